This is an optimization exercise on Yosys and OpenROAD, whose aim is small area and a short achievable clock period, not a production implementation.
Only simulation tests tie the RTL to the original design; equivalence was not proved.
The runs stand in the order in which they began. Some may have run side by side, so a run need not build on the results above it, and the first need not be the original design.
Not every run is shown, and edits may drop behaviour that the tests do not exercise.
Power figures rest on the tool's default switching activity, not on a simulated workload.

===== design/flow/run.sh =====
#!/bin/bash
# synth_recipe.tcl (not shown) runs the flow's synth.tcl, then flattens the netlist and writes it again
# the make line also repeats each setting of config.mk as NAME=value (left out here)
make -C /OpenROAD-flow-scripts/flow DESIGN_CONFIG=/design/flow/config.mk WORK_HOME=/design/flow/orfs CLKGATE_MAP_FILE= SYNTH_SCRIPT=/design/flow/synth_recipe.tcl finish

===== design/flow/constraint.sdc =====
create_clock -name core_clock -period 11.0 [get_ports {clk_div}]
set_input_delay 2.2000 -clock core_clock [delete_from_list [all_inputs] [get_ports {clk_div}]]
set_output_delay 2.2000 -clock core_clock [all_outputs]
set_load 0.01 [all_outputs]

===== design/flow/design.v =====
module CPU(
    input clk_div, rst_n,
    input ext_irq,
    output [31:0] imem_addr,
    input  [31:0] imem_data,
    output [31:0] dmem_addr,
    output [31:0] dmem_wdata,
    output dmem_we,
    output dmem_re,
    input  [31:0] dmem_rdata
);
    wire clk;
    assign clk = clk_div;
    wire rst;
    assign rst = ~rst_n;
    wire IF_flush,
        IF2ID_flush, 
        IF2ID_EN, 
        ID2EX_flush, 
        PCWrite;
    wire [31:0] IFPC_In;
    wire [31:0] IFPC_Out,  
        IF2ID_PCIn,
        IF2ID_PCOut,
        ID2EX_PC_In,
        ID2EX_PC_Out,
        EX2MEM_PC_In,
        EX2MEM_PC_Out,
        MEM2WB_PC_In,
        MEM2WB_PC_Out;
    wire [31:0] IF2ID_InstructionIn,
        IF2ID_InstructionOut;
    wire ID2EX_AluSrc1_In, 
        ID2EX_AluSrc2_In, 
        ID2EX_RegWrite_In, 
        ID2EX_Branch_In, 
        ID2EX_Jump_In, 
        ID2EX_MemWrite_In, 
        ID2EX_MemRead_In, 
        ID2EX_Sign_In;
    wire [31:0] rdata1, 
        rdata2, 
        ID2EX_DataBusA_In, 
        ID2EX_DataBusB_In, 
        ID2EX_Imm_In;
    wire [4:0] ID2EX_Rd_In, 
        ID2EX_Rt_In, 
        ID2EX_Rs_In, 
        ID2EX_Shamt_In; 
    wire [5:0] ID2EX_ALUFun_In; 
    wire [2:0] ID2EX_PCSrc_In;
    wire [1:0] ID2EX_RegDst_In, 
        ID2EX_MemtoReg_In;
    wire ID2EX_AluSrc1_Out, 
        ID2EX_AluSrc2_Out, 
        ID2EX_RegWrite_Out, 
        ID2EX_Branch_Out, 
        ID2EX_Jump_Out, 
        ID2EX_MemWrite_Out, 
        ID2EX_MemRead_Out, 
        ID2EX_Sign_Out;
    wire [31:0] ID2EX_DataBusA_Out, 
        ID2EX_DataBusB_Out, 
        ID2EX_Imm_Out,
        DataBusC;
    wire [4:0] ID2EX_Rd_Out, 
        ID2EX_Rt_Out, 
        ID2EX_Rs_Out,
        ID2EX_Shamt_Out;
    wire [5:0] ID2EX_ALUFun_Out; 
    wire [2:0] ID2EX_PCSrc_Out;  
    wire [1:0] ID2EX_RegDst_Out, 
        ID2EX_MemtoReg_Out;
    wire IRQ,                
        IRQ_;
    reg IRQ__;
    wire ExtOp,LuOp,Sign;    
    wire [4:0] Rs;
    wire [4:0] Rd;
    wire [4:0] Rt;
    wire [15:0] Imm16;
    wire [31:0] ConBA;
    reg [31:0] wdata;
    wire Branch;
    wire EX2MEM_RegWrite_In, 
        EX2MEM_MemWrite_In, 
        EX2MEM_MemRead_In;
    wire [31:0] EX2MEM_ALUOut_In, 
        EX2MEM_DataBusB_In;
    wire [4:0] EX2MEM_AddrC_In;
    wire [1:0] EX2MEM_MemtoReg_In;
    wire EX2MEM_RegWrite_Out, 
        EX2MEM_MemWrite_Out, 
        EX2MEM_MemRead_Out;
    wire [31:0] EX2MEM_ALUOut_Out,
        EX2MEM_DataBusB_Out;
    wire [4:0] EX2MEM_AddrC_Out;
    wire [1:0] EX2MEM_MemtoReg_Out; 
    wire ForwardC, 
        ForwardD;
    wire [1:0] ForwardA, 
        ForwardB;
    reg [31:0] ALU1, 
        ForwardB_Out;
    wire [31:0] ALU2;
    wire MEM2WB_RegWrite_Out; 
    wire [4:0] MEM2WB_AddrC_Out; 
    wire MEM2WB_RegWrite_In; 
    wire [31:0] MEM2WB_ALUOut_In, 
        MEM2WB_rdata_In;
    wire [4:0] MEM2WB_AddrC_In; 
    wire [1:0] MEM2WB_MemtoReg_In;
    wire [31:0] MEM2WB_ALUOut_Out, 
        MEM2WB_rdata_Out; 
    wire [1:0] MEM2WB_MemtoReg_Out; 
    wire Branch_;
    assign Branch_ = ~IRQ_ & Branch;
    IF RegIF(
        .clk(clk), 
        .rst(rst), 
        .flush(IF_flush), 
        .PCSrc(ID2EX_PCSrc_In), 
        .PCWrite(PCWrite), 
        .Branch(Branch_), 
        .ConBA(ConBA), 
        .JT(IF2ID_InstructionOut[25:0]), 
        .DataBusA(ID2EX_DataBusA_In), 
        .PC_In(IF2ID_PCIn), 
        .PC_Out(IFPC_Out)
    );
    assign imem_addr = IFPC_Out;
    assign IF2ID_InstructionIn = imem_data;
    assign IF2ID_PCIn = IFPC_Out; 
    wire irq_IF2ID_flush;
    wire irq_ID2EX_flush;
    assign irq_ID2EX_flush = ~IRQ_ & ID2EX_flush;
    assign irq_IF2ID_flush = ~IRQ_ & IF2ID_flush;
    IF2ID RegIF2ID(
        .clk(clk), 
        .rst(rst), 
        .flush(irq_IF2ID_flush), 
        .EN(IF2ID_EN), 
        .PCIn(IF2ID_PCIn), 
        .InstructionIn(IF2ID_InstructionIn), 
        .PCOut(IF2ID_PCOut), 
        .InstructionOut(IF2ID_InstructionOut)
    );
    assign ID2EX_PC_In = IF2ID_PCOut;
    assign ID2EX_Shamt_In = IF2ID_InstructionOut[10:6];
    assign Rd = IF2ID_InstructionOut[15:11];
    assign Rt = IF2ID_InstructionOut[20:16];
    assign Rs = IF2ID_InstructionOut[25:21];
    assign Imm16 = IF2ID_InstructionOut[15:0];
    assign ID2EX_Sign_In = Sign;
    assign DataBusC = ExtOp ? {{16{Imm16[15]}}, Imm16} : {16'b0, Imm16};
    assign ID2EX_Imm_In = LuOp ? {Imm16, 16'b0} : DataBusC;
    assign ConBA = {ID2EX_Imm_Out[29:0],2'b0} + ID2EX_PC_In;  
    assign ID2EX_Rd_In = IRQ_ ? 5'h0 : IF2ID_InstructionOut[15:11];
    assign ID2EX_Rt_In = IRQ_ ? 5'h0 : IF2ID_InstructionOut[20:16];
    assign ID2EX_Rs_In = IRQ_ ? 5'h0 : IF2ID_InstructionOut[25:21];
    always @ (posedge clk)
            IRQ__ <= IRQ;  
    assign IRQ_ = ~IRQ__ & IRQ;
    Control control(
        .irq(IRQ_), .PC31(IF2ID_PCOut[31]), 
        .OpCode(IF2ID_InstructionOut[31:26]), 
        .Funct(IF2ID_InstructionOut[5:0]), 
        .PCSrc(ID2EX_PCSrc_In), 
        .RegDst(ID2EX_RegDst_In), .MemtoReg(ID2EX_MemtoReg_In), 
        .ALUFun(ID2EX_ALUFun_In), 
        .RegWrite(ID2EX_RegWrite_In), .ALUSrc1(ID2EX_AluSrc1_In), .ALUSrc2(ID2EX_AluSrc2_In), .Branch(ID2EX_Branch_In),
        .Jump(ID2EX_Jump_In), .MemWrite(ID2EX_MemWrite_In), .MemRead(ID2EX_MemRead_In), .ExtOp(ExtOp), .LuOp(LuOp), .Sign(Sign)
    );
    assign Branch = ID2EX_Branch_Out & EX2MEM_ALUOut_In[0];  
    Hazard hzd(
        .ID2EX_MemRead(ID2EX_MemRead_Out), 
        .Branch(Branch), 
        .Jump(ID2EX_Jump_In),  
        .ID2EX_Rt(ID2EX_Rt_Out), 
        .IF2ID_Rs(ID2EX_Rs_In), 
        .IF2ID_Rt(ID2EX_Rt_In), 
        .PCWrite(PCWrite), 
        .IF2ID_flush(IF2ID_flush), 
        .IF2ID_write(IF2ID_EN), 
        .ID2EX_flush(ID2EX_flush)
    );
    Register register(
        .clk(clk), .rst(rst),
        .RegWrite(MEM2WB_RegWrite_Out), 
        .PC(IFPC_Out), 
        .r1(Rs), .r2(Rt), .w(MEM2WB_AddrC_Out), 
        .wdata(wdata), 
        .rdata1(rdata1), .rdata2(rdata2)
    );
    assign ID2EX_DataBusA_In = (IRQ_ & ~IF2ID_PCOut[31]) ? 32'b0 : 
        ForwardC ? wdata : 
        rdata1;
    assign ID2EX_DataBusB_In = (IRQ_ & ~IF2ID_PCOut[31]) ? (Branch ? ConBA : ID2EX_PC_In) : 
        ForwardD ? wdata : 
        rdata2;
    ID2EX RegID2EX(
        .clk(clk), 
        .rst(rst), 
        .flush(irq_ID2EX_flush), 
        .PC_In(ID2EX_PC_In), 
        .DataBusA_In(ID2EX_DataBusA_In), 
        .DataBusB_In(ID2EX_DataBusB_In), 
        .Imm_In(ID2EX_Imm_In), 
        .Rd_In(ID2EX_Rd_In), 
        .Rt_In(ID2EX_Rt_In), 
        .Rs_In(ID2EX_Rs_In), 
        .Shamt_In(ID2EX_Shamt_In),
        .Sign_In(ID2EX_Sign_In), 
        .AluSrc1_In(ID2EX_AluSrc1_In), 
        .AluSrc2_In(ID2EX_AluSrc2_In), 
        .RegWrite_In(ID2EX_RegWrite_In), 
        .Branch_In(ID2EX_Branch_In), 
        .Jump_In(ID2EX_Jump_In), 
        .MemWrite_In(ID2EX_MemWrite_In), 
        .MemRead_In(ID2EX_MemRead_In), 
        .ALUFun_In(ID2EX_ALUFun_In), 
        .PCSrc_In(ID2EX_PCSrc_In), 
        .RegDst_In(ID2EX_RegDst_In), 
        .MemtoReg_In(ID2EX_MemtoReg_In), 
        .Shamt_Out(ID2EX_Shamt_Out),
        .AluSrc1_Out(ID2EX_AluSrc1_Out), 
        .AluSrc2_Out(ID2EX_AluSrc2_Out), 
        .RegWrite_Out(ID2EX_RegWrite_Out), 
        .Branch_Out(ID2EX_Branch_Out), 
        .Jump_Out(ID2EX_Jump_Out), 
        .MemWrite_Out(ID2EX_MemWrite_Out), 
        .MemRead_Out(ID2EX_MemRead_Out), 
        .Sign_Out(ID2EX_Sign_Out), 
        .PC_Out(ID2EX_PC_Out), 
        .DataBusA_Out(ID2EX_DataBusA_Out), 
        .DataBusB_Out(ID2EX_DataBusB_Out), 
        .Imm_Out(ID2EX_Imm_Out), 
        .Rd_Out(ID2EX_Rd_Out), 
        .Rt_Out(ID2EX_Rt_Out), 
        .Rs_Out(ID2EX_Rs_Out), 
        .ALUFun_Out(ID2EX_ALUFun_Out), 
        .PCSrc_Out(ID2EX_PCSrc_Out),  
        .RegDst_Out(ID2EX_RegDst_Out), 
        .MemtoReg_Out(ID2EX_MemtoReg_Out) 
    );
    assign EX2MEM_RegWrite_In = ID2EX_RegWrite_Out;
    assign EX2MEM_MemWrite_In = ID2EX_MemWrite_Out;
    assign EX2MEM_MemRead_In = ID2EX_MemRead_Out;
    assign EX2MEM_PC_In = ID2EX_PC_Out;
    assign EX2MEM_MemtoReg_In = ID2EX_MemtoReg_Out;
    assign EX2MEM_DataBusB_In = ForwardB_Out;
    always @ (*)
        case (ForwardA)
            2'h0: ALU1 = ID2EX_AluSrc1_Out ? {27'b0,ID2EX_Shamt_Out[4:0]} : ID2EX_DataBusA_Out;
            2'h1: ALU1 = wdata;
            2'h2: ALU1 = EX2MEM_ALUOut_Out;
            default: ALU1 = 32'h0;
        endcase
    always @ (*)
        case (ForwardB)
            2'h0: ForwardB_Out = ID2EX_DataBusB_Out;
            2'h1: ForwardB_Out = wdata;
            2'h2: ForwardB_Out = EX2MEM_ALUOut_Out;
            default: ForwardB_Out = 32'h0;
        endcase
    assign ALU2 = ID2EX_AluSrc2_Out ? ID2EX_Imm_Out : ForwardB_Out;
    ALU alu(
        .in1(ALU1), .in2(ALU2), 
        .ALUFun(ID2EX_ALUFun_Out), .sign(ID2EX_Sign_Out), 
        .out(EX2MEM_ALUOut_In)
    );
    Forward fwd(
        .EX2MEM_RegWrite(EX2MEM_RegWrite_Out), 
        .MEM2WB_RegWrite(MEM2WB_RegWrite_Out), 
        .EX2MEM_Rd(EX2MEM_AddrC_Out), 
        .MEM2WB_Rd(MEM2WB_AddrC_Out), 
        .ID2EX_Rs(ID2EX_Rs_Out), 
        .IF2ID_Rs(ID2EX_Rs_In), 
        .ID2EX_Rt(ID2EX_Rt_Out), 
        .IF2ID_Rt(ID2EX_Rt_In), 
        .ID2EX_Rd(ID2EX_Rd_Out), 
        .ForwardA(ForwardA), 
        .ForwardB(ForwardB), 
        .ForwardC(ForwardC), 
        .ForwardD(ForwardD)
    );
    assign EX2MEM_AddrC_In = (ID2EX_RegDst_Out==2'h0) ? ID2EX_Rd_Out : 
        (ID2EX_RegDst_Out==2'h1) ? ID2EX_Rt_Out : 
        (ID2EX_RegDst_Out==2'h2) ? 5'd31 :  
        (ID2EX_RegDst_Out==2'h3) ? 5'd26 :  
        5'b0;  
    EX2MEM RegEX2MEM(
        .clk(clk), 
        .rst(rst), 
        .RegWrite_In(EX2MEM_RegWrite_In), 
        .MemWrite_In(EX2MEM_MemWrite_In), 
        .MemRead_In(EX2MEM_MemRead_In), 
        .PC_In(EX2MEM_PC_In),  
        .DataBusB_In(EX2MEM_DataBusB_In), 
        .MemtoReg_In(EX2MEM_MemtoReg_In), 
        .ALUOut_In(EX2MEM_ALUOut_In), 
        .AddrC_In(EX2MEM_AddrC_In), 
        .RegWrite_Out(EX2MEM_RegWrite_Out), 
        .MemWrite_Out(EX2MEM_MemWrite_Out), 
        .MemRead_Out(EX2MEM_MemRead_Out), 
        .PC_Out(EX2MEM_PC_Out),  
        .DataBusB_Out(EX2MEM_DataBusB_Out), 
        .ALUOut_Out(EX2MEM_ALUOut_Out), 
        .AddrC_Out(EX2MEM_AddrC_Out), 
        .MemtoReg_Out(EX2MEM_MemtoReg_Out)
    );
    always @ (*) begin
        case (MEM2WB_MemtoReg_Out)
            2'h0: wdata = MEM2WB_ALUOut_Out;
            2'h1: wdata = MEM2WB_rdata_Out;  
            default : wdata = 32'b0;
        endcase
    end
    assign dmem_addr = EX2MEM_ALUOut_Out;
    assign dmem_wdata = EX2MEM_DataBusB_Out;
    assign dmem_we = EX2MEM_MemWrite_Out;
    assign dmem_re = EX2MEM_MemRead_Out;
    assign MEM2WB_rdata_In = EX2MEM_MemRead_Out ? dmem_rdata : 32'b0;
    assign IRQ = ext_irq;
    assign IF_flush = 1'b0;
    assign MEM2WB_RegWrite_In = EX2MEM_RegWrite_Out;
    assign MEM2WB_PC_In = EX2MEM_PC_Out;
    assign MEM2WB_ALUOut_In = EX2MEM_ALUOut_Out;
    assign MEM2WB_AddrC_In = EX2MEM_AddrC_Out;
    assign MEM2WB_MemtoReg_In = EX2MEM_MemtoReg_Out;
    MEM2WB RegMEM2WB(
        .clk(clk), 
        .rst(rst), 
        .RegWrite_In(MEM2WB_RegWrite_In), 
        .PC_In(MEM2WB_PC_In),  
        .ALUOut_In(MEM2WB_ALUOut_In), 
        .rdata_In(MEM2WB_rdata_In), 
        .AddrC_In(MEM2WB_AddrC_In), 
        .MemtoReg_In(MEM2WB_MemtoReg_In), 
        .RegWrite_Out(MEM2WB_RegWrite_Out), 
        .PC_Out(MEM2WB_PC_Out),  
        .ALUOut_Out(MEM2WB_ALUOut_Out), 
        .rdata_Out(MEM2WB_rdata_Out), 
        .AddrC_Out(MEM2WB_AddrC_Out), 
        .MemtoReg_Out(MEM2WB_MemtoReg_Out)
    );
endmodule
module IF(
    input clk, rst, flush,
    input [31:0] PC_In,
    input [2:0] PCSrc, 
    input PCWrite, 
        Branch, 
    input [31:0] ConBA, 
        DataBusA, 
    input [25:0] JT, 
    output reg [31:0] PC_Out
);
    always @(posedge clk or posedge rst) begin
        if (rst) begin
            PC_Out <= 0;
        end else if(flush)
            PC_Out <= {PC_Out[31], {31{1'b0}}};
        else if (PCWrite) begin
            if(Branch) begin
                PC_Out <= ConBA;
            end else case (PCSrc)                 
                3'h0: PC_Out <= PC_In+32'h4;  
                3'h1: PC_Out <= PC_In+32'h4;
                3'h2: PC_Out <= {PC_In[31:28], JT, 2'b0};
                3'h3: PC_Out <= DataBusA;  
                3'h4: PC_Out <= 32'h8000_0004;  
                3'h5: PC_Out <= 32'h8000_0008;  
                default: PC_Out <= 32'h8000_0008;
            endcase
        end else
            PC_Out <= PC_Out; 
        end
endmodule
module IF2ID(
    input clk, rst, flush, EN, 
    input [31:0]PCIn, InstructionIn, 
    output reg [31:0] PCOut, InstructionOut
);
    always @(posedge clk or posedge rst) begin
        if (rst) begin
            PCOut<=32'h8000_0000;
            InstructionOut<=0;
        end else if(flush) begin
            PCOut <= {PCOut[31], {31{1'b0}}};
            InstructionOut<=32'h0;
        end else if(EN) begin
            PCOut<=PCIn;
            InstructionOut<=InstructionIn;
        end else begin
            PCOut<=PCOut;
            InstructionOut<=InstructionOut;
        end
    end
endmodule
module ID2EX(
    input clk, rst, flush, 
    input AluSrc1_In, AluSrc2_In, RegWrite_In, Branch_In, Jump_In, MemWrite_In, MemRead_In, Sign_In,
    input [31:0] PC_In, DataBusA_In, DataBusB_In, Imm_In,
    input [4:0] Rd_In, Rt_In, Rs_In, Shamt_In, 
    input [5:0] ALUFun_In, 
    input [2:0] PCSrc_In, 
    input [1:0] RegDst_In, MemtoReg_In, 
    output reg AluSrc1_Out, AluSrc2_Out, RegWrite_Out, Branch_Out, Jump_Out, MemWrite_Out, MemRead_Out, Sign_Out,
    output reg [31:0] PC_Out, DataBusA_Out, DataBusB_Out, Imm_Out,
    output reg [4:0] Rd_Out, Rt_Out, Rs_Out, Shamt_Out, 
    output reg [5:0] ALUFun_Out, 
    output reg [2:0] PCSrc_Out, 
    output reg [1:0] RegDst_Out, MemtoReg_Out
);
    always @(posedge clk or posedge rst) begin
        if (rst) begin
            AluSrc1_Out <= 0;
            AluSrc2_Out <= 0;
            RegWrite_Out <= 0;
            Branch_Out <= 0;
            Jump_Out <= 0;
            MemWrite_Out <= 0;
            MemRead_Out <= 0;
            Sign_Out <= 0;
            PC_Out <= 0;
            DataBusA_Out <= 0;
            DataBusB_Out <= 0;
            Imm_Out <= 0;
            Rd_Out <= 0;
            Rt_Out <= 0;
            Rs_Out <= 0;
            ALUFun_Out <= 0;
            PCSrc_Out <= 0;
            RegDst_Out <= 0;
            MemtoReg_Out <= 0;
            Shamt_Out <= 0;
        end else if (flush) begin
            AluSrc1_Out <= 0;
            AluSrc2_Out <= 0;
            RegWrite_Out <= 0;
            Branch_Out <= 0;
            Jump_Out <= 0;
            MemWrite_Out <= 0;
            MemRead_Out <= 0;
            Sign_Out <= 0;
            PC_Out <= {PC_Out[31], {31{1'b0}}};
            DataBusA_Out <= 0;
            DataBusB_Out <= 0;
            Imm_Out <= 0;
            Rd_Out <= 0;
            Rt_Out <= 0;
            Rs_Out <= 0;
            ALUFun_Out <= 0;
            PCSrc_Out <= 0;
            RegDst_Out <= 0;
            MemtoReg_Out <= 0;
            Shamt_Out <= 0;
        end else begin
            AluSrc1_Out <= AluSrc1_In;
            AluSrc2_Out <= AluSrc2_In;
            RegWrite_Out <= RegWrite_In;
            Branch_Out <= Branch_In;
            Jump_Out <= Jump_In;
            MemWrite_Out <= MemWrite_In;
            MemRead_Out <= MemRead_In;
            Sign_Out <= Sign_In;
            PC_Out <= PC_In;
            DataBusA_Out <= DataBusA_In;
            DataBusB_Out <= DataBusB_In;
            Imm_Out <= Imm_In;
            Rd_Out <= Rd_In;
            Rt_Out <= Rt_In;
            Rs_Out <= Rs_In;
            ALUFun_Out <= ALUFun_In;
            PCSrc_Out <= PCSrc_In;
            RegDst_Out <= RegDst_In;
            MemtoReg_Out <= MemtoReg_In;
            Shamt_Out <= Shamt_In;
        end
    end
endmodule
module EX2MEM(
    input clk, rst, 
    input RegWrite_In, MemWrite_In, MemRead_In, 
    input [31:0] PC_In, ALUOut_In, DataBusB_In, 
    input [4:0] AddrC_In, 
    input [1:0] MemtoReg_In, 
    output reg RegWrite_Out, MemWrite_Out, MemRead_Out, 
    output reg [31:0] PC_Out, ALUOut_Out, DataBusB_Out, 
    output reg [4:0] AddrC_Out, 
    output reg [1:0] MemtoReg_Out
);
    always @(posedge clk or posedge rst) begin
        if (rst) begin
            RegWrite_Out <= 0;
            MemWrite_Out <= 0;
            MemRead_Out <= 0;
            PC_Out <= 0;
            ALUOut_Out <= 0;
            AddrC_Out <= 0;
            MemtoReg_Out <= 0;
            DataBusB_Out <= 0;
        end else begin
            RegWrite_Out <= RegWrite_In;
            MemWrite_Out <= MemWrite_In;
            MemRead_Out <= MemRead_In;
            PC_Out <= PC_In;
            ALUOut_Out <= ALUOut_In;
            AddrC_Out <= AddrC_In;
            MemtoReg_Out <= MemtoReg_In;
            DataBusB_Out <= DataBusB_In;
        end
    end
endmodule
module MEM2WB(
    input clk, rst,
    input RegWrite_In, 
    input [31:0] PC_In, ALUOut_In, rdata_In, 
    input [4:0] AddrC_In, 
    input [1:0] MemtoReg_In, 
    output reg RegWrite_Out, 
    output reg [31:0] PC_Out, ALUOut_Out, rdata_Out, 
    output reg [4:0] AddrC_Out, 
    output reg [1:0] MemtoReg_Out
);
    always @(posedge clk or posedge rst) begin
        if (rst) begin
            RegWrite_Out <= 0;
            PC_Out <= 0;
            ALUOut_Out <= 0;
            AddrC_Out <= 0;
            MemtoReg_Out <= 0;
            rdata_Out <= 0;
        end else begin
            RegWrite_Out <= RegWrite_In;
            PC_Out <= PC_In;
            ALUOut_Out <= ALUOut_In;
            AddrC_Out <= AddrC_In;
            MemtoReg_Out <= MemtoReg_In;
            rdata_Out <= rdata_In;
        end
    end
endmodule
module Control (
    input irq, PC31,
    input [5:0] OpCode, Funct,
    output [2:0] PCSrc,  
    output [1:0] RegDst, MemtoReg,  
    output RegWrite, ALUSrc1, ALUSrc2, Branch,
        MemWrite, MemRead, ExtOp, LuOp, Sign, 
    output reg Jump, 
    output reg [5:0] ALUFun
);
    wire EXC;  
    reg [5:0] f;
    parameter ALUadd = 6'b000_000;
    parameter ALUsub = 6'b000_001;
    parameter ALUand = 6'b011_000;
    parameter ALUor  = 6'b011_110;
    parameter ALUxor = 6'b010_110;
    parameter ALUnor = 6'b010_001;
    parameter ALUnop = 6'b011_010;
    parameter ALUsll = 6'b100_000;
    parameter ALUsrl = 6'b100_001;
    parameter ALUsra = 6'b100_011;
    parameter ALUeq  = 6'b110_011;
    parameter ALUneq = 6'b110_001;
    parameter ALUlt  = 6'b110_101;
    parameter ALUlez = 6'b111_101;
    parameter ALUgez = 6'b111_001;
    parameter ALUgtz = 6'b111_111;
    assign EXC = ~( ( OpCode <= 6'hd && OpCode >= 6'h1 ) || (OpCode == 6'hf || OpCode == 6'h23 || OpCode == 6'h2b) || 
    ( OpCode == 6'h0 && (Funct == 6'h8 || Funct == 6'h9 || Funct == 6'h0 || Funct == 6'h2 || Funct == 6'h3 || (Funct >= 6'h20 && Funct <= 6'h27) || Funct == 6'h2a || Funct == 6'h2b ) ) );
    assign PCSrc = (~PC31&irq) ? 3'h4 :      
        (~PC31&EXC) ? 3'h5 :  
        (OpCode == 6'h00) ? ( (Funct == 6'h08)|(Funct == 6'h09) ? 3'h3 : 3'h0 ) :  
        (OpCode == 6'h02 || OpCode == 6'h03) ? 3'h2 :  
        (OpCode == 6'h01 || (OpCode > 6'h03 && OpCode < 6'h08)) ? 3'h1 :  
        3'h0 ;  
    assign Branch = (OpCode <= 6'h07 && OpCode >= 6'h4)|(OpCode == 6'h1)|(OpCode == 6'h00 && (Funct == 6'h8 || Funct == 6'h9)) ? 1'b1 : 1'b0;
    always @ (*)
        case (OpCode)
            6'h2: Jump = 1'h1;
            6'h3: Jump = 1'h1;
            6'h0: Jump = (Funct == 6'h8 || Funct == 6'h9) ? 1'h1 : 1'h0;
            default: Jump = 1'h0;
        endcase
    assign RegWrite = (~PC31&irq)|(~PC31&EXC) ? 1'b1 : 
        (OpCode == 6'h01 || OpCode == 6'h02 || OpCode == 6'h04 || OpCode == 6'h05 || OpCode == 6'h06 || OpCode == 6'h07 || OpCode == 6'h2b || (OpCode==6'h00 && Funct==6'h08)) ? 1'b0 : 1'b1;
    assign RegDst = (~PC31&irq)|(~PC31&EXC) ? 2'h3 : 
        (OpCode == 6'h23 || OpCode == 6'hf || OpCode == 6'h8 || OpCode == 6'h9 || OpCode == 6'hc || OpCode == 6'hd || OpCode == 6'ha || OpCode == 6'hb) ? 2'h1 : 
        (OpCode == 6'h03 || (OpCode == 6'h0 && Funct == 6'h9) ) ? 2'h2 : 
        2'h0 ;
    assign MemRead = (~PC31&irq) ? 1'b0 : 
        (OpCode == 6'h23) ? 1'b1 : 1'b0;
    assign MemWrite = (OpCode == 6'h2b) ? 1'b1 : 1'b0;
    assign MemtoReg = (~PC31&irq) ? 2'h0 : 
        (~PC31&EXC) ? 2'h2 :
        (OpCode == 6'h23) ? 2'h1 : 
        ( OpCode == 6'h03 || (OpCode==6'h00 && (Funct == 6'h08 || Funct == 6'h09)) ) ? 2'h2 : 
        2'h0 ;
    assign ALUSrc1 = (~PC31&irq) ? 1'b0 : 
        (OpCode == 6'h00) ? ( (Funct == 6'h0 || Funct == 6'h2 || Funct == 6'h3) ? 1'b1 : 1'b0 ) : 1'b0;
    assign ALUSrc2 = (~PC31&irq) ? 1'b0 : 
        (OpCode == 6'h00 || (OpCode >= 6'h1 && OpCode <= 6'h7) ) ? 1'b0 : 1'b1;
    assign ExtOp = (OpCode == 6'h0) ? ( (Funct == 6'h20 || Funct == 6'h22 || Funct == 6'h2a || Funct == 6'h8) ? 1'b1 : 1'b0 ) : 
            ( (OpCode == 6'h23 || OpCode == 6'h2b || OpCode == 6'h8 || OpCode == 6'h1 || OpCode == 6'ha || (OpCode >= 6'h4 && OpCode <= 6'h7) ) ? 1'b1 : 1'b0 );
    assign LuOp = (OpCode == 6'h0f) ? 1'b1 : 1'b0;
    assign Sign = ExtOp;
    always @ (*)
        case (Funct)
            6'd32: f = ALUadd;
            6'd33: f = ALUadd;
            6'd34: f = ALUsub;
            6'd35: f = ALUsub;
            6'd36: f = ALUand;
            6'd37: f = ALUor;
            6'd38: f = ALUxor;
            6'd39: f = ALUnor;
            6'd0 : f = ALUsll;
            6'd2 : f = ALUsrl;
            6'd3 : f = ALUsra;
            6'd42: f = ALUlt;
            6'd43: f = ALUlt;
            6'd8 : f = ALUadd;
            6'd9 : f = ALUadd;
            default : f = ALUnop;
        endcase
    always @ (*)
        if (~PC31&irq)
            ALUFun = ALUadd;
        else 
            case (OpCode)
                6'h00: ALUFun = f;
                6'h23: ALUFun = ALUadd;
                6'h2b: ALUFun = ALUadd;
                6'h0f: ALUFun = ALUadd;
                6'h08: ALUFun = ALUadd;
                6'h09: ALUFun = ALUadd;
                6'h0c: ALUFun = ALUand;
                6'h0d: ALUFun = ALUor;
                6'h0a: ALUFun = ALUlt;
                6'h0b: ALUFun = ALUlt;
                6'h04: ALUFun = ALUeq;
                6'h05: ALUFun = ALUneq;
                6'h06: ALUFun = ALUlez;
                6'h07: ALUFun = ALUgtz;
                6'h01: ALUFun = ALUgez;
                6'h02: ALUFun = ALUadd;
                6'h03: ALUFun = ALUadd;
                default : ALUFun = ALUnop;  
            endcase
endmodule
module ALU (
    input [31:0] in1, in2, 
    input [5:0] ALUFun,
    input sign, 
    output reg [31:0] out
);
    reg zero, overflow; 
    wire negative;
    reg [31:0] out00, out01, out10, out11;
    reg nega;
    assign negative = sign&nega;
    always @ (*) begin
        case (ALUFun[0])
            1'b0: begin
                out00 = in1 + in2;
                zero = (out00 == 1'b0)? 1'b1 : 1'b0;
                overflow = (sign&(in1[31]&in2[31]) ^ (in1[30]&in2[30])) | (~sign&(in1[31]&in2[31]));
                nega = out00[31];
            end
            1'b1: begin
                out00 = in1 + ~in2 + 32'b1;
                zero = (out00 == 1'b0)? 1'b1 : 1'b0;
                overflow = (sign&(in1[31]&in2[31]) ^ (in1[30]&in2[30])) | (~sign&(in1[31]&in2[31]));
                nega = out00[31];
            end
            default : out00 = 32'b0;
        endcase
        case (ALUFun[3:1])
            3'b001: out11 = zero ? 32'b1 : 32'b0;
            3'b000: out11 = zero ? 32'b0 : 32'b1;
            3'b010: out11 = nega ? 32'b1 : 32'b0;
            3'b110: out11 = (nega|zero) ? 32'b1 : 32'b0;  
            3'b100: out11 = (~in1[31]) ? 32'b1 : 32'b0;  
            3'b111: out11 = (~in1[31]&~zero) ? 32'b1 : 32'b0;  
            default : out11 = 32'b0;
        endcase
        case (ALUFun[3:0])
            4'b1000: out01 = in1 & in2;
            4'b1110: out01 = in1 | in2;
            4'b0110: out01 = in1 ^ in2;
            4'b0001: out01 = ~(in1 | in2);
            4'b1010: out01 = in1;
            default : out01 = 32'b0;
        endcase
        case (ALUFun[1:0])
            2'b00: begin                             
                        out10 = in2;
                        if (in1[4]) out10 = out10<<16;
                        if (in1[3]) out10 = out10<<8;
                        if (in1[2]) out10 = out10<<4;
                        if (in1[1]) out10 = out10<<2;
                        if (in1[0]) out10 = out10<<1;
                    end
            2'b01: begin                             
                        out10 = in2;
                        if (in1[4]) out10 = out10>>16;
                        if (in1[3]) out10 = out10>>8;
                        if (in1[2]) out10 = out10>>4;
                        if (in1[1]) out10 = out10>>2;
                        if (in1[0]) out10 = out10>>1;
                    end
            2'b11: begin                             
                        out10 = in2;
                        if (in1[4]) out10 = (out10>>16) | {{16{in2[31]}},{16{1'b0}}};
                        if (in1[3]) out10 = ((out10>>8) | {{8{in2[31]}},{24{1'b0}}});
                        if (in1[2]) out10 = (out10>>4) | {{4{in2[31]}},{28{1'b0}}};
                        if (in1[1]) out10 = (out10>>2) | {{2{in2[31]}},{30{1'b0}}};
                        if (in1[0]) out10 = (out10>>1) | {{1{in2[31]}},{31{1'b0}}};
                    end
            default : out10 = 32'b0;
        endcase
        case(ALUFun[5:4])
            2'b00: out = out00;
            2'b01: out = out01;
            2'b10: out = out10;
            2'b11: out = out11;
            default: out<= 32'b0;
        endcase
    end
endmodule
module Register (
    input clk, rst,
    input RegWrite, 
    input [4:0] r1, r2, w,  
    input [31:0] wdata,  
        PC,              
    output [31:0] rdata1, rdata2
);
    reg [31:0] Reg[31:1];  
    integer i;
    assign rdata1 = (r1==5'b0) ? 32'b0 : Reg[r1];  
    assign rdata2 = (r2==5'b0) ? 32'b0 : Reg[r2];
    always @ (posedge clk or posedge rst) begin  
        if (rst)                                
            for(i=1;i<32;i=i+1) Reg[i]<=32'b0;   
        else begin 
            if ( RegWrite && ~(w==5'b0) )       
                Reg[w] <= wdata;
        end
    end
endmodule
module Forward(
    input EX2MEM_RegWrite, 
    input MEM2WB_RegWrite, 
    input [4:0] EX2MEM_Rd,      
            MEM2WB_Rd,      
            ID2EX_Rs, 
            IF2ID_Rs, 
            ID2EX_Rt, 
            IF2ID_Rt, 
            ID2EX_Rd, 
    output reg[1:0] ForwardA,
        ForwardB, 
    output reg ForwardC, 
        ForwardD
);
    always @(*) begin
        if((EX2MEM_RegWrite)&&(EX2MEM_Rd!=5'h0)&&(EX2MEM_Rd==ID2EX_Rs))
            ForwardA <= 2'h2;
        else if( (MEM2WB_RegWrite) & (|MEM2WB_Rd) & (MEM2WB_Rd==ID2EX_Rs) & ~(EX2MEM_Rd==ID2EX_Rs&&EX2MEM_RegWrite))
            ForwardA <= 2'h1;
        else
            ForwardA <= 2'h0;
    end
    always @(*) begin
        if((EX2MEM_RegWrite)&(|EX2MEM_Rd)&(EX2MEM_Rd==ID2EX_Rt))
            ForwardB <= 2'h2;
        else if((MEM2WB_RegWrite) & (|MEM2WB_Rd) & (MEM2WB_Rd==ID2EX_Rt) & ~(EX2MEM_Rd==ID2EX_Rt&&EX2MEM_RegWrite)  )
            ForwardB <= 2'h1;
        else
            ForwardB <= 2'h0;
    end
    always @ (*)
        if(MEM2WB_RegWrite & (|MEM2WB_Rd) & (MEM2WB_Rd == IF2ID_Rs))  
            ForwardC = 1'b1;
        else
            ForwardC = 1'b0;
    always @ (*)
        if(MEM2WB_RegWrite & (|MEM2WB_Rd) & (MEM2WB_Rd == IF2ID_Rt))  
            ForwardD = 1'b1;
        else
            ForwardD = 1'b0;
endmodule
module Hazard(
    input ID2EX_MemRead, 
        Branch, 
        Jump, 
    input[4:0] ID2EX_Rt, 
        IF2ID_Rs, 
        IF2ID_Rt, 
    output reg PCWrite, 
        IF2ID_flush, 
        IF2ID_write,
        ID2EX_flush
);
    always @(*) begin
        if(ID2EX_MemRead&((ID2EX_Rt==IF2ID_Rs)|(ID2EX_Rt==IF2ID_Rt))) begin
            PCWrite = 1'b0;
            IF2ID_flush = 1'b0;
            IF2ID_write = 1'b0;
            ID2EX_flush = 1'b1;
        end else if(Jump) begin
            PCWrite = 1'b1;
            IF2ID_flush = 1'b1;
            IF2ID_write = 1'b0;
            ID2EX_flush = 1'b0;
        end else if(Branch) begin 
            PCWrite = 1'b1;
            IF2ID_flush = 1'b1;
            IF2ID_write = 1'b0;
            ID2EX_flush = 1'b1;
        end else begin
            PCWrite = 1'b1;
            IF2ID_flush = 1'b0;
            IF2ID_write = 1'b1;
            ID2EX_flush = 1'b0;
        end
    end
 endmodule

===== design/flow/config.mk =====
export PLATFORM = sky130hd
export DESIGN_NAME = CPU
export DESIGN_NICKNAME = CPU
export VERILOG_FILES = /design/flow/design.v
export SDC_FILE = /design/flow/constraint.sdc
export NUM_CORES = 4
export LEC_CHECK = 0
export CAP_MARGIN = 20
export CORE_MARGIN = 2
export CORE_UTILIZATION = 40
export PLACE_DENSITY = 0.6
export SLEW_MARGIN = 20

==> results.tsv, run 1 <==
stage	metric	value	unit
final_layout	Largest Register	register.Reg	
global_routing	initial antenna violation count	36	
cts	Post-CTS Hold Fix Bufs	0	
sta	Final Hold Fails	0	
synthesis	syn_area_per_cell	8.640	sq um
final_layout	max reg flops	992	
worst_setup_path	Worst EP required	11.75	ns
outcome	status	complete, no violations	
worst_setup_path	r2r endpoint	RegID2EX.Imm_Out[18]$_DFF_PN0_	
cts	CTS tree	built	
sta	RSZ-0062 raised after global routing	no	
worst_setup_path	Worst Setup Path Type	reg -> reg	
power_and_ir_drop	maximum vdd ir drop	0.2032	mV
final_layout	Final nets	8734	
worst_setup_path	Worst setup SP type	register	
synthesis	synthesized area	0.07571	sq mm
floorplan	DIE WIDTH	439.0	microns
synthesis	asr flop ratio synth	99.93	%
worst_setup_path	R2R Path Start	RegMEM2WB.AddrC_Out[2]$_DFF_PN0_	
worst_setup_path	Worst Path Max Fanout	62	
final_layout	share of layout cells above drive strength 1	8.305	%
floorplan	# IOs	165	
route	DRT Pass-1 Iters	13	
floorplan	Row Count	159	
synthesis	Post-synth EDFFs	0	
global_routing	first-pass GRT wire length	566200	microns
global_routing	grt ovf	0	
power_and_ir_drop	pwr/cell area	270.2	mW/mm^2
synthesis	sequential share of the synthesized area	45.18	%
cts	root cell of the clock tree	clkbuf_16	
cts	post-CTS sizing	0	
power_and_ir_drop	switch share	46.40	%
floorplan	Initial Utilization	40.27	%
cts	postcts setup bufs	0	
synthesis	area leader, netlist	dfrtp_1	
synthesis	Ys Warns	12	
power_and_ir_drop	Seq pwr share	36.8	%
route	DRC Markers	0	
sta	setup ws final	0.7964	ns
placement	dpl hpwl	256800	microns
sta	fmax	98.00	MHz
cts	Max clock buf depth	3	
worst_setup_path	flop2flop setup slack	0.80	ns
sta	final setup violation count	0	
route	drt wl/cell	36.65	microns
route	Vias/cell	7.015	
worst_setup_path	crit path capture type	register	
cts	clk slew on worst S/H paths	0.06	ns
global_routing	Total Routing Usage GR	41.30	%
synthesis	Primary FF master, synth	dfrtp_1	
worst_setup_path	R2R cell count	26	
route	Detail Route Antenna Nets	0	
placement	Port Buffers	164	
worst_setup_path	CP arrival	10.95	ns
floorplan	Core Region	0.1880	sq mm
worst_hold_path	HP Class	reg -> reg	
power_and_ir_drop	switching power	10.71	mW
synthesis	Gate Count Post-Synth	8762	
final_layout	Synth-to-Final Area Change	12.81	%
synthesis	Yosys top cell area share	45.12	%
sta	Slew Viols, Final	0	
global_routing	pin count of the biggest net entering global routing	163	
route	drt total wl	409900	microns
route	vias after detailed routing	78450	
sta	Worst-Margin Slew	1.392	ns
power_and_ir_drop	Leakage	36.38	nW
synthesis	Area contributors post-synth	dfrtp_1 (45%), o21ai_0 (8.8%), nand2_1 (7.0%)	
power_and_ir_drop	Combinational Power Share	40.7	%
final_layout	number of fillers in the final layout	18240	
sta	TNS Setup	0	ns
floorplan	DIE AREA	0.1928	sq mm
floorplan	die height	439.0	microns
cts	Skew-Pair Late Insertion Delay	0.84	ns
placement	placer congestion estimate	1.029	
worst_setup_path	Crit path largest cell delay	0.86	ns
cts	CTS Buf Count	147	
synthesis	post-synthesis register bit count	1367	
worst_setup_path	Critical path origin	RegMEM2WB.AddrC_Out[2]$_DFF_PN0_	
placement	DP Worst Slack	1.340	ns
worst_setup_path	end of the critical path	RegID2EX.Imm_Out[18]$_DFF_PN0_	
worst_setup_path	cell mode on critical path	buf_4	
power_and_ir_drop	total power draw	23.08	mW
sta	Layout Skew	0.04267	ns
sta	Min Clock Period, post-route	10.20	ns
power_and_ir_drop	Clk pwr share	22.5	%
synthesis	distinct cell type count after synthesis	94	
sta	Slew HR	6.396	%
sta	period utilization	92.76	%
route	First DRT Iteration DRCs	15550	
run	max_cap viols	0	
global_routing	vias in the first global route	72330	
cts	H-tree levels	4	
cts	clock sink count	1367	
worst_setup_path	Critical-path top delay cell	a222oi_1	
synthesis	Post-Syn Nets	8963	
power_and_ir_drop	Power Internal	12.37	mW
-- stage by stage --
stage / instance area [sq um] / util (%) / hold WS [ns] / std cells
after floorplan: 75710 / - / 0.3312 / 8762
after global placement: 80290 / 42.71 / 0.3331 / 10880
after detailed placement: 80290 / 42.71 / 0.3347 / 10880
after CTS: 85210 / 45.33 / 0.3475 / 11140
after global routing: 85320 / 45.39 / 0.3588 / 11150
final: 85400 / 45.43 / 0.3484 / 11180
-- power groups by stage --
| stage | sequential, mW | combinational [mW] | clock, mW |
|---|---|---|---|
| after global routing | 8.59 | 9.91 | 5.39 |
| final | 8.50 | 9.38 | 5.19 |
| after CTS | 8.36 | 8.99 | 5.18 |
| after detailed placement | 8.43 | 8.96 | 0 |
| after floorplan | 7.68 | 5.44 | 0 |
| after global placement | 8.40 | 8.88 | 0 |
-- cell families after synthesis --
| family | count (synthesis) | share of synthesized area (%) |
|---|---|---|
| flip-flops | 1367 | 45.18 |
| multiplexers | 169 | 2.425 |
| adder cells (fa/ha/maj) | 134 | 2.244 |
| AND/OR/NAND/NOR | 2786 | 16.10 |
| XOR/XNOR | 134 | 1.550 |
| AO/OA/AOI/OAI | 3218 | 27.70 |
| buffers and inverters | 954 | 4.808 |
-- cell usage in the layout, fill, tap and decap left out, types with 131 or more instances in the layout --
cell	instances
nand2_1	1395
buf_4	259
a21oi_1	376
nor3_1	131
a22o_1	201
a221oi_1	248
nand4_1	173
clkdlybuf4s50_1	163
o21ai_0	1331
inv_1	136
ha_1	131
clkbuf_16	154
mux2i_1	144
dfrtp_1	1361
nor2_1	516
nand3_1	141
a22oi_1	481
-- layout make-up --
cell class | instances | area, sq um | share of cell area (%)
flip-flops and latches | 1367 | 34210 | 40.06
inverters | 145 | 544.3 | 0.6373
multi-input cells | 6441 | 38740 | 45.36
clock buffers | 208 | 4367 | 5.113
clock inverters | 53 | 550.5 | 0.6446
repair buffers | 431 | 3766 | 4.410
well taps | 2495 | 3122 | 3.655
diodes | 43 | 107.6 | 0.1260
-- layer usage --
layer	vias to the layer above	part of all wire [%]	global-route usage, %
met5	-	0.13	1.390
met4	34	8.6	28.38
met3	2082	14	16.46
met2	6729	40	57.39
met1	37950	37	52.14
li1	31660	-	-
-- cell usage after synthesis (all sizes together), types with 21 or more instances --
cell type / count
a211oi: 42
a21o: 40
a21oi: 377
a221o: 44
a221oi: 248
a222oi: 86
a22o: 201
a22oi: 482
a31oi: 36
and2: 57
and3: 55
buf: 110
clkbuf: 699
dfrtp: 1365
ha: 131
inv: 141
mux2i: 144
nand2: 1421
nand2b: 34
nand3: 151
nand4: 173
nor2: 579
nor2b: 24
nor3: 135
nor4: 42
o2111ai: 23
o211ai: 37
o21ai: 1346
o221ai: 21
o22ai: 33
o311ai: 23
o31ai: 22
or2: 50
xnor2: 107
xor2: 27
-- worst min path at each step --
stage                                            start                                   to  slack [ns]  cells after the start
finish              RegID2EX.MemtoReg_Out[1]$_DFF_PN0_  RegEX2MEM.MemtoReg_Out[1]$_DFF_PN0_        0.35                      0
global route        RegID2EX.MemtoReg_Out[1]$_DFF_PN0_  RegEX2MEM.MemtoReg_Out[1]$_DFF_PN0_        0.36                      0
CTS                 RegID2EX.MemtoReg_Out[1]$_DFF_PN0_  RegEX2MEM.MemtoReg_Out[1]$_DFF_PN0_        0.35                      0
detailed placement  RegID2EX.MemtoReg_Out[1]$_DFF_PN0_  RegEX2MEM.MemtoReg_Out[1]$_DFF_PN0_        0.33                      0
global placement    RegID2EX.MemtoReg_Out[1]$_DFF_PN0_  RegEX2MEM.MemtoReg_Out[1]$_DFF_PN0_        0.33                      0
floorplan              RegID2EX.MemWrite_Out$_DFF_PN0_     RegEX2MEM.MemWrite_Out$_DFF_PN0_        0.33                      0
-- critical path, delay by kind of cell, from the launching register on --
family | cells | cell delay [ns]
AO/OA/AOI/OAI | 8 | 2.84
flip-flops | 1 | 0.32
adder cells (fa/ha/maj) | 1 | 0.66
AND/OR/NAND/NOR | 12 | 4.42
buffers and inverters | 5 | 1.82
==> run 2, diff against run 1 <==
==> design/flow/design.v (replaced) <==
module CPU(
    input clk_div, rst_n,
    input ext_irq,
    output [31:0] imem_addr,
    input  [31:0] imem_data,
    output [31:0] dmem_addr,
    output [31:0] dmem_wdata,
    output dmem_we,
    output dmem_re,
    input  [31:0] dmem_rdata
);
    wire clk = clk_div;
    reg [31:0] pc;                  
    reg [31:0] d_pc, d_ins;         
    reg        irq_q;               
    reg [31:0] e_a, e_b;            
    reg [15:0] e_imm;
    reg        e_lu, e_ext;
    reg        e_rw, e_mw, e_mr, e_zr;
    reg [4:0]  e_ac;                
    reg        e_fa, e_fb;          
    reg        e_src2, e_sub;
    reg        e_rsum, e_rand, e_ror, e_rxor, e_rnor, e_rpass;
    reg        e_rsll, e_rsrl, e_rsra, e_rlt;
    reg        e_beq, e_bne, e_blez, e_bgez, e_bgtz, e_badd;
    reg        m_rw, m_mw, m_mr, m_zr;
    reg [4:0]  m_ac;
    reg [31:0] m_alu, m_b;
    reg        w_rw;
    reg [4:0]  w_ac;
    reg [31:0] w_d;
    reg [32*32-1:32] rf;
    reg [31:1]       rv;
    wire [31:0] memres = m_mr ? dmem_rdata : (m_zr ? 32'b0 : m_alu);
    wire        m_we = m_rw & (|m_ac);
    wire        w_we = w_rw & (|w_ac);
    assign dmem_addr  = m_alu;
    assign dmem_wdata = m_b;
    assign dmem_we    = m_mw;
    assign dmem_re    = m_mr;
    assign imem_addr  = pc;
    wire irq = ext_irq & ~irq_q;
    wire k   = d_pc[31];
    wire [5:0]  op = d_ins[31:26];
    wire [5:0]  fn = d_ins[5:0];
    wire [4:0]  rs = d_ins[25:21];
    wire [4:0]  rt = d_ins[20:16];
    wire [4:0]  rd = d_ins[15:11];
    wire [15:0] imm = d_ins[15:0];
    wire op0 = (op == 6'h00);
    wire fjr = op0 & (fn == 6'h08 | fn == 6'h09);
    wire legal = (op >= 6'h01 && op <= 6'h0d) | op == 6'h0f | op == 6'h23 | op == 6'h2b |
        (op0 & (fn == 6'h08 | fn == 6'h09 | fn == 6'h00 | fn == 6'h02 | fn == 6'h03 |
                (fn >= 6'h20 && fn <= 6'h27) | fn == 6'h2a | fn == 6'h2b));
    wire ti = irq & ~k;             
    wire te = ~legal & ~k;          
    wire jump = (op == 6'h02) | (op == 6'h03) | fjr;
    wire brn  = (op >= 6'h04 && op <= 6'h07) | (op == 6'h01) | fjr;
    wire rw_i = (ti | te) ? 1'b1 :
        ~(op == 6'h01 || op == 6'h02 || op == 6'h04 || op == 6'h05 || op == 6'h06 ||
          op == 6'h07 || op == 6'h2b || (op0 && fn == 6'h08));
    wire [1:0] rdst = (ti | te) ? 2'h3 :
        (op == 6'h23 || op == 6'h0f || op == 6'h08 || op == 6'h09 || op == 6'h0c ||
         op == 6'h0d || op == 6'h0a || op == 6'h0b) ? 2'h1 :
        (op == 6'h03 || (op0 && fn == 6'h09)) ? 2'h2 : 2'h0;
    wire mr_i = ~ti & (op == 6'h23);
    wire mw_i = (op == 6'h2b);
    wire zr_i = ~ti & (te | op == 6'h03 | fjr);
    wire src1 = ~ti & op0 & (fn == 6'h00 | fn == 6'h02 | fn == 6'h03);
    wire src2 = ~ti & ~(op0 | (op >= 6'h01 && op <= 6'h07));
    wire ext = op0 ? (fn == 6'h20 | fn == 6'h22 | fn == 6'h2a | fn == 6'h08) :
        (op == 6'h23 | op == 6'h2b | op == 6'h08 | op == 6'h01 | op == 6'h0a |
         (op >= 6'h04 && op <= 6'h07));
    wire lu = (op == 6'h0f);
    localparam [5:0] ALUadd = 6'b000_000, ALUsub = 6'b000_001, ALUand = 6'b011_000,
        ALUor = 6'b011_110, ALUxor = 6'b010_110, ALUnor = 6'b010_001, ALUnop = 6'b011_010,
        ALUsll = 6'b100_000, ALUsrl = 6'b100_001, ALUsra = 6'b100_011, ALUeq = 6'b110_011,
        ALUneq = 6'b110_001, ALUlt = 6'b110_101, ALUlez = 6'b111_101, ALUgez = 6'b111_001,
        ALUgtz = 6'b111_111;
    reg [5:0] ff, af;
    always @(*) begin
        case (fn)
            6'd32, 6'd33, 6'd8, 6'd9: ff = ALUadd;
            6'd34, 6'd35: ff = ALUsub;
            6'd36: ff = ALUand;
            6'd37: ff = ALUor;
            6'd38: ff = ALUxor;
            6'd39: ff = ALUnor;
            6'd0:  ff = ALUsll;
            6'd2:  ff = ALUsrl;
            6'd3:  ff = ALUsra;
            6'd42, 6'd43: ff = ALUlt;
            default: ff = ALUnop;
        endcase
        if (ti)
            af = ALUadd;
        else case (op)
            6'h00: af = ff;
            6'h23, 6'h2b, 6'h0f, 6'h08, 6'h09, 6'h02, 6'h03: af = ALUadd;
            6'h0c: af = ALUand;
            6'h0d: af = ALUor;
            6'h0a, 6'h0b: af = ALUlt;
            6'h04: af = ALUeq;
            6'h05: af = ALUneq;
            6'h06: af = ALUlez;
            6'h07: af = ALUgtz;
            6'h01: af = ALUgez;
            default: af = ALUnop;
        endcase
    end
    reg [31:0] rd1, rd2;
    integer j;
    always @(*) begin
        rd1 = 32'b0;
        rd2 = 32'b0;
        for (j = 1; j < 32; j = j + 1) begin
            rd1 = rd1 | ({32{rs == j && rv[j]}} & rf[j*32 +: 32]);
            rd2 = rd2 | ({32{rt == j && rv[j]}} & rf[j*32 +: 32]);
        end
    end
    wire e_we = e_rw & (|e_ac);
    wire fa2_r = e_we & (e_ac == rs);
    wire fb2_r = e_we & (e_ac == rt);
    wire fa1_r = ~fa2_r & m_we & (m_ac == rs);
    wire fb1_r = ~fb2_r & m_we & (m_ac == rt);
    wire fc_r  = w_we & (w_ac == rs);
    wire fd_r  = w_we & (w_ac == rt);
    wire stall_n = e_mr & ((e_ac == rs) | (e_ac == rt));
    wire stall_i = e_mr & (e_ac == 5'd0);
    wire stall = irq ? stall_i : stall_n;
    wire [31:0] rs_wb = (fc_r & ~irq) ? w_d : rd1;      
    wire [31:0] a_id  = (fa1_r & ~irq) ? memres :
                        src1 ? {27'b0, d_ins[10:6]} :
                        ti ? 32'b0 : rs_wb;
    wire [31:0] imm32 = e_lu ? {e_imm, 16'b0} : {{16{e_ext & e_imm[15]}}, e_imm};
    wire [31:0] conba = {imm32[29:0], 2'b00} + d_pc;
    wire [31:0] A  = e_fa ? m_alu : e_a;
    wire [31:0] Bf = e_fb ? m_alu : e_b;
    wire [31:0] B  = e_src2 ? imm32 : Bf;
    wire [31:0] sum = A + (B ^ {32{e_sub}}) + {31'b0, e_sub};
    wire z = (A == B);
    wire n = sum[31];
    wire branch = (e_beq & z) | (e_bne & ~z) | (e_blez & (n | z)) | (e_bgez & ~A[31]) |
                  (e_bgtz & ~A[31] & ~z) | (e_badd & (A[0] ^ B[0]));
    wire [31:0] srl = B >> A[4:0];
    wire [31:0] sra = srl | ({32{B[31]}} & ~(32'hFFFF_FFFF >> A[4:0]));
    wire [31:0] alu =
        ({32{e_rsum}}  & sum) |
        ({32{e_rand}}  & (A & B)) |
        ({32{e_ror}}   & (A | B)) |
        ({32{e_rxor}}  & (A ^ B)) |
        ({32{e_rnor}}  & ~(A | B)) |
        ({32{e_rpass}} & A) |
        ({32{e_rsll}}  & (B << A[4:0])) |
        ({32{e_rsrl}}  & srl) |
        ({32{e_rsra}}  & sra) |
        {31'b0, e_rlt & n};
    wire [31:0] b_id = (fb1_r & ~irq) ? memres :
                       ti ? (branch ? conba : d_pc) :
                       (fd_r & ~irq) ? w_d : rd2;
    wire if_flush = ~irq & ~stall & (jump | branch);
    wire if_en    = ~stall & ~jump & ~branch;
    wire ex_flush = ~irq & (stall | (~jump & branch));
    wire [31:0] pc4 = pc + 32'h4;
    reg  [31:0] pc_nx;
    always @(*) begin
        if (~irq & branch)  pc_nx = conba;
        else if (ti)        pc_nx = 32'h8000_0004;
        else if (te)        pc_nx = 32'h8000_0008;
        else if (fjr)       pc_nx = rs_wb;
        else if (op == 6'h02 || op == 6'h03) pc_nx = {pc[31:28], d_ins[25:0], 2'b00};
        else                pc_nx = pc4;
    end
    always @(posedge clk)
        irq_q <= ext_irq;
    always @(posedge clk or negedge rst_n) begin
        if (!rst_n) begin
            pc    <= 32'b0;
            d_pc  <= 32'h8000_0000;
            d_ins <= 32'b0;
        end else begin
            if (~stall) pc <= pc_nx;
            if (if_flush) begin
                d_pc  <= {d_pc[31], 31'b0};
                d_ins <= 32'b0;
            end else if (if_en) begin
                d_pc  <= pc;
                d_ins <= imem_data;
            end
        end
    end
    always @(posedge clk or negedge rst_n) begin
        if (!rst_n) begin
            {e_rw, e_mw, e_mr, e_zr, e_ac, e_fa, e_fb, e_src2, e_sub} <= 0;
            {e_rsum, e_rand, e_ror, e_rxor, e_rnor, e_rpass, e_rsll, e_rsrl, e_rsra, e_rlt} <= 0;
            {e_beq, e_bne, e_blez, e_bgez, e_bgtz, e_badd} <= 0;
        end else if (ex_flush) begin
            {e_rw, e_mw, e_mr, e_zr, e_ac, e_fa, e_fb, e_src2, e_sub} <= 0;
            {e_rsum, e_rand, e_ror, e_rxor, e_rnor, e_rpass, e_rsll, e_rsrl, e_rsra, e_rlt} <= 0;
            {e_beq, e_bne, e_blez, e_bgez, e_bgtz, e_badd} <= 0;
        end else begin
            e_rw   <= rw_i;
            e_mw   <= mw_i;
            e_mr   <= mr_i;
            e_zr   <= zr_i;
            e_ac   <= (rdst == 2'h0) ? (irq ? 5'd0 : rd) :
                      (rdst == 2'h1) ? (irq ? 5'd0 : rt) :
                      (rdst == 2'h2) ? 5'd31 : 5'd26;
            e_fa   <= fa2_r & ~irq;
            e_fb   <= fb2_r & ~irq;
            e_src2 <= src2;
            e_sub  <= af[0];
            e_rsum  <= (af == ALUadd) | (af == ALUsub);
            e_rand  <= (af == ALUand);
            e_ror   <= (af == ALUor);
            e_rxor  <= (af == ALUxor);
            e_rnor  <= (af == ALUnor);
            e_rpass <= (af == ALUnop);
            e_rsll  <= (af == ALUsll);
            e_rsrl  <= (af == ALUsrl);
            e_rsra  <= (af == ALUsra);
            e_rlt   <= (af == ALUlt);
            e_beq  <= brn & (af == ALUeq);
            e_bne  <= brn & (af == ALUneq);
            e_blez <= brn & (af == ALUlez);
            e_bgez <= brn & (af == ALUgez);
            e_bgtz <= brn & (af == ALUgtz);
            e_badd <= brn & (af == ALUadd);
        end
    end
    always @(posedge clk) begin
        e_a   <= a_id;
        e_b   <= b_id;
        e_imm <= imm;
        e_lu  <= lu;
        e_ext <= ext;
    end
    always @(posedge clk or negedge rst_n) begin
        if (!rst_n) begin
            {m_rw, m_mw, m_mr, m_zr, m_ac} <= 0;
        end else begin
            m_rw <= e_rw;
            m_mw <= e_mw;
            m_mr <= e_mr;
            m_zr <= e_zr;
            m_ac <= e_ac;
        end
    end
    always @(posedge clk) begin
        m_alu <= alu;
        m_b   <= Bf;
    end
    always @(posedge clk or negedge rst_n) begin
        if (!rst_n) begin
            w_rw <= 1'b0;
            w_ac <= 5'd0;
        end else begin
            w_rw <= m_rw;
            w_ac <= m_ac;
        end
    end
    always @(posedge clk)
        w_d <= memres;
    genvar i;
    generate
        for (i = 1; i < 32; i = i + 1) begin : g_rf
            always @(posedge clk)
                if (w_we && w_ac == i) rf[i*32 +: 32] <= w_d;
            always @(posedge clk or negedge rst_n)
                if (!rst_n) rv[i] <= 1'b0;
                else if (w_we && w_ac == i) rv[i] <= 1'b1;
        end
    endgenerate
endmodule
==> results.tsv, run 2 <==
stage	metric	value	unit	change
worst_setup_path	Worst EP required	11.72	ns	-0.03 ns
route	vias after detailed routing	60750		-23%
route	DRC Markers	0		unchanged
route	Detail Route Antenna Nets	0		unchanged
worst_setup_path	Worst Path Max Fanout	70		+13%
global_routing	Total Routing Usage GR	39.16	%	-2.1 points
synthesis	distinct cell type count after synthesis	89		-5.3%
cts	post-CTS sizing	0		unchanged
synthesis	Area contributors post-synth	edfxtp_1 (45%), dfrtp_1 (6.4%), dfxtp_1 (5.4%)		
global_routing	pin count of the biggest net entering global routing	71		-56%
global_routing	grt peak-use layer	met2		
sta	Worst-Margin Slew	1.323	ns	-0.06936 ns
worst_setup_path	flop2flop setup slack	3.81	ns	+3.02 ns
worst_setup_path	Critical-path top delay cell	dfxtp_1		
synthesis	Post-synth EDFFs	992		+992
power_and_ir_drop	maximum vdd ir drop	0.1765	mV	-13%
floorplan	Initial Utilization	40.25	%	about the same
final_layout	Largest Register	rf		
placement	Port Buffers	164		unchanged
sta	Slew HR	11.11	%	+4.7 points
sta	period utilization	65.33	%	-27 points
floorplan	die height	411.2	microns	-6.3%
route	drt wl/cell	42.15	microns	+15%
cts	H-tree levels	4		unchanged
floorplan	# IOs	165		unchanged
synthesis	syn_area_per_cell	11.50	sq um	+33%
final_layout	Synth-to-Final Area Change	14.50	%	
worst_setup_path	cell mode on critical path	nand3_1		
sta	Min Clock Period, post-route	7.187	ns	-3.017 ns
synthesis	most numerous cell in the Yosys netlist	edfxtp_1		
floorplan	Core Region	0.1648	sq mm	-12%
worst_setup_path	Buf/Inv on CP	1		-4
synthesis	Primary FF master, synth	edfxtp_1		
placement	placer congestion estimate	1.039		+0.92%
global_routing	grt ovf	0		unchanged
worst_setup_path	Worst Setup Path Type	reg -> reg		
floorplan	DIE WIDTH	411.2	microns	-6.3%
route	Vias/cell	7.486		+6.7%
power_and_ir_drop	Leakage	27.43	nW	-25%
worst_setup_path	CP arrival	7.90	ns	-3.05 ns
global_routing	first-pass GRT wire length	459400	microns	-19%
final_layout	share of layout cells above drive strength 1	11.82	%	+3.5 points
synthesis	Ys Warns	1		-11
final_layout	commonest cells after routing, fill and taps aside	edfxtp_1 (992), a22oi_1 (353), a221oi_1 (313), a22o_1 (292), nor2_1 (284)		
cts	clock sink count	1342		-1.8%
cts	CTS tree	built		
worst_setup_path	Crit path largest cell delay	0.97	ns	+0.11 ns
outcome	status	complete, no violations		
sta	RSZ-0062 raised after global routing	no		
worst_setup_path	R2R Path Start	e_lu$_DFF_P_		
global_routing	routing usage on met3	15.71	%	-0.75 points
final_layout	max reg flops	992		unchanged
sta	Layout Skew	0.03712	ns	-0.005542 ns
placement	dpl hpwl	206000	microns	-20%
route	DRT Pass-1 Iters	10		-3
sta	Slew Viols, Final	0		unchanged
worst_setup_path	crit path cell chain	nand3b_1, nand3_1, o21ai_1, xnor2_1, ha_1, and2_1, and3_1, a21oi_1, o21a_1, and4_1, o31ai_1, and4_4, or4_4, buf_4, nand3_1, o21ai_0		
cts	Skew-Pair Late Insertion Delay	0.85	ns	about the same
power_and_ir_drop	total power draw	19.17	mW	-17%
global_routing	met2 usage	53.75	%	-3.6 points
sta	final setup violation count	0		unchanged
global_routing	vias in the first global route	55370		-23%
sta	fmax	139.1	MHz	+42%
worst_setup_path	Worst setup SP type	register		
sta	TNS Setup	0	ns	unchanged
floorplan	Row Count	149		-6.3%
cts	clk slew on worst S/H paths	0.06	ns	about the same
route	First DRT Iteration DRCs	14160		-8.9%
worst_setup_path	crit path capture type	register		
final_layout	number of fillers in the final layout	15010		-18%
global_routing	met1 usage	50.91	%	-1.2 points
final_layout	leading cell type in the layout, fill and taps excluded	edfxtp_1		
run	max_cap viols	0		unchanged
route	drt total wl	342000	microns	-17%
synthesis	synthesized area	0.06633	sq mm	-12%
placement	placed cell count	7831		-28%
cts	Max clock buf depth	3		unchanged
synthesis	post-synthesis register bit count	1342		-1.8%
worst_hold_path	HP Start	e_mw$_DFF_PN0_		
final_layout	Finished Layout Cells	8115		-27%
sta	Final Hold Fails	0		unchanged
final_layout	Final nets	5991		-31%
floorplan	DIE AREA	0.1691	sq mm	-12%
worst_hold_path	HP Class	reg -> reg		
worst_setup_path	Critical path origin	e_lu$_DFF_P_		
synthesis	area leader, netlist	edfxtp_1		
global_routing	initial antenna violation count	15		-58%
cts	postcts setup bufs	0		unchanged
synthesis	Yosys top cell area share	44.91	%	-0.21 points
synthesis	Gate Count Post-Synth	5766		-34%
synthesis	most frequent cells after synthesis	edfxtp_1 (992), clkbuf_1 (402), a22oi_1 (353)		
synthesis	Post-Syn Nets	5964		-33%
synthesis	asr flop ratio synth	12.74	%	-87 points
power_and_ir_drop	pwr/cell area	252.5	mW/mm^2	-6.6%
cts	CTS Buf Count	148		+0.68%
cts	Post-CTS Hold Fix Bufs	0		unchanged
worst_setup_path	Largest delay share family, worst path	simple AND/OR/NAND/NOR gates		
cts	root cell of the clock tree	clkbuf_16		
synthesis	sequential share of the synthesized area	56.76	%	+12 points
==> run 2: where the power goes <==
| part | internal, mW | switching, mW |
|---|---|---|
| logic | 1.99 | 4.41 |
| registers | 6.58 | 0.926 |
| clock network | 2.98 | 2.29 |
==> run 2: kinds of logic (layout without fill, tap and decap cells) <==
| group | Yosys count | count (layout) | synth area share [%] |
|---|---|---|---|
| AOI/OAI and AO/OA | 1871 | 1871 | 21.03 |
| and+or+nand+nor | 1397 | 1397 | 10.48 |
| DFF | 1342 | 1342 | 56.76 |
| buffers and inverters | 674 | 820 | 3.897 |
| muxes | 222 | 222 | 3.625 |
| adders and majority gates | 131 | 131 | 2.494 |
| xor gates and xnor gates | 129 | 129 | 1.715 |
| other | 0 | 14 | 0 |
==> run 2: per-stage QoR <==
stage	utilization (%)	hold slack [ns]	setup WS, ns	cell area [sq um]
5_1_grt	46.07	0.3544	3.327	75920
3_5_place_dp	42.92	0.3347	4.176	70730
6_report	46.09	0.3462	3.813	75950
4_1_cts	46.03	0.3467	4.167	75860
3_3_place_gp	42.92	0.3417	4.262	70730
2_1_floorplan	-	0.3312	6.466	66330
==> run 2: worst paths after layout <==
kind                                            end  cells after the start
max in group asynchronous            e_fb$_DFF_PN0_                      3
worst max register to register  d_pc[9]$_DFFE_PN0P_                     16
worst max-delay path            d_pc[9]$_DFFE_PN0P_                     16
worst min-delay path                 m_mw$_DFF_PN0_                      0
worst min register to register       m_mw$_DFF_PN0_                      0
min in group asynchronous          e_rxor$_DFF_PN0_                      1
==> run 2: worst register-to-register path: stages, from the launching register on <==
cell	delay (ns)
dfxtp_1	0.97
nand3b_1	0.84
nand3_1	0.15
o21ai_1	0.50
xnor2_1	0.17
ha_1	0.46
and2_1	0.25
and3_1	0.31
a21oi_1	0.10
o21a_1	0.22
and4_1	0.20
o31ai_1	0.75
and4_4	0.57
or4_4	0.57
buf_4	0.67
nand3_1	0.21
o21ai_0	0.15
==> run 2: area by class of cell <==
| class | instances | area [sq um] | share of cell area [%] |
|---|---|---|---|
| timing repair buffer | 358 | 3102 | 4.084 |
| multi-input combinational | 3750 | 26560 | 34.96 |
| sequential | 1342 | 37670 | 49.59 |
| clock buffer | 173 | 3890 | 5.122 |
| tap | 2189 | 2739 | 3.606 |
| inverter | 193 | 724.4 | 0.9538 |
| clock inverter | 96 | 1240 | 1.633 |
| antenna | 14 | 35.03 | 0.04613 |
==> run 2: layer usage <==
metal	vias up	part of all wire (%)
met5	-	0.068
met4	15	8.6
met3	1696	17
met2	6720	39
met1	29410	35
li1	22910	-
==> run 3, diff against run 2 <==
--- a/design/flow/design.v
+++ b/design/flow/design.v
@@ -138,10 +138,10 @@
     wire [31:0] Bf = e_fb ? m_alu : e_b;
     wire [31:0] B  = e_src2 ? imm32 : Bf;
     wire [31:0] sum = A + (B ^ {32{e_sub}}) + {31'b0, e_sub};
-    wire z = (A == B);
+    wire z = (A == Bf);                
     wire n = sum[31];
     wire branch = (e_beq & z) | (e_bne & ~z) | (e_blez & (n | z)) | (e_bgez & ~A[31]) |
-                  (e_bgtz & ~A[31] & ~z) | (e_badd & (A[0] ^ B[0]));
+                  (e_bgtz & ~A[31] & ~z) | (e_badd & (A[0] ^ Bf[0]));
     wire [31:0] srl = B >> A[4:0];
     wire [31:0] sra = srl | ({32{B[31]}} & ~(32'hFFFF_FFFF >> A[4:0]));
     wire [31:0] alu =
==> design/flow/flow/run.sh (new file) <==
#!/bin/bash
set -uo pipefail
bash standard.sh SETUP_SLACK_MARGIN=${MARGIN:-7} finish > make_flow.log 2>&1
==> design/flow/standard.sh (new file) <==
#!/bin/bash
# synth_recipe.tcl (not shown) runs the flow's synth.tcl, then flattens the netlist and writes it again
# the make line also repeats each setting of config.mk as NAME=value (left out here)
make -C /OpenROAD-flow-scripts/flow DESIGN_CONFIG=/design/flow/config.mk WORK_HOME=/design/flow/orfs CLKGATE_MAP_FILE= SYNTH_SCRIPT=/design/flow/synth_recipe.tcl "${@:-finish}"
removed: design/flow/run.sh
==> results.tsv, run 3 <==
stage	metric	value	unit	change
outcome	status	complete, no violations		
sta	Min Clock Period, post-route	4.899	ns	-2.288 ns
floorplan	# IOs	165		unchanged
global_routing	routing usage on met3	16.12	%	+0.41 points
sta	Slew HR	20.79	%	+9.7 points
route	Vias/cell	7.253		-3.1%
global_routing	initial antenna violation count	24		+9
sta	TNS Setup	0	ns	unchanged
route	vias after detailed routing	62590		+3.0%
worst_setup_path	Worst setup SP type	register		
final_layout	Final nets	6486		+8.3%
placement	placer congestion estimate	1.059		+2.0%
final_layout	Largest Register	rf		
global_routing	vias in the first global route	58270		+5.2%
worst_setup_path	Largest delay share family, worst path	compound AO/OA/AOI/OAI gates		
power_and_ir_drop	Leakage	30.16	nW	+10%
final_layout	commonest cells after routing, fill and taps aside	edfxtp_1 (992), a22oi_1 (789), nand2_1 (611), nor2_1 (308), buf_4 (271)		
final_layout	number of fillers in the final layout	14940		-0.49%
route	DRT Pass-1 Iters	12		+2
synthesis	most frequent cells after synthesis	edfxtp_1 (992), a22oi_1 (789), nand2_1 (616)		
cts	clk slew on worst S/H paths	0.06	ns	about the same
worst_setup_path	CP arrival	5.62	ns	-2.28 ns
floorplan	die height	415.1	microns	+0.95%
synthesis	Area contributors post-synth	edfxtp_1 (44%), a22oi_1 (8.8%), dfrtp_1 (6.3%)		
worst_setup_path	R2R cell count	19		+3
floorplan	DIE AREA	0.1723	sq mm	+1.9%
power_and_ir_drop	Combinational Power Share	37.7	%	+4.3 points
synthesis	area leader, netlist	edfxtp_1		
synthesis	Yosys top cell area share	44.06	%	-0.85 points
floorplan	DIE WIDTH	415.1	microns	+0.95%
cts	Skew-Pair Late Insertion Delay	0.84	ns	about the same
final_layout	share of layout cells above drive strength 1	18.09	%	+6.3 points
worst_hold_path	HP Start	e_mw$_DFF_PN0_		
synthesis	Primary FF master, synth	edfxtp_1		
placement	Port Buffers	164		unchanged
worst_setup_path	Critical-path top delay cell	dfrtp_4		
power_and_ir_drop	switching power	8.985	mW	+18%
worst_setup_path	cell mode on critical path	buf_12		
synthesis	asr flop ratio synth	12.74	%	unchanged
route	DRC Markers	0		unchanged
route	Detail Route Antenna Nets	0		unchanged
synthesis	synthesized area	0.06761	sq mm	+1.9%
global_routing	grt ovf	0		unchanged
floorplan	Initial Utilization	40.34	%	+0.090 points
cts	H-tree levels	4		unchanged
worst_setup_path	crit path capture type	register		
route	First DRT Iteration DRCs	13290		-6.1%
synthesis	Gate Count Post-Synth	6066		+5.2%
run	max_cap viols	0		unchanged
final_layout	Finished Layout Cells	8629		+6.3%
final_layout	multi-input logic area	0.02966	sq mm	+12%
synthesis	distinct cell type count after synthesis	90		+1.1%
worst_hold_path	Hold Crit Depth	0		unchanged
power_and_ir_drop	Power Internal	12.51	mW	+8.4%
worst_hold_path	HP Class	reg -> reg		
global_routing	first-pass GRT wire length	488100	microns	+6.2%
worst_setup_path	r2r endpoint	pc[30]$_DFFE_PN0P_		
sta	Final Hold Fails	0		unchanged
synthesis	sequential share of the synthesized area	55.69	%	-1.1 points
worst_setup_path	flop2flop setup slack	6.10	ns	+2.29 ns
sta	RSZ-0062 raised after global routing	yes		
power_and_ir_drop	maximum vdd ir drop	0.1854	mV	+5.0%
cts	CTS tree	built		
synthesis	Ys Warns	1		unchanged
sta	period utilization	44.53	%	-21 points
sta	Layout Skew	0.06720	ns	+0.03008 ns
global_routing	Total Routing Usage GR	40.84	%	+1.7 points
cts	clock sink count	1342		unchanged
power_and_ir_drop	Clk pwr share	24.6	%	-2.9 points
worst_setup_path	Critical path origin	e_fb$_DFF_PN0_		
sta	Slew Viols, Final	0		unchanged
placement	placed cell count	8151		+4.1%
floorplan	Core Region	0.1676	sq mm	+1.7%
global_routing	met1 usage	45.84	%	-5.1 points
cts	Max clock buf depth	3		unchanged
worst_setup_path	Crit path largest cell delay	0.56	ns	-0.41 ns
worst_setup_path	crit path cell chain	buf_6, buf_12, mux2_4, mux2i_4, inv_2, xnor2_2, ha_4, o211ai_1, a211oi_2, o2111ai_2, nand3_4, a311o_1, a221oi_4, o32ai_4, buf_12, buf_4, nand2_8, a31oi_4, mux2_2		
floorplan	Row Count	150		+0.67%
synthesis	Post-Syn Nets	6264		+5.0%
worst_setup_path	Worst EP required	11.72	ns	about the same
route	drt wl/cell	42.40	microns	+0.60%
power_and_ir_drop	total power draw	21.50	mW	+12%
sta	Worst-Margin Slew	1.186	ns	-0.1366 ns
worst_setup_path	R2R Path Start	e_fb$_DFF_PN0_		
final_layout	register area	0.03784	sq mm	+0.44%
global_routing	grt peak-use layer	met2		
route	drt total wl	365900	microns	+7.0%
cts	CTS Buf Count	148		unchanged
worst_setup_path	Buf/Inv on CP	5		+4
cts	Post-CTS Hold Fix Bufs	0		unchanged
power_and_ir_drop	switch share	41.79	%	+2.0 points
global_routing	pin count of the biggest net entering global routing	102		+44%
synthesis	post-synthesis register bit count	1342		unchanged
final_layout	leading cell type in the layout, fill and taps excluded	edfxtp_1		
power_and_ir_drop	pwr/cell area	264.7	mW/mm^2	+4.8%
final_layout	max reg flops	992		unchanged
worst_setup_path	Worst Path Max Fanout	8		-89%
sta	hold_ws	0.3500	ns	+0.003787 ns
placement	dpl hpwl	208900	microns	+1.4%
synthesis	Post-synth EDFFs	992		unchanged
power_and_ir_drop	Seq pwr share	37.7	%	-1.4 points
synthesis	most numerous cell in the Yosys netlist	edfxtp_1		
final_layout	Synth-to-Final Area Change	20.13	%	
global_routing	met2 usage	59.51	%	+5.8 points
sta	final setup violation count	0		unchanged
worst_hold_path	hold endpoint	m_mw$_DFF_PN0_		
cts	root cell of the clock tree	clkbuf_16		
sta	fmax	204.1	MHz	+47%
worst_setup_path	Worst Setup Path Type	reg -> reg		
synthesis	syn_area_per_cell	11.15	sq um	-3.1%
run 3: changes by cell type after synthesis, sizes merged, moves of 54 or more:
cell / previous run / this run
a22oi: 353 / 789
nand2: 271 / 616
a22o: 292 / 64
a221oi: 313 / 90
nand3: 251 / 154
clkbuf: 402 / 348
run 3: layout make-up:
| cell class | count | share of cell area (%) |
|---|---|---|
| timing repair buffer | 516 | 6.362 |
| inverter | 151 | 0.7394 |
| clock buffer | 181 | 4.874 |
| sequential | 1342 | 46.58 |
| antenna | 14 | 0.04313 |
| tap | 2204 | 3.395 |
| multi-input combinational | 4129 | 36.52 |
| clock inverter | 92 | 1.485 |
run 3: cells by family (layout without fill, tap and decap cells):
| logic type | count (synthesis) | count (layout) | share of synthesized area (%) |
|---|---|---|---|
| other | 0 | 14 | 0 |
| buffers and inverters | 599 | 940 | 3.444 |
| DFF | 1342 | 1342 | 55.69 |
| muxes | 243 | 243 | 4.364 |
| and+or+nand+nor | 1664 | 1668 | 11.64 |
| xor gates and xnor gates | 198 | 198 | 2.565 |
| adders and majority gates | 131 | 131 | 2.447 |
| AOI/OAI and AO/OA | 1889 | 1889 | 19.85 |
run 3: worst max path at each step:
stage	depth (start not counted)	to	slack, ns
after global placement	17	pc[28]$_DFFE_PN0P_	4.44
after detailed placement	18	pc[28]$_DFFE_PN0P_	4.41
final	19	pc[30]$_DFFE_PN0P_	6.10
after floorplan	19	d_pc[31]$_DFFE_PN1P_	6.55
after CTS	21	d_ins[17]$_DFFE_PN0P_	6.17
after global routing	20	e_b[27]$_DFF_P_	5.97
run 3: timing repair:
item,CTS,global route
pin swaps,38,33
endpoints found under the setup margin,301,201
setup buffers,106,61
endpoints found under the hold margin,0,0
gates resized for setup,375,153
gates cloned,19,4
run 3: power by group through the flow:
| stage | Sequential, mW | Clock [mW] | Combinational, mW |
|---|---|---|---|
| after floorplan | 7.53 | 0 | 3.67 |
| after global placement | 8.15 | 0 | 6.70 |
| after detailed placement | 8.14 | 0 | 6.71 |
| after CTS | 7.98 | 5.27 | 7.37 |
| after global routing | 8.11 | 5.47 | 8.25 |
| final | 8.10 | 5.30 | 8.10 |
run 3: worst register-to-register path, delay by kind of cell, from the launching register on:
family,cells,cell delay (ns)
AND/OR/NAND/NOR,2,0.28
AO/OA/AOI/OAI,7,1.77
multiplexers,3,0.91
adder cells (fa/ha/maj),1,0.33
XOR/XNOR,1,0.16
buffers and inverters,5,0.77
flip-flops,1,0.56
run 3: routing by layer:
layer / part of all wire (%) / up-vias / wire [microns]
met2: 42 / 6338 / 152200
met5: 0.067 / - / 244
li1: - / 23980 / -
met1: 32 / 30120 / 117100
met3: 15 / 2123 / 54180
met4: 12 / 26 / 42180
run 3: per-stage QoR:
stage | cell area (sq um) | worst slack, ns | util (%)
floorplan | 67960 | 6.554 | -
global placement | 72230 | 4.436 | 43.10
detailed placement | 72240 | 4.406 | 43.10
CTS | 79850 | 6.167 | 47.65
global route | 81200 | 5.975 | 48.45
finish | 81220 | 6.101 | 48.46
==> run 4, diff against run 3 <==
--- a/design/flow/design.v
+++ b/design/flow/design.v
@@ -52,22 +52,21 @@
     wire legal = (op >= 6'h01 && op <= 6'h0d) | op == 6'h0f | op == 6'h23 | op == 6'h2b |
         (op0 & (fn == 6'h08 | fn == 6'h09 | fn == 6'h00 | fn == 6'h02 | fn == 6'h03 |
                 (fn >= 6'h20 && fn <= 6'h27) | fn == 6'h2a | fn == 6'h2b));
-    wire ti = irq & ~k;             
     wire te = ~legal & ~k;          
     wire jump = (op == 6'h02) | (op == 6'h03) | fjr;
     wire brn  = (op >= 6'h04 && op <= 6'h07) | (op == 6'h01) | fjr;
-    wire rw_i = (ti | te) ? 1'b1 :
+    wire rw_r = te ? 1'b1 :
         ~(op == 6'h01 || op == 6'h02 || op == 6'h04 || op == 6'h05 || op == 6'h06 ||
           op == 6'h07 || op == 6'h2b || (op0 && fn == 6'h08));
-    wire [1:0] rdst = (ti | te) ? 2'h3 :
+    wire [1:0] rdst_r = te ? 2'h3 :
         (op == 6'h23 || op == 6'h0f || op == 6'h08 || op == 6'h09 || op == 6'h0c ||
          op == 6'h0d || op == 6'h0a || op == 6'h0b) ? 2'h1 :
         (op == 6'h03 || (op0 && fn == 6'h09)) ? 2'h2 : 2'h0;
-    wire mr_i = ~ti & (op == 6'h23);
-    wire mw_i = (op == 6'h2b);
-    wire zr_i = ~ti & (te | op == 6'h03 | fjr);
-    wire src1 = ~ti & op0 & (fn == 6'h00 | fn == 6'h02 | fn == 6'h03);
-    wire src2 = ~ti & ~(op0 | (op >= 6'h01 && op <= 6'h07));
+    wire mr_r = (op == 6'h23);
+    wire mw   = (op == 6'h2b);
+    wire zr_r = te | op == 6'h03 | fjr;
+    wire src1_r = op0 & (fn == 6'h00 | fn == 6'h02 | fn == 6'h03);
+    wire src2_r = ~(op0 | (op >= 6'h01 && op <= 6'h07));
     wire ext = op0 ? (fn == 6'h20 | fn == 6'h22 | fn == 6'h2a | fn == 6'h08) :
         (op == 6'h23 | op == 6'h2b | op == 6'h08 | op == 6'h01 | op == 6'h0a |
          (op >= 6'h04 && op <= 6'h07));
@@ -92,9 +91,7 @@
             6'd42, 6'd43: ff = ALUlt;
             default: ff = ALUnop;
         endcase
-        if (ti)
-            af = ALUadd;
-        else case (op)
+        case (op)
             6'h00: af = ff;
             6'h23, 6'h2b, 6'h0f, 6'h08, 6'h09, 6'h02, 6'h03: af = ALUadd;
             6'h0c: af = ALUand;
@@ -108,6 +105,13 @@
             default: af = ALUnop;
         endcase
     end
+    wire [9:0] hot_r = {af == ALUadd || af == ALUsub, af == ALUand, af == ALUor, af == ALUxor,
+                        af == ALUnor, af == ALUnop, af == ALUsll, af == ALUsrl, af == ALUsra,
+                        af == ALUlt};
+    wire [5:0] bhot_r = {6{brn}} & {af == ALUeq, af == ALUneq, af == ALUlez, af == ALUgez,
+                                    af == ALUgtz, af == ALUadd};
+    wire [9:0] hot_t  = 10'b10_0000_0000;
+    wire [5:0] bhot_t = {5'b0, brn};
     reg [31:0] rd1, rd2;
     integer j;
     always @(*) begin
@@ -128,18 +132,19 @@
     wire stall_n = e_mr & ((e_ac == rs) | (e_ac == rt));
     wire stall_i = e_mr & (e_ac == 5'd0);
     wire stall = irq ? stall_i : stall_n;
-    wire [31:0] rs_wb = (fc_r & ~irq) ? w_d : rd1;      
-    wire [31:0] a_id  = (fa1_r & ~irq) ? memres :
-                        src1 ? {27'b0, d_ins[10:6]} :
-                        ti ? 32'b0 : rs_wb;
+    wire [31:0] shamt = {27'b0, d_ins[10:6]};
+    wire [31:0] a_id_n = fa1_r ? memres : src1_r ? shamt : fc_r ? w_d : rd1;
+    wire [31:0] a_id_i = ~k ? 32'b0 : src1_r ? shamt : rd1;
+    wire [31:0] a_id = irq ? a_id_i : a_id_n;
     wire [31:0] imm32 = e_lu ? {e_imm, 16'b0} : {{16{e_ext & e_imm[15]}}, e_imm};
     wire [31:0] conba = {imm32[29:0], 2'b00} + d_pc;
     wire [31:0] A  = e_fa ? m_alu : e_a;
     wire [31:0] Bf = e_fb ? m_alu : e_b;
     wire [31:0] B  = e_src2 ? imm32 : Bf;
-    wire [31:0] sum = A + (B ^ {32{e_sub}}) + {31'b0, e_sub};
-    wire z = (A == Bf);                
-    wire n = sum[31];
+    wire [31:0] sum;
+    AddKS addks(.a(A), .b(B ^ {32{e_sub}}), .cin(e_sub), .s(sum));
+    wire z, n;
+    BrCmp brcmp(.a(A), .b(Bf), .z(z), .n(n));
     wire branch = (e_beq & z) | (e_bne & ~z) | (e_blez & (n | z)) | (e_bgez & ~A[31]) |
                   (e_bgtz & ~A[31] & ~z) | (e_badd & (A[0] ^ Bf[0]));
     wire [31:0] srl = B >> A[4:0];
@@ -154,23 +159,38 @@
         ({32{e_rsll}}  & (B << A[4:0])) |
         ({32{e_rsrl}}  & srl) |
         ({32{e_rsra}}  & sra) |
-        {31'b0, e_rlt & n};
-    wire [31:0] b_id = (fb1_r & ~irq) ? memres :
-                       ti ? (branch ? conba : d_pc) :
-                       (fd_r & ~irq) ? w_d : rd2;
-    wire if_flush = ~irq & ~stall & (jump | branch);
-    wire if_en    = ~stall & ~jump & ~branch;
-    wire ex_flush = ~irq & (stall | (~jump & branch));
+        {31'b0, e_rlt & sum[31]};
+    wire [31:0] b_id_n = fb1_r ? memres : fd_r ? w_d : rd2;
+    wire [31:0] b_id_i = ~k ? (branch ? conba : d_pc) : rd2;
+    wire [31:0] b_id = irq ? b_id_i : b_id_n;
+    wire jmp = (op == 6'h02) | (op == 6'h03);
+    wire [31:0] jt  = {pc[31:28], d_ins[25:0], 2'b00};
     wire [31:0] pc4 = pc + 32'h4;
-    reg  [31:0] pc_nx;
-    always @(*) begin
-        if (~irq & branch)  pc_nx = conba;
-        else if (ti)        pc_nx = 32'h8000_0004;
-        else if (te)        pc_nx = 32'h8000_0008;
-        else if (fjr)       pc_nx = rs_wb;
-        else if (op == 6'h02 || op == 6'h03) pc_nx = {pc[31:28], d_ins[25:0], 2'b00};
-        else                pc_nx = pc4;
-    end
+    reg [31:0] pc_n, pc_i;
+    always @(*) begin
+        if (stall_n)     pc_n = pc;
+        else if (branch) pc_n = conba;
+        else if (te)     pc_n = 32'h8000_0008;
+        else if (fjr)    pc_n = fc_r ? w_d : rd1;
+        else if (jmp)    pc_n = jt;
+        else             pc_n = pc4;
+        if (stall_i)     pc_i = pc;
+        else if (~k)     pc_i = 32'h8000_0004;
+        else if (fjr)    pc_i = rd1;
+        else if (jmp)    pc_i = jt;
+        else             pc_i = pc4;
+    end
+    wire [31:0] pc_d = irq ? pc_i : pc_n;
+    wire if_flush_n = ~stall_n & (jump | branch);
+    wire if_hold_n  = stall_n;
+    wire if_hold_i  = stall_i | jump | branch;
+    wire [31:0] d_ins_n = if_flush_n ? 32'b0 : if_hold_n ? d_ins : imem_data;
+    wire [31:0] d_pc_n  = if_flush_n ? {d_pc[31], 31'b0} : if_hold_n ? d_pc : pc;
+    wire [31:0] d_ins_i = if_hold_i ? d_ins : imem_data;
+    wire [31:0] d_pc_i  = if_hold_i ? d_pc : pc;
+    wire [31:0] d_ins_d = irq ? d_ins_i : d_ins_n;
+    wire [31:0] d_pc_d  = irq ? d_pc_i : d_pc_n;
+    wire ex_flush_n = stall_n | (~jump & branch);
     always @(posedge clk)
         irq_q <= ext_irq;
     always @(posedge clk or negedge rst_n) begin
@@ -179,54 +199,31 @@
             d_pc  <= 32'h8000_0000;
             d_ins <= 32'b0;
         end else begin
-            if (~stall) pc <= pc_nx;
-            if (if_flush) begin
-                d_pc  <= {d_pc[31], 31'b0};
-                d_ins <= 32'b0;
-            end else if (if_en) begin
-                d_pc  <= pc;
-                d_ins <= imem_data;
-            end
-        end
-    end
+            pc    <= pc_d;
+            d_pc  <= d_pc_d;
+            d_ins <= d_ins_d;
+        end
+    end
+    localparam NC = 29;
+    wire [NC-1:0] ctl_n, ctl_i;
+    wire [4:0] ac_n = (rdst_r == 2'h0) ? rd : (rdst_r == 2'h1) ? rt :
+                      (rdst_r == 2'h2) ? 5'd31 : 5'd26;
+    wire [4:0] ac_k = (rdst_r == 2'h2) ? 5'd31 : (rdst_r == 2'h3) ? 5'd26 : 5'd0;
+    assign ctl_n = ex_flush_n ? {NC{1'b0}} :
+        {rw_r, mw, mr_r, zr_r, ac_n, fa2_r, fb2_r, src2_r, af[0], hot_r, bhot_r};
+    assign ctl_i = k ?
+        {rw_r, mw, mr_r, zr_r, ac_k, 2'b00, src2_r, af[0], hot_r, bhot_r} :
+        {1'b1, mw, 1'b0, 1'b0, 5'd26, 2'b00, 1'b0, 1'b0, hot_t, bhot_t};
+    wire [NC-1:0] ctl_d = irq ? ctl_i : ctl_n;
     always @(posedge clk or negedge rst_n) begin
-        if (!rst_n) begin
-            {e_rw, e_mw, e_mr, e_zr, e_ac, e_fa, e_fb, e_src2, e_sub} <= 0;
-            {e_rsum, e_rand, e_ror, e_rxor, e_rnor, e_rpass, e_rsll, e_rsrl, e_rsra, e_rlt} <= 0;
-            {e_beq, e_bne, e_blez, e_bgez, e_bgtz, e_badd} <= 0;
-        end else if (ex_flush) begin
-            {e_rw, e_mw, e_mr, e_zr, e_ac, e_fa, e_fb, e_src2, e_sub} <= 0;
-            {e_rsum, e_rand, e_ror, e_rxor, e_rnor, e_rpass, e_rsll, e_rsrl, e_rsra, e_rlt} <= 0;
-            {e_beq, e_bne, e_blez, e_bgez, e_bgtz, e_badd} <= 0;
-        end else begin
-            e_rw   <= rw_i;
-            e_mw   <= mw_i;
-            e_mr   <= mr_i;
-            e_zr   <= zr_i;
-            e_ac   <= (rdst == 2'h0) ? (irq ? 5'd0 : rd) :
-                      (rdst == 2'h1) ? (irq ? 5'd0 : rt) :
-                      (rdst == 2'h2) ? 5'd31 : 5'd26;
-            e_fa   <= fa2_r & ~irq;
-            e_fb   <= fb2_r & ~irq;
-            e_src2 <= src2;
-            e_sub  <= af[0];
-            e_rsum  <= (af == ALUadd) | (af == ALUsub);
-            e_rand  <= (af == ALUand);
-            e_ror   <= (af == ALUor);
-            e_rxor  <= (af == ALUxor);
-            e_rnor  <= (af == ALUnor);
-            e_rpass <= (af == ALUnop);
-            e_rsll  <= (af == ALUsll);
-            e_rsrl  <= (af == ALUsrl);
-            e_rsra  <= (af == ALUsra);
-            e_rlt   <= (af == ALUlt);
-            e_beq  <= brn & (af == ALUeq);
-            e_bne  <= brn & (af == ALUneq);
-            e_blez <= brn & (af == ALUlez);
-            e_bgez <= brn & (af == ALUgez);
-            e_bgtz <= brn & (af == ALUgtz);
-            e_badd <= brn & (af == ALUadd);
-        end
+        if (!rst_n)
+            {e_rw, e_mw, e_mr, e_zr, e_ac, e_fa, e_fb, e_src2, e_sub,
+             e_rsum, e_rand, e_ror, e_rxor, e_rnor, e_rpass, e_rsll, e_rsrl, e_rsra, e_rlt,
+             e_beq, e_bne, e_blez, e_bgez, e_bgtz, e_badd} <= {NC{1'b0}};
+        else
+            {e_rw, e_mw, e_mr, e_zr, e_ac, e_fa, e_fb, e_src2, e_sub,
+             e_rsum, e_rand, e_ror, e_rxor, e_rnor, e_rpass, e_rsll, e_rsrl, e_rsra, e_rlt,
+             e_beq, e_bne, e_blez, e_bgez, e_bgtz, e_badd} <= ctl_d;
     end
     always @(posedge clk) begin
         e_a   <= a_id;
@@ -272,3 +269,45 @@
         end
     endgenerate
 endmodule
+module BrCmp (
+    input  [31:0] a, b,
+    output z, n
+);
+    wire [31:0] p = a ~^ b;           
+    wire [31:0] g = a & ~b;           
+    reg  [30:0] G, P;
+    integer i, s;
+    always @(*) begin
+        G = {g[30:1], g[0] | p[0]};   
+        P = p[30:0];
+        for (s = 1; s < 31; s = s * 2)
+            for (i = 30; i >= 0; i = i - 1)
+                if (i >= s) begin
+                    G[i] = G[i] | (P[i] & G[i-s]);
+                    P[i] = P[i] & P[i-s];
+                end
+    end
+    assign n = p[31] ^ G[30];
+    assign z = &p;
+endmodule
+module AddKS (
+    input  [31:0] a, b,
+    input  cin,
+    output [31:0] s
+);
+    wire [31:0] p = a ^ b;
+    wire [31:0] g = a & b;
+    reg  [31:0] G, P;
+    integer i, d;
+    always @(*) begin
+        G = {g[31:1], g[0] | (p[0] & cin)};
+        P = p;
+        for (d = 1; d < 32; d = d * 2)
+            for (i = 31; i >= 0; i = i - 1)
+                if (i >= d) begin
+                    G[i] = G[i] | (P[i] & G[i-d]);
+                    P[i] = P[i] & P[i-d];
+                end
+    end
+    assign s = p ^ {G[30:0], cin};
+endmodule
==> design/flow/flow/run.sh (replaced) <==
#!/bin/bash
set -uo pipefail
bash standard.sh SETUP_SLACK_MARGIN=7 finish > make_flow.log 2>&1
==> design/flow/config.mk (replaced) <==
export PLATFORM = sky130hd
export DESIGN_NAME = CPU
export DESIGN_NICKNAME = CPU
export VERILOG_FILES = /design/flow/design.v
export SDC_FILE = /design/flow/constraint.sdc
export NUM_CORES = 4
export LEC_CHECK = 0
export CAP_MARGIN = 30
export CORE_MARGIN = 2
export CORE_UTILIZATION = 40
export PLACE_DENSITY = 0.6
export SLEW_MARGIN = 30
==> results.tsv, run 4 <==
stage	metric	value	unit	change
outcome	status	complete, no violations		
sta	final setup violation count	0		unchanged
global_routing	vias in the first global route	61290		+5.2%
final_layout	Finished Layout Cells	8983		+4.1%
route	DRC Markers	0		unchanged
synthesis	Post-Syn Nets	6432		+2.7%
final_layout	leading cell type in the layout, fill and taps excluded	edfxtp_1		
synthesis	Primary FF master, synth	edfxtp_1		
sta	Worst-Margin Slew	1.228	ns	+0.04118 ns
power_and_ir_drop	Leakage	32.16	nW	+6.6%
sta	RSZ-0062 raised after global routing	yes		
cts	root cell of the clock tree	clkbuf_16		
synthesis	Post-synth EDFFs	992		unchanged
cts	clk slew on worst S/H paths	0.06	ns	about the same
worst_setup_path	Worst EP required	11.70	ns	-0.02 ns
synthesis	distinct cell type count after synthesis	100		+11%
cts	Post-CTS Hold Fix Bufs	0		unchanged
global_routing	pin count of the biggest net entering global routing	119		+17%
sta	Slew Viols, Final	0		unchanged
cts	CTS Buf Count	149		+0.68%
sta	Layout Skew	0.06798	ns	+0.0007782 ns
floorplan	Initial Utilization	40.37	%	about the same
sta	Min Clock Period, post-route	4.271	ns	-0.6278 ns
route	Detail Route Antenna Nets	0		unchanged
run	max_cap viols	0		unchanged
worst_setup_path	crit path capture type	register		
sta	Final Hold Fails	0		unchanged
sta	hold_ws	0.3545	ns	+0.004589 ns
worst_setup_path	Worst Setup Path Type	reg -> reg		
floorplan	# IOs	165		unchanged
worst_hold_path	HP Class	reg -> reg		
final_layout	Final nets	6714		+3.5%
cts	H-tree levels	4		unchanged
placement	DP Worst Slack	5.111	ns	+0.7046 ns
placement	placer congestion estimate	1.009		-4.7%
final_layout	Synth-to-Final Area Change	22.14	%	
synthesis	Yosys top cell area share	42.87	%	-1.2 points
synthesis	area leader, netlist	edfxtp_1		
global_routing	Total Routing Usage GR	41.92	%	+1.1 points
global_routing	first-pass GRT wire length	510000	microns	+4.5%
floorplan	DIE AREA	0.1771	sq mm	+2.7%
sta	Slew HR	17.99	%	-2.8 points
floorplan	Core Region	0.1721	sq mm	+2.7%
placement	placed cell count	8417		+3.3%
synthesis	Gate Count Post-Synth	6203		+2.3%
power_and_ir_drop	total power draw	18.80	mW	-13%
route	drt wl/cell	43.15	microns	+1.8%
route	drt total wl	387700	microns	+5.9%
global_routing	initial antenna violation count	52		+120%
floorplan	Row Count	152		+1.3%
cts	Skew-Pair Late Insertion Delay	0.84	ns	about the same
floorplan	die height	420.8	microns	+1.4%
power_and_ir_drop	maximum vdd ir drop	0.1536	mV	-17%
placement	dpl hpwl	231200	microns	+11%
synthesis	synthesized area	0.06948	sq mm	+2.8%
cts	CTS tree	built		
synthesis	Area contributors post-synth	edfxtp_1 (43%), a22oi_1 (8.2%), dfrtp_1 (6.1%)		
sta	TNS Setup	0	ns	unchanged
worst_setup_path	Worst setup SP type	register		
sta	period utilization	38.83	%	-5.7 points
synthesis	asr flop ratio synth	12.74	%	unchanged
final_layout	number of fillers in the final layout	15010		+0.48%
sta	setup ws final	6.729	ns	+0.6278 ns
global_routing	grt ovf	0		unchanged
route	First DRT Iteration DRCs	15240		+15%
route	Vias/cell	7.467		+2.9%
cts	Max clock buf depth	3		unchanged
synthesis	most frequent cells after synthesis	edfxtp_1 (992), a22oi_1 (755), nand2_1 (526)		
route	DRT Pass-1 Iters	11		-1
sta	fmax	234.1	MHz	+15%
worst_setup_path	Worst Path Max Fanout	33		+25
final_layout	commonest cells after routing, fill and taps aside	edfxtp_1 (992), a22oi_1 (755), nand2_1 (485), buf_4 (325), and3_1 (252)		
final_layout	max reg flops	992		unchanged
route	vias after detailed routing	67080		+7.2%
synthesis	post-synthesis register bit count	1342		unchanged
final_layout	share of layout cells above drive strength 1	21.24	%	+3.1 points
floorplan	DIE WIDTH	420.8	microns	+1.4%
cts	clock sink count	1342		unchanged
power_and_ir_drop	pwr/cell area	221.5	mW/mm^2	-16%
synthesis	Ys Warns	3		+2
synthesis	syn_area_per_cell	11.20	sq um	+0.50%
final_layout	Largest Register	rf		
placement	Port Buffers	164		unchanged
synthesis	sequential share of the synthesized area	54.19	%	-1.5 points
synthesis	most numerous cell in the Yosys netlist	edfxtp_1		
worst_setup_path	CP arrival	4.97	ns	-0.65 ns
-- run 4: cell count changes after synthesis, moves of 36 or more --
cell / change
mux2i_1: +41
xnor2_1: -67
nand2_1: -90
or4_1: +37
mux2_2: +36
nor3_1: -51
o221ai_1: +36
nor2_1: -105
a31oi_1: -37
and3_1: +193
nand3_1: +51
a22o_1: -40
a2111oi_0: +63
-- run 4: repair_timing --
action | in CTS | in global routing
buffers inserted | 95 | 94
setup endpoints to repair | 290 | 209
pin swaps | 74 | 127
gates resized for setup | 438 | 354
gates cloned | 21 | 16
-- run 4: report_power, final --
group          leakage (nW)  internal (mW)  switching [mW]
clock network          2.48           3.00            2.29
registers              12.7           6.39           0.924
logic                  17.0           2.15            4.05
-- run 4: logic make-up after synthesis --
group	share of synthesized area, %
flip-flops	54.19
buffers and inverters	3.636
AO/OA/AOI/OAI	19.40
XOR/XNOR	1.689
multiplexers	5.339
adder cells (fa/ha/maj)	2.939
AND/OR/NAND/NOR	12.81
-- run 4: final timing paths --
kind / startpoint / end / slack, ns / depth (start not counted)
max: d_ins[25]$_DFFE_PN0P_ / pc[19]$_DFFE_PN0P_ / 6.73 / 12
min: e_mw$_DFF_PN0_ / m_mw$_DFF_PN0_ / 0.35 / 0
max reg2reg: d_ins[25]$_DFFE_PN0P_ / pc[19]$_DFFE_PN0P_ / 6.73 / 12
min reg2reg: e_mw$_DFF_PN0_ / m_mw$_DFF_PN0_ / 0.35 / 0
max in group asynchronous: rst_n / m_mr$_DFF_PN0_ / 8.29 / 2
min in group asynchronous: rst_n / m_mw$_DFF_PN0_ / 1.34 / 1
-- run 4: layer usage --
metal | vias up | GRT usage [%] | part of all wire (%)
li1 | 25020 | - | -
met1 | 32050 | 47.30 | 32
met5 | - | 1.640 | 0.15
met3 | 2511 | 18.64 | 16
met4 | 28 | 37.94 | 12
met2 | 7472 | 59.28 | 40
-- run 4: critical path, cell delays in order (launching register included) --
cell,delay [ns]
dfrtp_1,0.37
buf_6,0.17
nor3b_2,0.17
buf_4,0.34
and2_1,0.33
buf_4,0.38
a222oi_1,0.53
nand3_1,0.16
or4_4,0.61
mux2_2,0.34
a21oi_1,0.25
o22ai_2,0.12
a221o_1,0.26
-- run 4: layout make-up --
cell class,count,area (sq um),area share (%)
flip-flops and latches,1342,37800,44.54
multi-input cells,4245,32130,37.86
repair buffers,606,6264,7.380
clock buffers,182,3998,4.710
well taps,2310,2890,3.406
clock inverters,91,1085,1.278
inverters,141,536.8,0.6325
diodes,66,165.2,0.1946
-- run 4: stage by stage --
step	util [%]	instance area, sq um
finish	49.31	84870
global route	49.24	84750
CTS	47.72	82140
detailed placement	43.13	74240
global placement	43.09	74160
floorplan	-	69570
==> run 5, diff against run 4 <==
==> design/flow/flow/run.sh (replaced) <==
#!/bin/bash
set -uo pipefail
bash standard.sh SETUP_SLACK_MARGIN=7 "BUFFER_PORTS_ARGS=-buffer_cell sky130_fd_sc_hd__buf_2" finish > make_flow.log 2>&1
--- a/design/flow/config.mk
+++ b/design/flow/config.mk
@@ -8,5 +8,7 @@
 export CAP_MARGIN = 30
 export CORE_MARGIN = 2
 export CORE_UTILIZATION = 40
+export CTS_CLUSTER_DIAMETER = 80
+export CTS_CLUSTER_SIZE = 24
 export PLACE_DENSITY = 0.6
 export SLEW_MARGIN = 30
==> results.tsv, run 5 <==
stage	metric	value	unit	change
sta	RSZ-0062 raised after global routing	yes		
synthesis	Post-synth EDFFs	992		unchanged
synthesis	synthesized area	0.06948	sq mm	unchanged
global_routing	Total Routing Usage GR	42.07	%	+0.15 points
floorplan	die height	420.8	microns	unchanged
placement	placer congestion estimate	1.025		+1.5%
power_and_ir_drop	maximum vdd ir drop	0.1444	mV	-6.0%
route	First DRT Iteration DRCs	15550		+2.0%
global_routing	initial antenna violation count	52		unchanged
power_and_ir_drop	Leakage	30.71	nW	-4.5%
route	Vias/cell	7.473		about the same
synthesis	Post-Synth Adder-Cell Area	2.939	%	unchanged
placement	Port Buffers	164		unchanged
synthesis	post-synthesis register bit count	1342		unchanged
power_and_ir_drop	total power draw	16.86	mW	-10%
global_routing	first-pass GRT wire length	510500	microns	about the same
sta	fmax	235.8	MHz	+0.71%
worst_setup_path	r2r endpoint	d_pc[14]$_DFFE_PN0P_		
cts	CTS Buf Count	83		-44%
worst_hold_path	Hold Crit Depth	0		unchanged
sta	final setup violation count	0		unchanged
synthesis	Yosys top cell area share	42.87	%	unchanged
synthesis	Gate Count Post-Synth	6203		unchanged
synthesis	Post-Syn Nets	6432		unchanged
synthesis	Ys Warns	3		unchanged
route	DRC Markers	0		unchanged
worst_setup_path	Worst Path Max Fanout	14		-58%
sta	Final Hold Fails	0		unchanged
placement	dpl hpwl	234500	microns	+1.4%
synthesis	distinct cell type count after synthesis	100		unchanged
cts	Max clock buf depth	3		unchanged
synthesis	most frequent cells after synthesis	edfxtp_1 (992), a22oi_1 (755), nand2_1 (526)		
worst_setup_path	crit path capture type	register		
cts	Skew-Pair Late Insertion Delay	0.80	ns	-0.04 ns
sta	period utilization	38.55	%	-0.27 points
cts	clock sink count	1342		unchanged
sta	Slew HR	22.96	%	+5.0 points
worst_setup_path	Worst Setup Path Type	reg -> reg		
final_layout	max reg flops	992		unchanged
sta	TNS Setup	0	ns	unchanged
synthesis	fraction of the mapped netlist area in simple logic gates	12.81	%	unchanged
worst_hold_path	HP Start	e_zr$_DFF_PN0_		
global_routing	vias in the first global route	60040		-2.0%
final_layout	Util after Layout	47.20	%	-2.1 points
cts	H-tree levels	3		-1
route	DRT Pass-1 Iters	10		-1
route	Detail Route Antenna Nets	0		unchanged
floorplan	# IOs	165		unchanged
global_routing	grt ovf	0		unchanged
synthesis	Primary FF master, synth	edfxtp_1		
floorplan	Row Count	152		unchanged
synthesis	combinational family with the most area after synthesis	compound AO/OA/AOI/OAI gates		
final_layout	Final nets	6625		-1.3%
synthesis	asr flop ratio synth	12.74	%	unchanged
cts	root cell of the clock tree	clkbuf_16		
worst_setup_path	R2R Path Start	e_fa$_DFF_PN0_		
worst_setup_path	CP arrival	4.86	ns	-0.11 ns
placement	DP Worst Slack	5.208	ns	+0.09724 ns
worst_hold_path	HP Class	reg -> reg		
global_routing	pin count of the biggest net entering global routing	71		-40%
route	wl on met1	126000	microns	+2.7%
final_layout	leading cell type in the layout, fill and taps excluded	edfxtp_1		
worst_setup_path	crit path cell chain	buf_12, buf_16, mux2_4, ha_4, nand4_1, or4_4, or4_4, nor3_4, a2bb2oi_2, nand2_2, buf_12, nor3_4, buf_6, clkbuf_16, o21ai_0		
final_layout	share of layout cells above drive strength 1	20.68	%	-0.56 points
worst_setup_path	Largest delay share family, worst path	simple AND/OR/NAND/NOR gates		
worst_setup_path	Worst EP required	11.62	ns	-0.08 ns
synthesis	Area contributors post-synth	edfxtp_1 (43%), a22oi_1 (8.2%), dfrtp_1 (6.1%)		
synthesis	sequential share of the synthesized area	54.19	%	unchanged
worst_setup_path	Crit path largest cell delay	0.69	ns	+0.08 ns
worst_setup_path	Critical-path top delay cell	or4_4		
power_and_ir_drop	pwr/cell area	207.5	mW/mm^2	-6.3%
synthesis	post-synthesis mux area share	5.339	%	unchanged
floorplan	DIE AREA	0.1771	sq mm	unchanged
sta	Slew Viols, Final	0		unchanged
cts	clk slew on worst S/H paths	0.08	ns	+0.02 ns
cts	Post-CTS Hold Fix Bufs	0		unchanged
route	highest routed layer	met5		
route	routed wl met3	59210	microns	-4.7%
worst_setup_path	Worst setup SP type	register		
route	drt wl/cell	43.74	microns	+1.4%
synthesis	syn_area_per_cell	11.20	sq um	unchanged
route	drt total wl	387600	microns	about the same
sta	setup ws final	6.759	ns	+0.03014 ns
worst_setup_path	R2R cell count	15		+3
final_layout	commonest cells after routing, fill and taps aside	edfxtp_1 (992), a22oi_1 (755), nand2_1 (508), buf_4 (303), and3_1 (252)		
synthesis	most numerous cell in the Yosys netlist	edfxtp_1		
worst_hold_path	hold endpoint	m_zr$_DFF_PN0_		
sta	Worst-Margin Slew	1.156	ns	-0.07205 ns
final_layout	Largest Register	rf		
route	vias after detailed routing	66230		-1.3%
run	max_cap viols	0		unchanged
synthesis	Compound-Gate Fraction of Synth Area	19.40	%	unchanged
route	met2 WL post-DR	158100	microns	+1.6%
floorplan	Initial Utilization	40.37	%	unchanged
floorplan	DIE WIDTH	420.8	microns	unchanged
synthesis	post-synthesis xor/xnor area fraction	1.689	%	unchanged
cts	CTS tree	built		
final_layout	Synth-to-Final Area Change	16.91	%	
floorplan	Core Region	0.1721	sq mm	unchanged
outcome	status	complete, no violations		
synthesis	area leader, netlist	edfxtp_1		
worst_setup_path	Buf/Inv on CP	5		+2
sta	Layout Skew	0.07788	ns	+0.009904 ns
worst_setup_path	flop2flop setup slack	6.76	ns	+0.03 ns
sta	Min Clock Period, post-route	4.241	ns	-0.03014 ns
-- run 5: cell counts after synthesis --
Identical to the previous run, type by type.
-- run 5: cells by family (layout without fill, tap and decap cells) --
| group | Yosys count | count (layout) |
|---|---|---|
| and+or+nand+nor | 1743 | 1744 |
| buffers and inverters | 617 | 865 |
| xor gates and xnor gates | 134 | 134 |
| other | 0 | 100 |
| muxes | 317 | 317 |
| AOI/OAI and AO/OA | 1888 | 1888 |
| adders and majority gates | 162 | 162 |
| DFF | 1342 | 1342 |
-- run 5: timing repair --
item,in CTS,in global routing
endpoints found under the setup margin,216,205
gates cloned,17,7
setup buffers,81,83
resized for setup,306,310
pin swaps,53,86
-- run 5: through the flow --
step	instance area (sq um)	instances	hold slack [ns]
after floorplan	69570	6203	0.3312
after global placement	73400	8426	0.3377
after detailed placement	73510	8430	0.3536
after CTS	78720	8669	0.3712
after global routing	81080	8801	0.3769
final	81230	8862	0.3709
-- run 5: layout make-up --
class / count / area (sq um)
diodes: 100 / 250.2
clock buffers: 95 / 2175
clock inverters: 46 / 648.1
fillers: 15670 / 90880
inverters: 141 / 546.8
multi-input cells: 4245 / 31910
flip-flops and latches: 1342 / 37680
well taps: 2310 / 2890
repair buffers: 583 / 5127
-- run 5: power breakdown --
part / total [mW] / switching, mW / internal (mW)
combinational: 6.03 / 4.04 / 1.99
sequential: 7.23 / 0.872 / 6.36
clock: 3.60 / 2.00 / 1.60
-- run 5: worst max-delay path by stage --
stage                        start              endpoint  slack [ns]  depth (start not counted)
finish              e_fa$_DFF_PN0_  d_pc[14]$_DFFE_PN0P_        6.76                         15
CTS                 e_fa$_DFF_PN0_  d_pc[23]$_DFFE_PN0P_        6.75                         16
global placement    e_fa$_DFF_PN0_    pc[21]$_DFFE_PN0P_        5.18                         15
floorplan           e_fa$_DFF_PN0_    pc[31]$_DFFE_PN0P_        6.97                         17
global route        e_fa$_DFF_PN0_   d_pc[0]$_DFFE_PN0P_        6.67                         18
detailed placement  e_fa$_DFF_PN0_  d_pc[31]$_DFFE_PN1P_        5.21                         16
-- run 5: per-layer routing --
metal / vias to the layer above / track usage (%)
li1: 24810 / -
met1: 31850 / 49.09
met2: 7240 / 60.04
met3: 2296 / 17.04
met4: 39 / 35.64
met5: - / 1.258
==> run 6, diff against run 5 <==
--- a/design/flow/design.v
+++ b/design/flow/design.v
@@ -105,6 +105,7 @@
             default: af = ALUnop;
         endcase
     end
+    wire sub_r = (af == ALUsub) | (af == ALUlt);
     wire [9:0] hot_r = {af == ALUadd || af == ALUsub, af == ALUand, af == ALUor, af == ALUxor,
                         af == ALUnor, af == ALUnop, af == ALUsll, af == ALUsrl, af == ALUsra,
                         af == ALUlt};
@@ -141,24 +142,30 @@
     wire [31:0] A  = e_fa ? m_alu : e_a;
     wire [31:0] Bf = e_fb ? m_alu : e_b;
     wire [31:0] B  = e_src2 ? imm32 : Bf;
-    wire [31:0] sum;
-    AddKS addks(.a(A), .b(B ^ {32{e_sub}}), .cin(e_sub), .s(sum));
+    wire [31:0] sum, ap, ag;
+    AddKS addks(.a(A), .b(B ^ {32{e_sub}}), .cin(e_sub), .s(sum), .p(ap), .g(ag));
     wire z, n;
     BrCmp brcmp(.a(A), .b(Bf), .z(z), .n(n));
     wire branch = (e_beq & z) | (e_bne & ~z) | (e_blez & (n | z)) | (e_bgez & ~A[31]) |
                   (e_bgtz & ~A[31] & ~z) | (e_badd & (A[0] ^ Bf[0]));
-    wire [31:0] srl = B >> A[4:0];
-    wire [31:0] sra = srl | ({32{B[31]}} & ~(32'hFFFF_FFFF >> A[4:0]));
+    wire [31:0] shr, B_rev, shr_rev;
+    genvar q;
+    generate
+        for (q = 0; q < 32; q = q + 1) begin : g_rev
+            assign B_rev[q]   = B[31-q];
+            assign shr_rev[q] = shr[31-q];
+        end
+    endgenerate
+    ShiftR shifter(.x(e_rsll ? B_rev : B), .fill(e_rsra & B[31]), .s(A[4:0]), .y(shr));
     wire [31:0] alu =
         ({32{e_rsum}}  & sum) |
-        ({32{e_rand}}  & (A & B)) |
-        ({32{e_ror}}   & (A | B)) |
-        ({32{e_rxor}}  & (A ^ B)) |
-        ({32{e_rnor}}  & ~(A | B)) |
+        ({32{e_rand}}  & ag) |
+        ({32{e_ror}}   & (ap | ag)) |
+        ({32{e_rxor}}  & ap) |
+        ({32{e_rnor}}  & ~(ap | ag)) |
         ({32{e_rpass}} & A) |
-        ({32{e_rsll}}  & (B << A[4:0])) |
-        ({32{e_rsrl}}  & srl) |
-        ({32{e_rsra}}  & sra) |
+        ({32{e_rsll}}  & shr_rev) |
+        ({32{e_rsrl | e_rsra}} & shr) |
         {31'b0, e_rlt & sum[31]};
     wire [31:0] b_id_n = fb1_r ? memres : fd_r ? w_d : rd2;
     wire [31:0] b_id_i = ~k ? (branch ? conba : d_pc) : rd2;
@@ -210,9 +217,9 @@
                       (rdst_r == 2'h2) ? 5'd31 : 5'd26;
     wire [4:0] ac_k = (rdst_r == 2'h2) ? 5'd31 : (rdst_r == 2'h3) ? 5'd26 : 5'd0;
     assign ctl_n = ex_flush_n ? {NC{1'b0}} :
-        {rw_r, mw, mr_r, zr_r, ac_n, fa2_r, fb2_r, src2_r, af[0], hot_r, bhot_r};
+        {rw_r, mw, mr_r, zr_r, ac_n, fa2_r, fb2_r, src2_r, sub_r, hot_r, bhot_r};
     assign ctl_i = k ?
-        {rw_r, mw, mr_r, zr_r, ac_k, 2'b00, src2_r, af[0], hot_r, bhot_r} :
+        {rw_r, mw, mr_r, zr_r, ac_k, 2'b00, src2_r, sub_r, hot_r, bhot_r} :
         {1'b1, mw, 1'b0, 1'b0, 5'd26, 2'b00, 1'b0, 1'b0, hot_t, bhot_t};
     wire [NC-1:0] ctl_d = irq ? ctl_i : ctl_n;
     always @(posedge clk or negedge rst_n) begin
@@ -293,10 +300,11 @@
 module AddKS (
     input  [31:0] a, b,
     input  cin,
-    output [31:0] s
+    output [31:0] s,
+    output [31:0] p, g
 );
-    wire [31:0] p = a ^ b;
-    wire [31:0] g = a & b;
+    assign p = a ^ b;
+    assign g = a & b;
     reg  [31:0] G, P;
     integer i, d;
     always @(*) begin
@@ -311,3 +319,15 @@
     end
     assign s = p ^ {G[30:0], cin};
 endmodule
+module ShiftR (
+    input  [31:0] x,
+    input  fill,
+    input  [4:0] s,
+    output [31:0] y
+);
+    wire [31:0] s0 = s[0] ? {fill, x[31:1]} : x;
+    wire [31:0] s1 = s[1] ? {{2{fill}}, s0[31:2]} : s0;
+    wire [31:0] s2 = s[2] ? {{4{fill}}, s1[31:4]} : s1;
+    wire [31:0] s3 = s[3] ? {{8{fill}}, s2[31:8]} : s2;
+    assign y = s[4] ? {{16{fill}}, s3[31:16]} : s3;
+endmodule
--- a/design/flow/config.mk
+++ b/design/flow/config.mk
@@ -7,8 +7,8 @@
 export LEC_CHECK = 0
 export CAP_MARGIN = 30
 export CORE_MARGIN = 2
-export CORE_UTILIZATION = 40
+export CORE_UTILIZATION = 55
 export CTS_CLUSTER_DIAMETER = 80
 export CTS_CLUSTER_SIZE = 24
-export PLACE_DENSITY = 0.6
+export PLACE_DENSITY = 0.7
 export SLEW_MARGIN = 30
==> results.tsv, run 6 <==
stage	metric	value	unit	change
sta	setup ws final	6.653	ns	-0.1064 ns
sta	Slew Viols, Final	0		unchanged
floorplan	Row Count	128		-16%
floorplan	Core Region	0.1217	sq mm	-29%
sta	hold_ws	0.4060	ns	+0.03504 ns
synthesis	Post-Syn Nets	6099		-5.2%
cts	Skew-Pair Late Insertion Delay	0.79	ns	about the same
cts	CTS tree	built		
sta	Final Hold Fails	0		unchanged
sta	fmax	230.0	MHz	-2.4%
synthesis	Post-synth EDFFs	992		unchanged
final_layout	share of layout cells above drive strength 1	17.25	%	-3.4 points
synthesis	asr flop ratio synth	12.74	%	unchanged
synthesis	synthesized area	0.06744	sq mm	-2.9%
worst_setup_path	Worst Path Max Fanout	25		+11
cts	clk slew on worst S/H paths	0.10	ns	+0.02 ns
placement	dpl hpwl	201900	microns	-14%
synthesis	syn_area_per_cell	11.43	sq um	+2.0%
worst_hold_path	hold endpoint	m_zr$_DFF_PN0_		
sta	Layout Skew	0.04891	ns	-0.02897 ns
global_routing	first-pass GRT wire length	456900	microns	-11%
power_and_ir_drop	Leakage	27.73	nW	-9.7%
worst_hold_path	HP Start	e_zr$_DFF_PN0_		
cts	CTS Buf Count	77		-7.2%
sta	Slew HR	13.98	%	-9.0 points
route	drt wl/cell	44.51	microns	+1.8%
global_routing	pin count of the biggest net entering global routing	118		+66%
floorplan	Initial Utilization	55.41	%	+15 points
run	max_cap viols	0		unchanged
worst_setup_path	crit path capture type	register		
sta	Min Clock Period, post-route	4.347	ns	+0.1064 ns
sta	final setup violation count	0		unchanged
worst_setup_path	flop2flop setup slack	6.65	ns	-0.11 ns
global_routing	Total Routing Usage GR	52.30	%	+10 points
route	DRT Pass-1 Iters	14		+4
synthesis	Area contributors post-synth	edfxtp_1 (44%), a22oi_1 (7.0%), dfrtp_1 (6.3%)		
synthesis	sequential share of the synthesized area	55.83	%	+1.6 points
route	Detail Route Antenna Nets	0		unchanged
placement	placed inst area	0.07008	sq mm	-4.7%
route	DRC Markers	0		unchanged
worst_setup_path	Worst Setup Path Type	reg -> reg		
final_layout	Largest Register	rf		
cts	Max clock buf depth	3		unchanged
cts	root cell of the clock tree	clkbuf_16		
final_layout	Final nets	6175		-6.8%
route	drt total wl	341200	microns	-12%
final_layout	Finished Layout Cells	7666		-13%
worst_setup_path	Worst EP required	11.59	ns	-0.03 ns
final_layout	Synth-to-Final Area Change	12.11	%	
outcome	status	complete, no violations		
global_routing	vias in the first global route	56890		-5.3%
synthesis	Yosys top cell area share	44.17	%	+1.3 points
power_and_ir_drop	pwr/cell area	212.7	mW/mm^2	+2.5%
floorplan	DIE WIDTH	354.2	microns	-16%
floorplan	die height	354.2	microns	-16%
worst_setup_path	CP arrival	4.94	ns	+0.08 ns
synthesis	Gate Count Post-Synth	5901		-4.9%
worst_setup_path	R2R Path Start	d_ins[22]$_DFFE_PN0P_		
placement	placer congestion estimate	1.094		+6.7%
sta	period utilization	39.52	%	+0.97 points
worst_setup_path	Worst setup SP type	register		
sta	TNS Setup	0	ns	unchanged
floorplan	# IOs	165		unchanged
cts	H-tree levels	3		unchanged
synthesis	Ys Warns	3		unchanged
worst_hold_path	HP Class	reg -> reg		
sta	RSZ-0062 raised after global routing	yes		
worst_setup_path	r2r endpoint	e_a[3]$_DFF_P_		
final_layout	max reg flops	992		unchanged
placement	Port Buffers	164		unchanged
synthesis	most frequent cells after synthesis	edfxtp_1 (992), a22oi_1 (633), nand2_1 (315)		
worst_hold_path	Hold Crit Depth	0		unchanged
placement	DP Worst Slack	5.157	ns	-0.05075 ns
global_routing	grt ovf	0		unchanged
route	Vias/cell	8.243		+10%
synthesis	post-synthesis register bit count	1342		unchanged
synthesis	area leader, netlist	edfxtp_1		
placement	placed cell count	7408		-12%
worst_setup_path	R2R cell count	11		-4
power_and_ir_drop	maximum vdd ir drop	0.1800	mV	+25%
synthesis	Primary FF master, synth	edfxtp_1		
synthesis	distinct cell type count after synthesis	100		unchanged
final_layout	commonest cells after routing, fill and taps aside	edfxtp_1 (992), a22oi_1 (633), nand2_1 (312), nand3_1 (267), o21ai_0 (231)		
floorplan	DIE AREA	0.1254	sq mm	-29%
global_routing	initial antenna violation count	28		-46%
route	vias after detailed routing	63190		-4.6%
sta	Worst-Margin Slew	1.277	ns	+0.1212 ns
route	First DRT Iteration DRCs	16230		+4.4%
cts	clock sink count	1342		unchanged
final_layout	final instance area	0.07561	sq mm	-6.9%
synthesis	most numerous cell in the Yosys netlist	edfxtp_1		
final_layout	leading cell type in the layout, fill and taps excluded	edfxtp_1		
run 6: repair_timing:
action,in CTS,in global routing
setup endpoints to repair,212,173
cloned,11,14
resized for setup,182,199
pin swaps,20,43
hold buffers,0,0
setup buffers,37,52
run 6: final cells by class:
cell class	instances	area, sq um
Antenna cell	19	47.55
Clock buffer	88	2031
Clock inverter	36	471.7
Fill cell	9624	46100
Inverter	208	800.8
Multi-Input combinational cell	3892	28760
Sequential cell	1342	37700
Tap cell	1625	2033
Timing Repair Buffer	456	3771
run 6: kinds of logic after synthesis:
group                      count (synthesis)  synth area share (%)
adders and majority gates                131                 2.453
AOI/OAI and AO/OA                       1943                 20.92
DFF                                     1342                 55.83
xor gates and xnor gates                 135                 1.753
and+or+nand+nor                         1455                 11.10
buffers and inverters                    671                 4.169
muxes                                    224                 3.773
run 6: worst max-delay path by stage:
| stage | from | endpoint | slack [ns] | depth (start not counted) |
|---|---|---|---|---|
| after floorplan | e_fa$_DFF_PN0_ | d_ins[26]$_DFFE_PN0P_ | 7.01 | 19 |
| after global placement | e_fa$_DFF_PN0_ | d_pc[15]$_DFFE_PN0P_ | 5.30 | 15 |
| after detailed placement | e_fa$_DFF_PN0_ | d_ins[8]$_DFFE_PN0P_ | 5.16 | 15 |
| after CTS | e_fb$_DFF_PN0_ | m_alu[30]$_DFF_P_ | 6.97 | 15 |
| after global routing | e_imm[0]$_DFF_P_ | pc[30]$_DFFE_PN0P_ | 6.82 | 14 |
| final | d_ins[22]$_DFFE_PN0P_ | e_a[3]$_DFF_P_ | 6.65 | 11 |
run 6: report_power, final:
group / switching (mW) / internal, mW
registers: 0.890 / 6.30
clock network: 1.90 / 1.44
logic: 3.74 / 1.81
run 6: layer usage:
layer  global-route usage, %  wire (microns)  up-vias
li1                        -               -    23430
met1                   62.73          107700    29750
met2                   69.93          130100     7463
met3                   26.60           63040     2506
met4                   42.26           39850       41
met5                   1.887             563        -
run 6: critical path: stages, from the launching register on:
cell	delay, ns
dfrtp_1	0.37
buf_6	0.29
and3_1	0.59
and2_2	0.53
buf_4	0.58
a22oi_1	0.19
nand3_1	0.15
or4_1	0.31
mux2_2	0.26
nand2_1	0.06
and3_1	0.20
o32ai_4	0.60
run 6: stage by stage:
stage                     util, %  power [mW]
final                       62.12       16.08
after global routing        62.08       16.24
after detailed placement    57.57       11.82
after global placement      57.56       11.81
after CTS                   60.81       15.27
after floorplan                 -       9.484
==> run 7, diff against run 6 <==
--- a/design/flow/design.v
+++ b/design/flow/design.v
@@ -211,27 +211,25 @@
             d_ins <= d_ins_d;
         end
     end
-    localparam NC = 29;
-    wire [NC-1:0] ctl_n, ctl_i;
     wire [4:0] ac_n = (rdst_r == 2'h0) ? rd : (rdst_r == 2'h1) ? rt :
                       (rdst_r == 2'h2) ? 5'd31 : 5'd26;
     wire [4:0] ac_k = (rdst_r == 2'h2) ? 5'd31 : (rdst_r == 2'h3) ? 5'd26 : 5'd0;
-    assign ctl_n = ex_flush_n ? {NC{1'b0}} :
-        {rw_r, mw, mr_r, zr_r, ac_n, fa2_r, fb2_r, src2_r, sub_r, hot_r, bhot_r};
-    assign ctl_i = k ?
-        {rw_r, mw, mr_r, zr_r, ac_k, 2'b00, src2_r, sub_r, hot_r, bhot_r} :
-        {1'b1, mw, 1'b0, 1'b0, 5'd26, 2'b00, 1'b0, 1'b0, hot_t, bhot_t};
-    wire [NC-1:0] ctl_d = irq ? ctl_i : ctl_n;
+    wire [8:0] act_n = ex_flush_n ? 9'b0 : {rw_r, mw, mr_r, bhot_r};
+    wire [8:0] act_i = k ? {rw_r, mw, mr_r, bhot_r} : {1'b1, mw, 1'b0, bhot_t};
+    wire [8:0] act_d = irq ? act_i : act_n;
+    wire [19:0] opc_n = {zr_r, ac_n, fa2_r, fb2_r, src2_r, sub_r, hot_r};
+    wire [19:0] opc_i = k ? {zr_r, ac_k, 2'b00, src2_r, sub_r, hot_r} :
+                            {1'b0, 5'd26, 2'b00, 1'b0, 1'b0, hot_t};
+    wire [19:0] opc_d = irq ? opc_i : opc_n;
     always @(posedge clk or negedge rst_n) begin
         if (!rst_n)
-            {e_rw, e_mw, e_mr, e_zr, e_ac, e_fa, e_fb, e_src2, e_sub,
-             e_rsum, e_rand, e_ror, e_rxor, e_rnor, e_rpass, e_rsll, e_rsrl, e_rsra, e_rlt,
-             e_beq, e_bne, e_blez, e_bgez, e_bgtz, e_badd} <= {NC{1'b0}};
+            {e_rw, e_mw, e_mr, e_beq, e_bne, e_blez, e_bgez, e_bgtz, e_badd} <= 9'b0;
         else
-            {e_rw, e_mw, e_mr, e_zr, e_ac, e_fa, e_fb, e_src2, e_sub,
-             e_rsum, e_rand, e_ror, e_rxor, e_rnor, e_rpass, e_rsll, e_rsrl, e_rsra, e_rlt,
-             e_beq, e_bne, e_blez, e_bgez, e_bgtz, e_badd} <= ctl_d;
+            {e_rw, e_mw, e_mr, e_beq, e_bne, e_blez, e_bgez, e_bgtz, e_badd} <= act_d;
     end
+    always @(posedge clk)
+        {e_zr, e_ac, e_fa, e_fb, e_src2, e_sub,
+         e_rsum, e_rand, e_ror, e_rxor, e_rnor, e_rpass, e_rsll, e_rsrl, e_rsra, e_rlt} <= opc_d;
     always @(posedge clk) begin
         e_a   <= a_id;
         e_b   <= b_id;
@@ -241,30 +239,29 @@
     end
     always @(posedge clk or negedge rst_n) begin
         if (!rst_n) begin
-            {m_rw, m_mw, m_mr, m_zr, m_ac} <= 0;
+            {m_rw, m_mw, m_mr} <= 3'b0;
         end else begin
             m_rw <= e_rw;
             m_mw <= e_mw;
             m_mr <= e_mr;
-            m_zr <= e_zr;
-            m_ac <= e_ac;
         end
     end
     always @(posedge clk) begin
+        m_zr  <= e_zr;
+        m_ac  <= e_ac;
         m_alu <= alu;
         m_b   <= Bf;
     end
     always @(posedge clk or negedge rst_n) begin
-        if (!rst_n) begin
+        if (!rst_n)
             w_rw <= 1'b0;
-            w_ac <= 5'd0;
-        end else begin
+        else
             w_rw <= m_rw;
-            w_ac <= m_ac;
-        end
     end
-    always @(posedge clk)
-        w_d <= memres;
+    always @(posedge clk) begin
+        w_ac <= m_ac;
+        w_d  <= memres;
+    end
     genvar i;
     generate
         for (i = 1; i < 32; i = i + 1) begin : g_rf
==> design/flow/flow/run.sh (replaced) <==
#!/bin/bash
set -uo pipefail
PORTS="BUFFER_PORTS_ARGS=-buffer_cell sky130_fd_sc_hd__buf_2"
bash standard.sh SETUP_SLACK_MARGIN=7 "$PORTS" cts > make_flow_cts.log 2>&1 || exit 1
bash standard.sh SETUP_SLACK_MARGIN=5 "$PORTS" finish > make_flow_finish.log 2>&1
==> results.tsv, run 7 <==
stage	metric	value	unit	change
cts	CTS tree	built		
cts	Post-CTS Hold Fix Bufs	0		unchanged
worst_setup_path	R2R cell count	12		+1
run	max_cap viols	0		unchanged
route	First DRT Iteration DRCs	16320		+0.59%
final_layout	commonest cells after routing, fill and taps aside	edfxtp_1 (992), a22oi_1 (780), nand2_1 (569), o21ai_0 (259), a21oi_1 (254)		
synthesis	Yosys top cell area share	43.56	%	-0.61 points
global_routing	grt ovf	0		unchanged
floorplan	Initial Utilization	55.39	%	about the same
worst_setup_path	CP arrival	5.13	ns	+0.19 ns
synthesis	distinct cell type count after synthesis	87		-13%
worst_setup_path	crit path capture type	register		
global_routing	first-pass GRT wire length	490900	microns	+7.4%
final_layout	Synth-to-Final Area Change	11.82	%	
placement	placer congestion estimate	1.056		-3.5%
worst_setup_path	Worst setup SP type	input pin		
floorplan	DIE WIDTH	356.6	microns	+0.69%
synthesis	Ys Warns	3		unchanged
cts	clock sink count	1342		unchanged
synthesis	most numerous cell in the Yosys netlist	edfxtp_1		
floorplan	die height	356.6	microns	+0.69%
outcome	status	complete, no violations		
sta	fmax	224.1	MHz	-2.6%
synthesis	syn_area_per_cell	10.94	sq um	-4.3%
sta	Layout Skew	0.04901	ns	+0.00009580 ns
sta	Slew HR	11.01	%	-3.0 points
sta	Final Hold Fails	0		unchanged
final_layout	share of layout cells above drive strength 1	15.71	%	-1.5 points
final_layout	number of fillers in the final layout	9974		+3.6%
cts	Max clock buf depth	3		unchanged
synthesis	Area contributors post-synth	edfxtp_1 (44%), a22oi_1 (8.6%), dfxtp_1 (6.1%)		
placement	dpl hpwl	222500	microns	+10%
synthesis	area leader, netlist	edfxtp_1		
route	DRC Markers	0		unchanged
synthesis	Post-Syn Nets	6450		+5.8%
floorplan	DIE AREA	0.1272	sq mm	+1.4%
final_layout	max reg flops	992		unchanged
placement	Port Buffers	164		unchanged
route	vias after detailed routing	66740		+5.6%
power_and_ir_drop	total power draw	17.27	mW	+7.4%
synthesis	Primary FF master, synth	edfxtp_1		
power_and_ir_drop	pwr/cell area	225.8	mW/mm^2	+6.2%
final_layout	Largest Register	rf		
synthesis	most frequent cells after synthesis	edfxtp_1 (992), a22oi_1 (780), nand2_1 (579)		
worst_hold_path	Hold Crit Depth	0		unchanged
global_routing	Total Routing Usage GR	56.05	%	+3.8 points
worst_setup_path	Worst Setup Path Type	in -> reg		
worst_setup_path	Worst Path Max Fanout	51		+100%
cts	Skew-Pair Late Insertion Delay	0.77	ns	-0.02 ns
final_layout	Final nets	6508		+5.4%
synthesis	Gate Count Post-Synth	6252		+5.9%
global_routing	initial antenna violation count	49		+75%
global_routing	pin count of the biggest net entering global routing	87		-26%
sta	RSZ-0062 raised after global routing	no		
worst_setup_path	flop2flop setup slack	6.55	ns	-0.10 ns
final_layout	leading cell type in the layout, fill and taps excluded	edfxtp_1		
sta	Min Clock Period, post-route	4.463	ns	+0.1156 ns
synthesis	synthesized area	0.06839	sq mm	+1.4%
worst_hold_path	HP Class	reg -> reg		
final_layout	register area	0.03755	sq mm	-0.41%
route	DRT Pass-1 Iters	17		+3
synthesis	Post-synth EDFFs	992		unchanged
global_routing	vias in the first global route	59990		+5.5%
route	Vias/cell	8.282		+0.47%
cts	CTS Buf Count	75		-2.6%
sta	Slew Viols, Final	0		unchanged
final_layout	Util after Layout	61.93	%	-0.19 points
sta	TNS Setup	0	ns	unchanged
route	drt wl/cell	45.45	microns	+2.1%
cts	root cell of the clock tree	clkbuf_16		
power_and_ir_drop	Leakage	28.54	nW	+2.9%
worst_setup_path	Worst EP required	11.67	ns	+0.08 ns
floorplan	Core Region	0.1235	sq mm	+1.4%
sta	hold_ws	0.3561	ns	-0.04990 ns
floorplan	# IOs	165		unchanged
final_layout	Finished Layout Cells	8058		+5.1%
route	Detail Route Antenna Nets	0		unchanged
sta	period utilization	40.57	%	+1.1 points
route	drt total wl	366200	microns	+7.3%
cts	H-tree levels	3		unchanged
power_and_ir_drop	maximum vdd ir drop	0.1778	mV	-1.2%
synthesis	asr flop ratio synth	10.43	%	-2.3 points
floorplan	Row Count	129		+0.78%
placement	placed cell count	7789		+5.1%
synthesis	post-synthesis register bit count	1342		unchanged
sta	Worst-Margin Slew	1.321	ns	+0.04403 ns
cts	clk slew on worst S/H paths	0.10	ns	about the same
sta	final setup violation count	0		unchanged
synthesis	sequential share of the synthesized area	54.83	%	-1.0 points
final_layout	multi-input logic area	0.02992	sq mm	+4.1%
[run 7: changes by cell type after synthesis, moves of 47 or more]
cell and delta:
and3_1 +90, nand3_1 -69, clkbuf_1 +91, a22oi_1 +147
a2111oi_0 +47, inv_1 -59, a221oi_1 -94, nand2_1 +264
a22o_1 -115, buf_2 -52
[run 7: power breakdown]
part / total, mW / internal [mW] / switching (mW)
clock network: 3.25 / 1.35 / 1.90
logic: 6.34 / 2.03 / 4.31
registers: 7.68 / 6.52 / 1.17
total: 17.3 / 9.90 / 7.37
[run 7: layout make-up]
cell class,instances,area share [%]
Timing Repair Buffer,463,4.963
Clock inverter,31,0.6071
Inverter,142,0.7363
Antenna cell,70,0.2291
Timing Repair inverter,2,0.04254
Clock buffer,87,2.513
Multi-Input combinational cell,4284,39.13
Sequential cell,1342,49.10
Tap cell,1637,2.679
[run 7: per-stage QoR]
step / area, sq um / setup slack (ns)
final: 76470 / 6.537
after global routing: 76340 / 6.589
after CTS: 76250 / 6.776
after detailed placement: 71580 / 4.721
after global placement: 71520 / 4.765
after floorplan: 68520 / 6.988
[run 7: critical path, stage by stage]
cell and delay (ns):
buf_2 0.12, nand2b_2 0.06, buf_4 0.51, o21ai_0 0.31, o21ai_0 0.92, o21ai_0 0.71
o221ai_1 0.24
[run 7: routing by layer]
layer | part of all wire [%] | track usage (%) | up-vias
met3 | 18 | 27.32 | 2716
met5 | 0.22 | 2.000 | -
met1 | 32 | 67.03 | 31380
met2 | 38 | 75.19 | 7936
met4 | 12 | 47.00 | 38
li1 | - | - | 24660
[run 7: final timing paths]
path                                       start                  to
max                                      ext_irq     e_b[14]$_DFF_P_
min                               e_mw$_DFF_PN0_      m_mw$_DFF_PN0_
max reg2reg                d_ins[25]$_DFFE_PN0P_  pc[23]$_DFFE_PN0P_
min reg2reg                       e_mw$_DFF_PN0_      m_mw$_DFF_PN0_
max in group asynchronous                  rst_n   pc[9]$_DFFE_PN0P_
min in group asynchronous                  rst_n      m_mw$_DFF_PN0_
[run 7: repair_timing]
action | CTS | global route
resized for setup | 316 | 0
buffers inserted | 60 | 0
endpoints found under the hold margin | 0 | 0
setup endpoints to repair | 201 | 0
[run 7: kinds of logic after synthesis]
family          Yosys count  share of synthesized area (%)
fa+ha+maj               131                          2.419
buf+inv                 628                          3.515
simple gates           1761                          12.94
flops                  1342                          54.83
mux                     193                          3.167
xor+xnor                131                          1.678
compound gates         2066                          21.45

## re-timing with driven ports
How much do the figures lean on ideal ports? The routed layouts below were timed once more, with nothing changed but the port constraints. Step 1: set_driving_cell puts a clkbuf_16 on clk_div and a buf_2 on each other input, an assumption about the parent block. Step 2 also shifts input and output timing later by t, the mid clock arrival at the registers, as if the neighbouring blocks saw the same clock. Slacks: no drivers / after step 1 / after step 2; pairs: no drivers / after step 1.
run	t, ns	setup WS [ns]	worst setup path after step 2	latest minus earliest clock arrival (ns)	worst slew at a driven data input, ns
run 1	0.912	0.796 / 0.796 / 0.796	register to register	0.051 / 0.051	0.13
run 2	0.907	3.813 / 3.813 / 3.813	register to register	0.045 / 0.045	0.10
run 3	0.895	6.101 / 6.101 / 5.622	input to register	0.077 / 0.078	0.11
run 4	0.895	6.729 / 6.729 / 5.865	input to register	0.073 / 0.073	0.12
run 5	0.849	6.759 / 6.759 / 6.008	input to register	0.083 / 0.084	0.08
run 6	0.842	6.653 / 6.653 / 6.047	input to register	0.060 / 0.059	0.06
run 7	0.824	6.537 / 6.551 / 5.774	input to register	0.065 / 0.065	0.05
After both steps every run listed still meets setup and hold. The setup slack of run 4, which loses most, moves by 0.000 ns with the drivers and by -0.864 ns with both steps.
